Background: an optimization exercise with open tools, aiming at small area. Do not read the settings as production practice.
RTL that was checked went through simulation tests only; none was proved equivalent to the original.
The runs stand in the order in which they began. Some may have run side by side, so a run need not build on the results above it, and the first need not be the original design.
The series may have gaps, and a smaller design here may also do less where the tests do not look.
For run 10, only the layout was checked, not whether the RTL still works.
No activity file was given, so power comes from the tool's default toggle rates.

### flow/config.mk
export PLATFORM = sky130hd
export DESIGN_NAME = lightcube8_top
export DESIGN_NICKNAME = lightcube8_top
export VERILOG_FILES = /design/flow/design.v
export SDC_FILE = /design/flow/constraint.sdc
export NUM_CORES = 4
export LEC_CHECK = 0
export CAP_MARGIN = 40
export CORE_MARGIN = 2
export CORE_UTILIZATION = 40
export SLEW_MARGIN = 40
export SYNTH_MEMORY_MAX_BITS = 8192
### flow/constraint.sdc
create_clock -name core_clock -period 10.0 [get_ports {clk}]
set_input_delay 2.0000 -clock core_clock [delete_from_list [all_inputs] [get_ports {clk}]]
set_output_delay 2.0000 -clock core_clock [all_outputs]
set_load 0.01 [all_outputs]
### flow/design.v
module lightcube8_top #(parameter FRAME_GEN_CLK_DIV = 14, parameter SCAN_CLK_DIV = 14)
(
    input wire clk,
    input wire resetn,
    input wire [15:0] switch,
    output wire [15:0] led,
    output wire [7 :0] num_csn,
    output wire [6 :0] num_a_g,
    input wire rx,
    output wire tx,
    output wire [7:0] high_csn,
    output wire [7:0] row,
    output wire [7:0] row_cs
);
    wire rst = ~resetn;
    assign led = switch;
    assign tx  = 1'b1;
    wire sel_uart   = switch[15:14] == 2'b11;
    wire sel_gen    = switch[15:14] == 2'b10;
    wire sel_static = ~switch[15];
    reg rx_delay;
    always @(posedge clk) rx_delay <= rst ? 1'b1 : rx;
    wire rx_neg_edge = ~rx & rx_delay;
    wire byte_valid;
    reg  rx_en;
    always @(posedge clk) begin
        if (rst)        rx_en <= 1'b0;
        else if (rx_en) rx_en <= ~byte_valid;
        else            rx_en <= rx_neg_edge;
    end
    localparam BAUD_DIV = 868;
    reg [9:0] bcount;
    reg       flag_start_bit;
    wire sample1 = flag_start_bit && bcount == (BAUD_DIV >> 1);
    wire sample2 = bcount == BAUD_DIV;
    always @(posedge clk) begin
        if (rx_en) begin
            if (sample1) begin
                bcount <= 0;
                flag_start_bit <= 1'b0;
            end else if (sample2) begin
                bcount <= 0;
            end else begin
                bcount <= bcount + 1'b1;
            end
        end else begin
            bcount <= 0;
            flag_start_bit <= 1'b1;
        end
    end
    wire rx_valid = sample1 | sample2;
    reg [3:0] rx_cnt;
    assign byte_valid = rx_valid && rx_cnt == 4'd9;
    always @(posedge clk)
        rx_cnt <= rst | byte_valid ? 4'd0 :
                  rx_valid         ? rx_cnt + 1'b1 : rx_cnt;
    wire flag_data = rx_cnt != 4'd0 && rx_cnt != 4'd9;
    reg pbit;
    always @(posedge clk) if (rx_valid & flag_data) pbit <= rx;
    wire       have_bit = (rx_cnt >= 4'd2) && (rx_cnt <= 4'd9);
    wire [2:0] bit_idx  = rx_cnt[2:0] - 3'd2;
    reg [5:0] byte_cnt;
    always @(posedge clk)
        byte_cnt <= rst        ? 6'd0 :
                    byte_valid ? byte_cnt + 1'b1 : byte_cnt;
    reg fv_uart;
    always @(posedge clk)
        fv_uart <= rst ? 1'b0 : ~fv_uart & byte_valid & (byte_cnt == 6'd63);
    reg [3:0] speed_cnt;
    wire speed_ctrl = speed_cnt == switch[3:0];
    always @(posedge clk)
        speed_cnt <= rst | ~sel_gen | speed_ctrl ? 4'd0 : speed_cnt + 1'b1;
    reg [FRAME_GEN_CLK_DIV-1:0] gcnt;
    always @(posedge clk)
        gcnt <= rst | ~sel_gen ? {FRAME_GEN_CLK_DIV{1'b0}} :
                speed_ctrl     ? gcnt + 1'b1 : gcnt;
    wire fv_gen = sel_gen & (gcnt == 0) & (speed_cnt == 4'd0);
    reg [5:0] grow;
    always @(posedge clk)
        if (rst)         grow <= 6'd0;
        else if (fv_gen) grow <= grow + 1'b1;
    wire take = sel_uart & fv_uart;
    reg sync;
    always @(posedge clk) sync <= take | fv_gen;
    reg [31:0] frame_cnt;
    always @(posedge clk)
        if (rst)                    frame_cnt <= 32'd0;
        else if (fv_uart | fv_gen)  frame_cnt <= frame_cnt + 1'b1;
    reg       tag_uart, tag_anim, ptr;
    reg [5:0] pat;
    always @(posedge clk) begin
        if (sel_static) begin
            tag_uart <= 1'b0;
            tag_anim <= 1'b0;
            pat      <= {2'b00, switch[3:0]};
        end else if (take) begin
            tag_uart <= 1'b1;
            tag_anim <= 1'b0;
            ptr      <= ~ptr;
        end else if (fv_gen) begin
            tag_uart <= 1'b0;
            tag_anim <= 1'b1;
            pat      <= grow;
        end
    end
    reg [SCAN_CLK_DIV-1:0] dcnt;
    always @(posedge clk) dcnt <= rst | sync ? {SCAN_CLK_DIV{1'b0}} : dcnt + 1'b1;
    wire [5:0] srow = dcnt[SCAN_CLK_DIV-1 -: 6];
    wire scan_step = ~(rst | sync) & (&dcnt[SCAN_CLK_DIV-7:0]);
    assign high_csn = ~(8'd1 << srow[5:3]);
    assign row_cs   =  (8'd1 << srow[2:0]);
    reg [5:0] phi;
    always @(posedge clk) phi <= (phi == 6'd62) ? 6'd0 : phi + 1'b1;
    wire wbank   = ~ptr;
    wire slot_in = have_bit & (phi + 6'd1 == byte_cnt);
    wire r0_in   = have_bit & (byte_cnt == 6'd0);
    wire refresh = phi == srow;
    wire load_cur = scan_step & (srow != 6'd63);
    wire [7:0] r0_0, r0_1, cur_0, cur_1;
    lc_bank bank0 (
        .clk(clk), .we(wbank == 1'b0), .slot_in(slot_in), .r0_in(r0_in),
        .bit_idx(bit_idx), .pbit(pbit), .refresh(refresh), .load_cur(load_cur),
        .r0(r0_0), .cur(cur_0)
    );
    lc_bank bank1 (
        .clk(clk), .we(wbank == 1'b1), .slot_in(slot_in), .r0_in(r0_in),
        .bit_idx(bit_idx), .pbit(pbit), .refresh(refresh), .load_cur(load_cur),
        .r0(r0_1), .cur(cur_1)
    );
    wire [7:0] uart_row = (srow == 6'd0) ? (ptr ? r0_1 : r0_0) : (ptr ? cur_1 : cur_0);
    reg [7:0] static_row;
    always @(*) begin
        static_row = 8'h00;
        case (pat[3:0])
            4'h0: static_row = 8'hff;
            4'h1, 4'h2, 4'h3, 4'h4, 4'h5, 4'h6, 4'h7, 4'h8:
                  static_row = (srow[5:3] == pat[2:0] - 3'd1) ? 8'hff : 8'h00;
            4'h9: static_row = (srow == 6'd0) ? 8'hff : 8'h00;
            4'ha: static_row = (srow == 6'd1) ? 8'hff : 8'h00;
            4'hb: static_row = (srow == 6'd2) ? 8'hff : 8'h00;
            4'hc: static_row = (srow[5:3] == 3'd0) ? 8'h01 : 8'h00;
            4'hd: static_row = (srow[5:3] == 3'd1) ? 8'h01 : 8'h00;
            4'he: static_row = (srow[5:3] == 3'd2) ? 8'h01 : 8'h00;
            4'hf: begin
                if (srow[5:3] == 3'd0 || srow[5:3] == 3'd7)
                    static_row = (srow[2:0] == 3'd0 || srow[2:0] == 3'd7) ? 8'hff : 8'h81;
                else
                    static_row = (srow[2:0] == 3'd0 || srow[2:0] == 3'd7) ? 8'h81 : 8'h00;
            end
        endcase
    end
    wire [7:0] anim_row = (srow == pat) ? 8'hff : 8'h00;
    assign row = tag_uart ? uart_row : tag_anim ? anim_row : static_row;
    reg [19:0] count;
    always @(posedge clk) count <= rst ? 20'd0 : count + 1'b1;
    reg [3:0] scan_data;
    reg [2:0] csel;
    reg       csv;
    reg [3:0] sd2;
    always @(posedge clk) begin
        if (rst) begin
            scan_data <= 4'd0;
            csv       <= 1'b0;
        end else begin
            case (count[19:17])
                3'd0: scan_data <= frame_cnt[31:28];
                3'd1: scan_data <= frame_cnt[27:24];
                3'd2: scan_data <= frame_cnt[23:20];
                3'd3: scan_data <= frame_cnt[19:16];
                3'd4: scan_data <= frame_cnt[15:12];
                3'd5: scan_data <= frame_cnt[11: 8];
                3'd6: scan_data <= frame_cnt[7 : 4];
                3'd7: scan_data <= frame_cnt[3 : 0];
            endcase
            csv <= 1'b1;
        end
        csel <= count[19:17];
        sd2  <= rst ? 4'd8 : scan_data;
    end
    assign num_csn = csv ? ~(8'h80 >> csel) : 8'hff;
    reg [6:0] seg;
    always @(*) begin
        case (sd2)
            4'd0 : seg = 7'b0000001;
            4'd1 : seg = 7'b1001111;
            4'd2 : seg = 7'b0010010;
            4'd3 : seg = 7'b0000110;
            4'd4 : seg = 7'b1001100;
            4'd5 : seg = 7'b0100100;
            4'd6 : seg = 7'b0100000;
            4'd7 : seg = 7'b0001111;
            4'd8 : seg = 7'b0000000;
            4'd9 : seg = 7'b0000100;
            4'd10: seg = 7'b0001000;
            4'd11: seg = 7'b1100000;
            4'd12: seg = 7'b0110001;
            4'd13: seg = 7'b1000010;
            4'd14: seg = 7'b0110000;
            default: seg = 7'b0111000;
        endcase
    end
    assign num_a_g = seg;
endmodule
module lc_bank (
    input  wire       clk,
    input  wire       we,         
    input  wire       slot_in,    
    input  wire       r0_in,      
    input  wire [2:0] bit_idx,
    input  wire       pbit,
    input  wire       refresh,    
    input  wire       load_cur,   
    output reg  [7:0] r0,
    output reg  [7:0] cur
);
    reg  [7:0] nxt;
    wire [7:0] head;
    wire [7:0] sel;
    genvar j;
    generate
        for (j = 0; j < 8; j = j + 1) begin : col
            reg [62:0] rg;
            assign sel[j]  = we & (bit_idx == j);
            assign head[j] = (sel[j] & slot_in) ? pbit : rg[0];
            always @(posedge clk) rg <= {head[j], rg[62:1]};
        end
    endgenerate
    always @(posedge clk) begin
        r0 <= (sel & {8{r0_in}}) & {8{pbit}} | ~(sel & {8{r0_in}}) & r0;
        if (refresh)  nxt <= head;
        if (load_cur) cur <= nxt;
    end
endmodule
### flow/run.sh
#!/bin/bash
# synth_recipe.tcl (not shown) runs the flow's synth.tcl, then flattens the netlist and writes it again
# the make line also repeats each setting of config.mk as NAME=value (left out here)
make -C /OpenROAD-flow-scripts/flow DESIGN_CONFIG=/design/flow/config.mk WORK_HOME=/design/flow/orfs CLKGATE_MAP_FILE= SYNTH_SCRIPT=/design/flow/synth_recipe.tcl finish
==> results.sh, run 1 <==
export IMPL_endpoint_kind="output pin"
export IMPL_synth_xor_area_share_pct=2.38
export IMPL_cp_top_family="compound AO/OA/AOI/OAI gates"
export IMPL_required_ns=8.00
export IMPL_area_growth_pct=17.4
export IMPL_tightest_slew_ns=0.810
export IMPL_grt_pass1_vias=14400
export IMPL_status="no timing/DRC/antenna violations"
export IMPL_power_switching_w=0.00178
export IMPL_power_density_nw_per_um2=258
export IMPL_postCtsSetupRepairBufs=0
export IMPL_drc=0
export IMPL_path_class="reg2out"
export IMPL_vias_per_cell=4.41
export IMPL_nNetsFinal=2233
export IMPL_slowest_stage="a211oi_2"
export IMPL_arrival_ns=3.32
export IMPL_relSlewSlack_pct=45.6
export IMPL_crit_buf_inv=2
export IMPL_cts_tree="built"
export IMPL_wl_per_cell_um=13.3
export IMPL_h_tree_depth=3
export IMPL_cts_root_buf="clkbuf_16"
export IMPL_setup_slack_ns=4.68
export IMPL_synthesis_area_um2=30100
export IMPL_path_clk_slew_ns=0.06
export IMPL_postCtsHoldBufs=0
export IMPL_die_area_um2=77500
export IMPL_globalRouteOverflowTotal=0
export IMPL_drt_first_pass_iters=5
export IMPL_placedCellCount=3048
export IMPL_synthMuxAreaShare_pct=1.79
export IMPL_boundaryPins=75
export IMPL_synth_compound_area_share_pct=2.94
export IMPL_p_int_w=0.00734
export IMPL_rsz0062_at_grt="no"
export IMPL_fp_dieH_um=278
export IMPL_synth_edf_count=54
export IMPL_final_common_cell="dfxtp_1"
export IMPL_start_util_pct=40.5
export IMPL_hold_violations=0
export IMPL_min_delay_start="bank1.col[7].rg[2]$_DFF_P_"
export IMPL_grt_max_degree=61
export IMPL_gp_congestion=0.780
export IMPL_cp_start_kind="flip-flop"
export IMPL_max_cap_violations=0
export IMPL_syn_nets=2137
export IMPL_antenna_found_initial=1
export IMPL_clk_latency_ns=0.66
export IMPL_synth_distinct_cells=65
export IMPL_setup_viol=0
export IMPL_fmax_mhz=188
export IMPL_synth_top_area_cell="dfxtp_1"
export IMPL_vdd_ir_drop_max_mv=0.182
export IMPL_drtIter0Drc=747
export IMPL_power_frac_seq_pct=53.0
export IMPL_critPathMaxFanout=8
export IMPL_core_region_area_um2=74400
export IMPL_synth_simple_area_share_pct=8.30
export IMPL_fin_tns_setup_ns=0
export IMPL_synth_top_family_by_area="simple AND/OR/NAND/NOR gates"
export IMPL_p_clk_share_pct=46.1
export IMPL_route_vias_total=14300
export IMPL_ys_async_sr_fraction_pct=0
export IMPL_cts_repair_resized=0
export IMPL_synth_top_area_share_pct=76.3
export IMPL_synth_area_leaders="dfxtp_1 (76%), edfxtp_1 (5.4%), nor2_1 (1.3%)"
export IMPL_seq_area_frac_synth_pct=81.7
export IMPL_fin_cells=3242
export IMPL_cp_startpoint="pat[0]$_DFFE_PP_"
export IMPL_period_share_pct=53.2
export IMPL_synth_cells=2088
export IMPL_gr_usage_all_layers_pct=11.3
export IMPL_ys_ff_latch=1202
export IMPL_placedInstanceArea_um2=31600
export IMPL_worstHoldPathType="reg2reg"
export IMPL_ys_flop_type="dfxtp_1"
export IMPL_cts_buffers_inserted=102
export IMPL_fin_util_pct=47.5
export IMPL_p_leak_nw=13.5
export IMPL_dieWidth_um=278
export IMPL_finClkSkew_ns=0.0381
export IMPL_drive_above_1_share_pct=9.94
export IMPL_drtAntennaViolNets=0
export IMPL_numPortBuffers=53
export IMPL_syn_mean_instance_area_um2=14.4
export IMPL_hpwlAfterDp_mm=24.8
export IMPL_drv_slew=0
export IMPL_p_comb_share_pct=0.9
export IMPL_p_sw_share_pct=19.5
export IMPL_wl_mm=43.2
export IMPL_cts_num_sinks=1202
export IMPL_grt_pass1_wl_mm=72.5
export IMPL_r2r_start="rx_cnt[1]$_SDFFE_PP0N_"
export IMPL_num_rows=100
export IMPL_max_stage_delay_ns=0.55
export IMPL_ys_warn_count=2
export IMPL_clock_path_buffers=3
export IMPL_timing_final_crit_period_ns=5.32
export IMPL_crit_chain="inv_1, ha_1, nor3_1, a211o_1, a31oi_1, a211oi_2, nand3_1, clkdlybuf4s50_1"
export IMPL_design_area_um2=35400
export IMPL_insertedDiodeCount=0
export IMPL_synth_fa_ha_area_share_pct=1.25
export IMPL_layout_common_cells="dfxtp_1 (1148), nor2_1 (107), clkbuf_16 (104)"
export IMPL_dp_worst_setup_slack_ns=4.67
[flip-flops by register name, summed over array words and instances, names as in the netlist, 8 cells and up, named ones only]
| signal | flops |
|---|---|
| bcount | 10 |
| bank1.nxt | 8 |
| bank1.col.rg | 504 |
| bank1.cur | 8 |
| count | 20 |
| frame_cnt | 32 |
| bank0.col.rg | 504 |
| bank0.nxt | 8 |
| bank0.cur | 8 |
| dcnt | 14 |
| gcnt | 14 |
[area by class of cell]
| type | instances | area (um2) |
|---|---|---|
| clock buffer | 137 | 2930 |
| clock inverter | 56 | 805 |
| fill | 6341 | 39100 |
| inverter | 38 | 143 |
| multi-input combinational | 776 | 5050 |
| sequential | 1202 | 24600 |
| tap | 969 | 1210 |
| timing repair buffer | 64 | 636 |
[power by group through the flow]
stage | Combinational, W | Sequential (W) | Clock (W)
floorplan | 0.0000534 | 0.00494 | 0
global placement | 0.0000799 | 0.00494 | 0
detailed placement | 0.0000843 | 0.00494 | 0
CTS | 0.0000850 | 0.00483 | 0.00431
global route | 0.0000920 | 0.00483 | 0.00451
finish | 0.0000838 | 0.00483 | 0.00420
[worst paths after layout]
path                                                   end  depth (start not counted)  slack [ns]
worst max register to register      bank1.nxt[4]$_DFFE_PN_                          7        7.27
worst min-delay path            bank1.col[7].rg[1]$_DFF_P_                          0        0.30
worst min register to register  bank1.col[7].rg[1]$_DFF_P_                          0        0.30
worst max-delay path                                row[5]                          8        4.68
[cell usage after synthesis, types with 30 or more instances]
| cell type | count |
|---|---|
| nand3_1 | 65 |
| edfxtp_1 | 54 |
| a21oi_1 | 59 |
| xor2_1 | 39 |
| xnor2_1 | 43 |
| clkbuf_1 | 41 |
| nand4_1 | 41 |
| dfxtp_1 | 1148 |
| nand2_1 | 79 |
| nor2_1 | 107 |
| ha_1 | 30 |
| inv_1 | 37 |
| nor3_1 | 38 |
[through the flow]
stage                     hold WS [ns]  total power [W]
after global placement           0.311          0.00502
after global routing             0.302          0.00943
after detailed placement         0.312          0.00503
final                            0.297          0.00911
after CTS                        0.296          0.00923
after floorplan                  0.310          0.00499
[routing by layer]
layer	GRT usage [%]	part of all wire, %	vias up
li1	-	-	7171
met1	15.1	49	6807
met2	17.4	44	221
met3	2.85	4.0	101
met4	4.67	2.7	2
met5	0	0.035	-
[logic make-up after synthesis]
group	Yosys count
AO/OA/AOI/OAI	151
multiplexers	41
XOR/XNOR	82
other	1
flip-flops	1202
AND/OR/NAND/NOR	471
adder cells (fa/ha/maj)	30
buffers and inverters	110
==> run 2, diff against run 1 <==
--- a/flow/config.mk
+++ b/flow/config.mk
@@ -10,2 +10,5 @@
 export CORE_UTILIZATION = 40
+export CTS_BUF_LIST = sky130_fd_sc_hd__clkbuf_8
+export CTS_CLUSTER_DIAMETER = 40
+export CTS_CLUSTER_SIZE = 20
 export SLEW_MARGIN = 40
==> run 2 against run 1 <==
Against the previous run: sequential cell count unchanged; largest cell class unchanged; critical path type unchanged; global-route usage shrank 0.11 points; still clean; sequential power about the same; count of clock-buffer cells in the layout decreased by 24.
==> results.sh, run 2 <==
export IMPL_status="no timing/DRC/antenna violations"
export IMPL_cts_root_buf="clkbuf_8"
export IMPL_hold_violations=0
export IMPL_fin_cells=3242
export IMPL_synth_cells=2088
export IMPL_cts_num_sinks=1202
export IMPL_whs_endpoint="bank1.col[3].rg[11]$_DFF_P_"
export IMPL_fin_tns_setup_ns=0
export IMPL_gr_usage_all_layers_pct=11.2
export IMPL_grtUsageMet2_pct=17.0
export IMPL_layout_common_cells="dfxtp_1 (1148), clkbuf_8 (113), nor2_1 (107)"
export IMPL_synth_distinct_cells=65
export IMPL_hpwlAfterDp_mm=24.8
export IMPL_drtIter0Drc=765
export IMPL_ys_async_sr_fraction_pct=0
export IMPL_postCtsHoldBufs=0
export IMPL_syn_nets=2137
export IMPL_path_clk_slew_ns=0.11
export IMPL_timing_final_crit_period_ns=5.36
export IMPL_core_region_area_um2=74400
export IMPL_cts_buffers_inserted=105
export IMPL_cts_repair_resized=0
export IMPL_yosys_top_cells_count="dfxtp_1 (1148), nor2_1 (107), nand2_1 (79)"
export IMPL_synth_top_area_share_pct=76.3
export IMPL_finClkSkew_ns=0.0431
export IMPL_p_leak_nw=12.9
export IMPL_boundaryPins=75
export IMPL_clk_latency_ns=0.72
export IMPL_r2r_start="rx_cnt[1]$_SDFFE_PP0N_"
export IMPL_yosysMostFrequentCell="dfxtp_1"
export IMPL_endpoint_kind="output pin"
export IMPL_path_class="reg2out"
export IMPL_area_growth_pct=13.2
export IMPL_nNetsFinal=2236
export IMPL_h_tree_depth=3
export IMPL_power_density_nw_per_um2=234
export IMPL_vdd_ir_drop_max_mv=0.169
export IMPL_gp_congestion=0.780
export IMPL_reg_top3="bank0.col.rg x504, bank1.col.rg x504, frame_cnt x32"
export IMPL_period_share_pct=53.6
export IMPL_fin_util_pct=45.8
export IMPL_use_met3_pct=2.93
export IMPL_arrival_ns=3.36
export IMPL_r2r_end="bank1.nxt[2]$_DFFE_PN_"
export IMPL_total_power_w=0.00799
export IMPL_final_common_cell="dfxtp_1"
export IMPL_dieWidth_um=278
export IMPL_met1_usage_pct=15.2
export IMPL_postCtsSetupRepairBufs=0
export IMPL_synthesis_area_um2=30100
export IMPL_max_stage_delay_ns=0.56
export IMPL_slowest_stage="a211oi_2"
export IMPL_cp_start_kind="flip-flop"
export IMPL_worstHoldPathType="reg2reg"
export IMPL_placedCellCount=3048
export IMPL_die_area_um2=77500
export IMPL_ys_warn_count=2
export IMPL_rsz0062_at_grt="no"
export IMPL_reg2reg_slack_ns=7.27
export IMPL_fmax_mhz=187
export IMPL_synth_area_leaders="dfxtp_1 (76%), edfxtp_1 (5.4%), nor2_1 (1.3%)"
export IMPL_grt_pass1_wl_mm=71.8
export IMPL_cts_tree="built"
export IMPL_tightest_slew_ns=0.814
export IMPL_hold_path_cell_count=0
export IMPL_start_util_pct=40.5
export IMPL_antenna_found_initial=1
export IMPL_ys_ff_latch=1202
export IMPL_numPortBuffers=53
export IMPL_globalRouteOverflowTotal=0
export IMPL_seq_area_frac_synth_pct=81.7
export IMPL_cp_top_family="compound AO/OA/AOI/OAI gates"
export IMPL_synth_top_area_cell="dfxtp_1"
export IMPL_drv_slew=0
export IMPL_clock_path_buffers=3
export IMPL_busiest_layer="met2"
export IMPL_synth_edf_count=54
export IMPL_num_rows=100
export IMPL_required_ns=8.00
export IMPL_max_cap_violations=0
export IMPL_ys_flop_type="dfxtp_1"
export IMPL_wl_mm=42.8
export IMPL_grt_max_degree=61
export IMPL_insertedDiodeCount=0
export IMPL_drtAntennaViolNets=0
export IMPL_vias_per_cell=4.43
export IMPL_crit_chain="inv_1, ha_1, nor3_1, a211o_1, a31oi_1, a211oi_2, nand3_1, clkdlybuf4s50_1"
export IMPL_hold_slack_ns=0.307
export IMPL_drc=0
export IMPL_wl_per_cell_um=13.2
export IMPL_critPathMaxFanout=8
export IMPL_rr_worst_depth=7
export IMPL_drt_first_pass_iters=5
export IMPL_drive_above_1_share_pct=10.3
export IMPL_setup_viol=0
export IMPL_fp_dieH_um=278
export IMPL_relSlewSlack_pct=45.3
export IMPL_min_delay_start="bank1.col[3].rg[12]$_DFF_P_"
export IMPL_crit_buf_inv=2
export IMPL_route_vias_total=14400
export IMPL_syn_mean_instance_area_um2=14.4
export IMPL_grt_pass1_vias=14400
-- run 2: cell counts after synthesis --
No cell type changed its count.
-- run 2: cell families (layout without fill, tap and decap cells) --
family / count (synthesis) / in the layout / synth area share [%]
buf+inv: 110 / 295 / 1.64
simple gates: 471 / 471 / 8.30
flops: 1202 / 1202 / 81.7
other cells: 1 / 1 / 0.0124
xor+xnor: 82 / 82 / 2.38
mux: 41 / 41 / 1.79
fa+ha+maj: 30 / 30 / 1.25
compound gates: 151 / 151 / 2.94
-- run 2: cell type report --
cell class / instances / area [um2]
Fill cell: 6462 / 40300
Sequential cell: 1202 / 24600
Multi-Input combinational cell: 776 / 5050
Clock buffer: 113 / 1560
Tap cell: 969 / 1210
Clock inverter: 80 / 900
Timing Repair Buffer: 64 / 636
Inverter: 38 / 143
-- run 2: how the worst max path moves through the flow --
stage	depth (start not counted)	slack (ns)	startpoint	end
final	8	4.64	pat[0]$_DFFE_PP_	row[5]
after global placement	2	4.70	switch[15]	led[15]
after floorplan	1	5.88	switch[0]	led[0]
after detailed placement	2	4.67	switch[15]	led[15]
after global routing	8	4.36	pat[0]$_DFFE_PP_	row[3]
after CTS	8	4.54	pat[0]$_DFFE_PP_	row[5]
-- run 2: stage by stage --
stage | area [um2] | setup slack (ns)
6_report | 34100 | 4.64
3_5_place_dp | 31600 | 4.67
4_1_cts | 34100 | 4.54
2_1_floorplan | 30100 | 5.88
5_1_grt | 34100 | 4.36
3_3_place_gp | 31600 | 4.70
-- run 2: per-layer routing --
layer	up-vias	wire (um)
met5	-	15
met3	107	1700
met2	233	18700
met1	6836	21200
met4	2	1200
li1	7192	-
-- run 2: power by group --
group / internal, W / switching [W]
logic: 0.0000367 / 0.0000469
clock network: 0.00136 / 0.00171
registers: 0.00482 / 0.00000921
-- run 2: worst register-to-register path, stage by stage, from the launching register on --
cell and delay (ns):
dfxtp_1 0.37, inv_1 0.11, ha_1 0.33, o21bai_1 0.12, a21oi_1 0.24, nand3_1 0.46
nor3_1 0.41, mux2_1 0.42
==> run 3, diff against run 2 <==
--- a/flow/config.mk
+++ b/flow/config.mk
@@ -9,6 +9,6 @@
 export CORE_MARGIN = 2
-export CORE_UTILIZATION = 40
+export CORE_UTILIZATION = 65
 export CTS_BUF_LIST = sky130_fd_sc_hd__clkbuf_8
-export CTS_CLUSTER_DIAMETER = 40
-export CTS_CLUSTER_SIZE = 20
+export CTS_CLUSTER_DIAMETER = 30
+export CTS_CLUSTER_SIZE = 25
 export SLEW_MARGIN = 40
==> run 3 against run 2 <==
Against the previous run: global-route usage up 8.2 points; clock skew rose by 0.017 ns; sequential cell count stayed put; total power grew 7.4%; highest routed layer is now met4; utilization up 30 points; still clean on timing, DRC and antenna; synthesized cell count is the same.
==> results.sh, run 3 <==
export IMPL_ys_ff_latch=1202
export IMPL_synth_edf_count=54
export IMPL_postCtsHoldBufs=0
export IMPL_syn_nets=2137
export IMPL_p_comb_share_pct=0.9
export IMPL_hold_path_cell_count=0
export IMPL_power_frac_seq_pct=56.3
export IMPL_yosysMostFrequentCell="dfxtp_1"
export IMPL_tightest_slew_ns=0.708
export IMPL_synth_distinct_cells=65
export IMPL_nNetsFinal=2267
export IMPL_core_region_area_um2=45600
export IMPL_globalRouteOverflowTotal=0
export IMPL_setup_viol=0
export IMPL_rr_worst_depth=7
export IMPL_grt_max_degree=55
export IMPL_fin_util_pct=75.4
export IMPL_h_tree_depth=4
export IMPL_rsz0062_at_grt="no"
export IMPL_drive_above_1_share_pct=12.3
export IMPL_die_area_um2=48100
export IMPL_fin_cells=2928
export IMPL_multiInputGateArea_um2=5060
export IMPL_placedCellCount=2677
export IMPL_ys_async_sr_fraction_pct=0
export IMPL_antenna_found_initial=1
export IMPL_p_clk_share_pct=42.7
export IMPL_final_common_cell="dfxtp_1"
export IMPL_p_leak_nw=13.3
export IMPL_critPathMaxFanout=15
export IMPL_vias_per_cell=4.96
export IMPL_status="no timing/DRC/antenna violations"
export IMPL_boundaryPins=75
export IMPL_route_vias_total=14500
export IMPL_area_growth_pct=14.1
export IMPL_gr_usage_all_layers_pct=19.3
export IMPL_finClkSkew_ns=0.0602
export IMPL_path_class="reg2out"
export IMPL_cp_start_kind="flip-flop"
export IMPL_synth_top_area_cell="dfxtp_1"
export IMPL_drt_first_pass_iters=5
export IMPL_max_cap_violations=0
export IMPL_worstHoldPathType="reg2reg"
export IMPL_seq_area_frac_synth_pct=81.7
export IMPL_fin_tns_setup_ns=0
export IMPL_clk_latency_ns=0.79
export IMPL_hold_violations=0
export IMPL_num_fill_cells=2691
export IMPL_cts_repair_resized=0
export IMPL_cts_buffers_inserted=137
export IMPL_clock_path_buffers=3
export IMPL_relSlewSlack_pct=52.3
export IMPL_numPortBuffers=53
export IMPL_yosys_top_cells_count="dfxtp_1 (1148), nor2_1 (107), nand2_1 (79)"
export IMPL_total_power_w=0.00857
export IMPL_fp_dieH_um=219
export IMPL_fmax_mhz=189
export IMPL_arrival_ns=3.30
export IMPL_seqCellArea_um2=24600
export IMPL_synthesis_area_um2=30100
export IMPL_vdd_ir_drop_max_mv=0.218
export IMPL_cts_root_buf="clkbuf_8"
export IMPL_drv_slew=0
export IMPL_layout_common_cells="dfxtp_1 (1147), clkbuf_8 (151), nor2_1 (107)"
export IMPL_cts_tree="built"
export IMPL_grt_pass1_wl_mm=72.9
export IMPL_ys_warn_count=2
export IMPL_timing_final_crit_period_ns=5.30
export IMPL_grt_pass1_vias=14500
export IMPL_power_switching_w=0.00185
export IMPL_hpwlAfterDp_mm=24.2
export IMPL_cts_num_sinks=1202
export IMPL_wl_per_cell_um=15.0
export IMPL_synth_top_area_share_pct=76.3
export IMPL_p_sw_share_pct=21.5
export IMPL_dieWidth_um=219
export IMPL_reg_top3="bank0.col.rg x504, bank1.col.rg x504, frame_cnt x32"
export IMPL_required_ns=8.00
export IMPL_synth_cells=2088
export IMPL_drtAntennaViolNets=0
export IMPL_period_share_pct=53.0
export IMPL_drc=0
export IMPL_drtIter0Drc=999
export IMPL_endpoint_kind="output pin"
export IMPL_num_rows=78
export IMPL_syn_mean_instance_area_um2=14.4
export IMPL_wl_mm=44.0
export IMPL_synth_area_leaders="dfxtp_1 (76%), edfxtp_1 (5.4%), nor2_1 (1.3%)"
export IMPL_gp_congestion=0.864
export IMPL_start_util_pct=66.1
export IMPL_power_density_nw_per_um2=249
export IMPL_path_clk_slew_ns=0.09
export IMPL_postCtsSetupRepairBufs=0
export IMPL_ys_flop_type="dfxtp_1"
export IMPL_p_int_w=0.00673
[run 3: per-stage QoR]
step | hold slack (ns) | area (um2) | setup WS, ns
after floorplan | 0.310 | 30100 | 5.88
after global placement | 0.311 | 31100 | 4.71
after detailed placement | 0.312 | 31200 | 4.70
after CTS | 0.300 | 34300 | 4.40
after global routing | 0.304 | 34400 | 4.38
final | 0.302 | 34400 | 4.70
[run 3: final timing paths]
check                           endpoint  slack, ns                         from
max                               row[0]       4.70          dcnt[11]$_SDFF_PP0_
min          bank1.col[2].rg[16]$_DFF_P_       0.30  bank1.col[2].rg[17]$_DFF_P_
max reg2reg       bank0.nxt[2]$_DFFE_PN_       7.30       rx_cnt[0]$_SDFFE_PP0N_
min reg2reg  bank1.col[2].rg[16]$_DFF_P_       0.30  bank1.col[2].rg[17]$_DFF_P_
[run 3: power groups by stage]
| stage | registers, W | clock network [W] | logic [W] |
|---|---|---|---|
| global route | 0.00483 | 0.00396 | 0.0000893 |
| finish | 0.00483 | 0.00366 | 0.0000808 |
| CTS | 0.00483 | 0.00377 | 0.0000806 |
| floorplan | 0.00494 | 0 | 0.0000534 |
| global placement | 0.00494 | 0 | 0.0000755 |
| detailed placement | 0.00494 | 0 | 0.0000804 |
[run 3: logic make-up after synthesis]
logic type	after synthesis	synth area share, %
flops	1202	81.7
simple gates	471	8.30
compound gates	151	2.94
buf+inv	110	1.64
xor+xnor	82	2.38
mux	41	1.79
fa+ha+maj	30	1.25
other cells	1	0.0124
[run 3: critical path, stage by stage, from the launching register on]
cell and delay [ns]:
dfxtp_1 0.48, nor3_1 0.51, nand2_1 0.38, mux4_2 0.39, a22oi_1 0.18, nand3_1 0.11, clkdlybuf4s50_1 0.50
[run 3: metal layers]
metal / track usage (%) / wire length [um] / share of wire, %
met1: 27.3 / 22000 / 50
met2: 27.8 / 18700 / 42
met3: 5.67 / 2260 / 5.1
met4: 8.45 / 1120 / 2.5
met5: 0 / 0 / 0
[run 3: layout make-up]
cell class	instances	share of cell area [%]
multi-input combinational	776	14.7
tap	600	2.18
clock buffer	151	6.04
timing repair buffer	63	1.87
clock inverter	97	3.20
inverter	38	0.415
sequential	1202	71.6
antenna	1	0.00728
==> run 4, diff against run 3 <==
--- a/flow/design.v
+++ b/flow/design.v
@@ -30,7 +30,6 @@
     end
-    localparam BAUD_DIV = 868;
     reg [9:0] bcount;
     reg       flag_start_bit;
-    wire sample1 = flag_start_bit && bcount == (BAUD_DIV >> 1);
-    wire sample2 = bcount == BAUD_DIV;
+    wire sample1 = flag_start_bit && bcount == 10'b0100000010;
+    wire sample2 = bcount == 10'b1011001100;
     always @(posedge clk) begin
@@ -43,3 +42,3 @@
             end else begin
-                bcount <= bcount + 1'b1;
+                bcount <= {bcount[8:0], ~(bcount[9] ^ bcount[6])};
             end
@@ -61,9 +60,9 @@
     wire [2:0] bit_idx  = rx_cnt[2:0] - 3'd2;
-    reg [5:0] byte_cnt;
-    always @(posedge clk)
-        byte_cnt <= rst        ? 6'd0 :
-                    byte_valid ? byte_cnt + 1'b1 : byte_cnt;
+    reg [5:0] bc1;
+    always @(posedge clk)
+        bc1 <= rst        ? 6'd63 :
+               byte_valid ? bc1 + 1'b1 : bc1;
     reg fv_uart;
     always @(posedge clk)
-        fv_uart <= rst ? 1'b0 : ~fv_uart & byte_valid & (byte_cnt == 6'd63);
+        fv_uart <= rst ? 1'b0 : ~fv_uart & byte_valid & (bc1 == 6'd62);
     reg [3:0] speed_cnt;
@@ -72,6 +71,7 @@
         speed_cnt <= rst | ~sel_gen | speed_ctrl ? 4'd0 : speed_cnt + 1'b1;
-    reg [FRAME_GEN_CLK_DIV-1:0] gcnt;
-    always @(posedge clk)
-        gcnt <= rst | ~sel_gen ? {FRAME_GEN_CLK_DIV{1'b0}} :
-                speed_ctrl     ? gcnt + 1'b1 : gcnt;
+    reg [13:0] gcnt;
+    wire gfb = gcnt[13] ^ gcnt[12] ^ gcnt[11] ^ gcnt[1] ^ (gcnt[12:0] == 13'd0);
+    always @(posedge clk)
+        gcnt <= rst | ~sel_gen ? 14'd0 :
+                speed_ctrl     ? {gcnt[12:0], gfb} : gcnt;
     wire fv_gen = sel_gen & (gcnt == 0) & (speed_cnt == 4'd0);
@@ -105,6 +105,12 @@
     end
-    reg [SCAN_CLK_DIV-1:0] dcnt;
-    always @(posedge clk) dcnt <= rst | sync ? {SCAN_CLK_DIV{1'b0}} : dcnt + 1'b1;
-    wire [5:0] srow = dcnt[SCAN_CLK_DIV-1 -: 6];
-    wire scan_step = ~(rst | sync) & (&dcnt[SCAN_CLK_DIV-7:0]);
+    reg [7:0] dlo;
+    reg [5:0] srow;
+    wire dz    = dlo[6:0] == 7'd0;
+    wire dlast = dlo[7] & dz;
+    wire dfb   = dlo[7] ^ dlo[5] ^ dlo[4] ^ dlo[3] ^ dz;
+    always @(posedge clk) begin
+        dlo  <= rst | sync ? 8'd0 : {dlo[6:0], dfb};
+        srow <= rst | sync ? 6'd0 : srow + dlast;
+    end
+    wire scan_step = ~(rst | sync) & dlast;
     assign high_csn = ~(8'd1 << srow[5:3]);
@@ -114,4 +120,4 @@
     wire wbank   = ~ptr;
-    wire slot_in = have_bit & (phi + 6'd1 == byte_cnt);
-    wire r0_in   = have_bit & (byte_cnt == 6'd0);
+    wire slot_in = have_bit & (phi == bc1);
+    wire r0_in   = have_bit & (bc1 == 6'd63);
     wire refresh = phi == srow;
@@ -153,4 +159,10 @@
     assign row = tag_uart ? uart_row : tag_anim ? anim_row : static_row;
-    reg [19:0] count;
-    always @(posedge clk) count <= rst ? 20'd0 : count + 1'b1;
+    reg [16:0] clo;
+    reg [2:0]  digit;
+    wire cz    = clo[15:0] == 16'd0;
+    wire cfb   = clo[16] ^ clo[13] ^ cz;
+    always @(posedge clk) begin
+        clo   <= rst ? 17'd0 : {clo[15:0], cfb};
+        digit <= rst ? 3'd0  : digit + (clo[16] & cz);
+    end
     reg [3:0] scan_data;
@@ -164,3 +176,3 @@
         end else begin
-            case (count[19:17])
+            case (digit)
                 3'd0: scan_data <= frame_cnt[31:28];
@@ -176,3 +188,3 @@
         end
-        csel <= count[19:17];
+        csel <= digit;
         sd2  <= rst ? 4'd8 : scan_data;
--- a/flow/config.mk
+++ b/flow/config.mk
@@ -9,6 +9,6 @@
 export CORE_MARGIN = 2
-export CORE_UTILIZATION = 65
+export CORE_UTILIZATION = 60
 export CTS_BUF_LIST = sky130_fd_sc_hd__clkbuf_8
-export CTS_CLUSTER_DIAMETER = 30
-export CTS_CLUSTER_SIZE = 25
+export CTS_CLUSTER_DIAMETER = 60
+export CTS_CLUSTER_SIZE = 20
 export SLEW_MARGIN = 40
==> run 4 against run 3 <==
Against the previous run: synthesized cell count down 6.8%; sequential share of layout area up 6.1 points; still clean on timing, DRC and antenna; highest routed layer is now met5; area after synthesis down 2.4%; global-route usage down 3.7 points; largest cell class unchanged.
==> results.sh, run 4 <==
export IMPL_status="no timing/DRC/antenna violations"
export IMPL_path_clk_slew_ns=0.10
export IMPL_rsz0062_at_grt="no"
export IMPL_timing_final_crit_period_ns=5.31
export IMPL_synthMuxAreaShare_pct=2.51
export IMPL_min_delay_start="bank1.col[1].rg[36]$_DFF_P_"
export IMPL_max_cap_violations=0
export IMPL_required_ns=8.00
export IMPL_synth_compound_area_share_pct=2.67
export IMPL_endpoint_kind="output pin"
export IMPL_p_sw_share_pct=19.9
export IMPL_cts_tree="built"
export IMPL_hpwlAfterDp_mm=22.6
export IMPL_yosys_top_cells_count="dfxtp_1 (1148), nor2_1 (91), nand2_1 (81)"
export IMPL_start_util_pct=60.4
export IMPL_syn_nets=1994
export IMPL_num_rows=81
export IMPL_crit_top_cell="clkdlybuf4s50_1"
export IMPL_grt_max_degree=55
export IMPL_crit_chain="clkdlybuf4s50_1, clkdlybuf4s50_1"
export IMPL_synthesis_area_um2=29400
export IMPL_vdd_ir_drop_max_mv=0.200
export IMPL_arrival_ns=3.31
export IMPL_grt_pass1_vias=12600
export IMPL_synth_fa_ha_area_share_pct=1.19
export IMPL_clk_latency_ns=0.68
export IMPL_cts_root_buf="clkbuf_8"
export IMPL_power_switching_w=0.00139
export IMPL_fin_cells=2659
export IMPL_p_clk_share_pct=29.5
export IMPL_slowest_stage="clkdlybuf4s50_1"
export IMPL_die_area_um2=50800
export IMPL_drv_slew=0
export IMPL_cp_startpoint="switch[15]"
export IMPL_h_tree_depth=3
export IMPL_critPathMaxFanout=11
export IMPL_ys_flop_type="dfxtp_1"
export IMPL_path_class="in2out"
export IMPL_core_region_area_um2=48600
export IMPL_postCtsSetupRepairBufs=0
export IMPL_cp_top_family="buffers and inverters"
export IMPL_dieWidth_um=225
export IMPL_wl_mm=37.9
export IMPL_setup_viol=0
export IMPL_synth_edf_count=54
export IMPL_placedCellCount=2566
export IMPL_synth_cells=1947
export IMPL_drive_above_1_share_pct=7.36
export IMPL_synth_top_area_share_pct=78.2
export IMPL_crit_buf_inv=2
export IMPL_gr_usage_all_layers_pct=15.6
export IMPL_p_leak_nw=12.3
export IMPL_area_growth_pct=7.72
export IMPL_ys_warn_count=2
export IMPL_fin_tns_setup_ns=0
export IMPL_cp_start_kind="input port"
export IMPL_clock_path_buffers=3
export IMPL_ys_async_sr_fraction_pct=0
export IMPL_antenna_found_initial=2
export IMPL_reg_top3="bank0.col.rg x504, bank1.col.rg x504, frame_cnt x32"
export IMPL_fp_dieH_um=225
export IMPL_synth_simple_area_share_pct=6.88
export IMPL_yosysMostFrequentCell="dfxtp_1"
export IMPL_r2r_start="rx_cnt[1]$_SDFFE_PP0N_"
export IMPL_gp_congestion=0.787
export IMPL_synth_area_leaders="dfxtp_1 (78%), edfxtp_1 (5.5%), ha_1 (1.2%)"
export IMPL_drtIter0Drc=511
export IMPL_drt_first_pass_iters=5
export IMPL_route_vias_total=12800
export IMPL_p_int_w=0.00558
export IMPL_grt_pass1_wl_mm=63.5
export IMPL_numPortBuffers=53
export IMPL_finClkSkew_ns=0.0287
export IMPL_relSlewSlack_pct=49.7
export IMPL_postCtsHoldBufs=0
export IMPL_cts_repair_resized=0
export IMPL_globalRouteOverflowTotal=0
export IMPL_synth_top_family_by_area="simple AND/OR/NAND/NOR gates"
export IMPL_vias_per_cell=4.83
export IMPL_power_density_nw_per_um2=220
export IMPL_tightest_slew_ns=0.747
export IMPL_synth_distinct_cells=65
export IMPL_layout_common_cells="dfxtp_1 (1148), nor2_1 (91), nand2_1 (81)"
export IMPL_syn_mean_instance_area_um2=15.1
export IMPL_period_share_pct=53.1
export IMPL_insertedDiodeCount=0
export IMPL_wl_per_cell_um=14.3
export IMPL_power_frac_seq_pct=69.3
export IMPL_fmax_mhz=188
export IMPL_hold_violations=0
export IMPL_cts_num_sinks=1202
export IMPL_synth_top_area_cell="dfxtp_1"
export IMPL_drc=0
export IMPL_seq_area_frac_synth_pct=83.7
export IMPL_nNetsFinal=2066
export IMPL_final_common_cell="dfxtp_1"
export IMPL_worstHoldPathType="reg2reg"
export IMPL_ys_ff_latch=1202
export IMPL_max_stage_delay_ns=0.70
export IMPL_boundaryPins=75
export IMPL_p_comb_share_pct=1.2
export IMPL_synth_xor_area_share_pct=1.61
export IMPL_cts_buffers_inserted=73
export IMPL_drtAntennaViolNets=0
[run 4: changes by cell type in the layout (fill, tap and decap cells not counted), sizes merged, moves of 11 or more]
cell	change
and2	+37
mux2i	+14
xor2	-21
nor3	-28
inv	-26
clkbuf	-78
nand3	-30
o21ai	-11
nand4	-21
a21oi	-16
nor2	-16
clkinv	-35
bufinv	-14
[run 4: worst paths after layout]
check / end / depth (start not counted) / slack [ns]
max: led[15] / 2 / 4.69
min reg2reg: bank1.col[1].rg[35]$_DFF_P_ / 0 / 0.32
max reg2reg: bank0.nxt[2]$_DFFE_PN_ / 7 / 7.40
min: bank1.col[1].rg[35]$_DFF_P_ / 0 / 0.32
[run 4: metal layers]
metal / up-vias / global-route usage (%) / part of all wire (%)
met5: - / 0 / 0.034
met3: 88 / 3.96 / 4.2
li1: 6460 / - / -
met4: 2 / 5.58 / 2.7
met1: 6101 / 22.0 / 50
met2: 192 / 23.6 / 43
[run 4: kinds of logic after synthesis]
logic type	count (synthesis)
buffers and inverters	92
adders and majority gates	28
and+or+nand+nor	385
xor gates and xnor gates	54
AOI/OAI and AO/OA	128
DFF	1202
other	1
muxes	57
[run 4: area by class of cell]
cell class              count  area (um2)
flip-flops and latches   1202       24600
multi-input cells         653        4420
repair buffers             59         579
well taps                 622         778
inverters                  30         113
clock inverters            20         180
fillers                  3608       17000
clock buffers              73        1000
[run 4: power by group through the flow]
| stage | registers [W] | clock network, W | logic (W) |
|---|---|---|---|
| 5_1_grt | 0.00483 | 0.00231 | 0.0000932 |
| 3_5_place_dp | 0.00494 | 0 | 0.0000847 |
| 6_report | 0.00483 | 0.00206 | 0.0000838 |
| 2_1_floorplan | 0.00494 | 0 | 0.0000560 |
| 3_3_place_gp | 0.00494 | 0 | 0.0000829 |
| 4_1_cts | 0.00483 | 0.00214 | 0.0000853 |
[run 4: stage by stage]
step	area (um2)	power [W]	util [%]	setup WS [ns]	hold WS, ns
after floorplan	29400	0.00499	-	5.88	0.310
after global placement	30400	0.00502	62.6	4.74	0.310
after detailed placement	30500	0.00502	62.6	4.71	0.312
after CTS	31700	0.00706	65.1	4.63	0.318
after global routing	31700	0.00723	65.1	4.46	0.321
final	31700	0.00697	65.1	4.69	0.320
==> run 5, diff against run 4 <==
==> flow/flow/run.sh (new file) <==
#!/bin/bash
# Standard layout, with clock-tree synthesis told not to add dummy loads and
# the port buffers made of the smallest buffer cell.
set -euo pipefail
export CTS_ARGS="-sink_clustering_enable -repair_clock_nets -dont_use_dummy_load -buf_list sky130_fd_sc_hd__clkbuf_8 -sink_clustering_size 20 -sink_clustering_max_diameter 60"
export BUFFER_PORTS_ARGS="-buffer_cell sky130_fd_sc_hd__buf_1"
bash standard.sh > standard_flow.log 2>&1
==> flow/standard.sh (new file) <==
#!/bin/bash
# synth_recipe.tcl (not shown) runs the flow's synth.tcl, then flattens the netlist and writes it again
# the make line also repeats each setting of config.mk as NAME=value (left out here)
make -C /OpenROAD-flow-scripts/flow DESIGN_CONFIG=/design/flow/config.mk WORK_HOME=/design/flow/orfs CLKGATE_MAP_FILE= SYNTH_SCRIPT=/design/flow/synth_recipe.tcl "${@:-finish}"
removed: flow/run.sh
==> run 5 against run 4 <==
Against the previous run: cell area is 1.6% lower; combinational power is 16% lower; register-to-register slack worse by 0.11 ns; worst hold slack worse by 0.033 ns; synthesized cell count unchanged; largest cell class unchanged; still clean; sequential cell count unchanged; sequential share of layout area up 1.3 points; via count shrank 0.25%; non-clock buffer count rose by 1.
==> results.sh, run 5 <==
export IMPL_reg_top3="bank0.col.rg x504, bank1.col.rg x504, frame_cnt x32"
export IMPL_timing_final_crit_period_ns=4.93
export IMPL_insertedDiodeCount=0
export IMPL_drtIter0Drc=553
export IMPL_synth_edf_count=54
export IMPL_r2r_start="rx_cnt[1]$_SDFFE_PP0N_"
export IMPL_cts_num_sinks=1202
export IMPL_synth_top_area_share_pct=78.2
export IMPL_drive_above_1_share_pct=6.69
export IMPL_yosys_top_cells_count="dfxtp_1 (1148), nor2_1 (91), nand2_1 (81)"
export IMPL_ys_flop_type="dfxtp_1"
export IMPL_boundaryPins=75
export IMPL_synth_simple_area_share_pct=6.88
export IMPL_route_vias_total=12800
export IMPL_required_ns=8.00
export IMPL_rsz0062_at_grt="no"
export IMPL_h_tree_depth=3
export IMPL_crit_chain="inv_1, ha_1, nor4_1, o31ai_1, o21ai_0, nand4_1, a21o_1, buf_1"
export IMPL_cts_repair_resized=0
export IMPL_area_growth_pct=6.00
export IMPL_tightest_slew_ns=0.797
export IMPL_postCtsHoldBufs=0
export IMPL_antenna_found_initial=2
export IMPL_core_region_area_um2=48600
export IMPL_seq_area_frac_synth_pct=83.7
export IMPL_drt_first_pass_iters=7
export IMPL_ys_async_sr_fraction_pct=0
export IMPL_synth_distinct_cells=65
export IMPL_numPortBuffers=53
export IMPL_fp_dieH_um=225
export IMPL_dp_worst_setup_slack_ns=5.47
export IMPL_cts_root_buf="clkbuf_8"
export IMPL_worstHoldPathType="reg2reg"
export IMPL_reg2reg_slack_ns=7.29
export IMPL_layout_common_cells="dfxtp_1 (1148), nor2_1 (91), nand2_1 (81)"
export IMPL_clk_latency_ns=0.67
export IMPL_setup_slack_ns=5.07
export IMPL_max_cap_violations=0
export IMPL_hpwlAfterDp_mm=22.6
export IMPL_synth_top_family_by_area="simple AND/OR/NAND/NOR gates"
export IMPL_synthMuxAreaShare_pct=2.51
export IMPL_path_clk_slew_ns=0.12
export IMPL_ys_ff_latch=1202
export IMPL_drv_slew=0
export IMPL_num_rows=81
export IMPL_synth_fa_ha_area_share_pct=1.19
export IMPL_path_class="reg2out"
export IMPL_nNetsFinal=2067
export IMPL_gp_congestion=0.813
export IMPL_final_common_cell="dfxtp_1"
export IMPL_slowest_stage="edfxtp_1"
export IMPL_synthesis_area_um2=29400
export IMPL_fin_tns_setup_ns=0
export IMPL_synth_xor_area_share_pct=1.61
export IMPL_hold_violations=0
export IMPL_power_density_nw_per_um2=219
export IMPL_r2r_end="bank1.nxt[2]$_DFFE_PN_"
export IMPL_gr_usage_all_layers_pct=15.6
export IMPL_synth_top_area_cell="dfxtp_1"
export IMPL_clock_path_buffers=3
export IMPL_synth_cells=1947
export IMPL_syn_nets=1994
export IMPL_die_area_um2=50800
export IMPL_grt_pass1_vias=12500
export IMPL_grt_pass1_wl_mm=63.6
export IMPL_endpoint_kind="output pin"
export IMPL_cp_startpoint="pat[0]$_DFFE_PP_"
export IMPL_vdd_ir_drop_max_mv=0.162
export IMPL_synth_area_leaders="dfxtp_1 (78%), edfxtp_1 (5.5%), ha_1 (1.2%)"
export IMPL_relSlewSlack_pct=46.4
export IMPL_wl_mm=38.1
export IMPL_globalRouteOverflowTotal=0
export IMPL_ys_warn_count=2
export IMPL_hold_slack_ns=0.288
export IMPL_setup_viol=0
export IMPL_rr_worst_depth=7
export IMPL_syn_mean_instance_area_um2=15.1
export IMPL_start_util_pct=60.4
export IMPL_max_stage_delay_ns=0.50
export IMPL_vias_per_cell=4.85
export IMPL_whs_endpoint="bank1.col[7].rg[4]$_DFF_P_"
export IMPL_hold_path_cell_count=0
export IMPL_grt_max_degree=55
export IMPL_drtAntennaViolNets=0
export IMPL_period_share_pct=49.3
export IMPL_critPathMaxFanout=6
export IMPL_p_leak_nw=12.1
export IMPL_status="no timing/DRC/antenna violations"
export IMPL_dieWidth_um=225
export IMPL_yosysMostFrequentCell="dfxtp_1"
export IMPL_fmax_mhz=203
export IMPL_min_delay_start="bank1.col[7].rg[5]$_DFF_P_"
export IMPL_drc=0
export IMPL_postCtsSetupRepairBufs=0
export IMPL_finClkSkew_ns=0.0757
export IMPL_wl_per_cell_um=14.4
export IMPL_num_fill_cells=3620
export IMPL_cts_buffers_inserted=73
export IMPL_cp_start_kind="flip-flop"
export IMPL_arrival_ns=2.93
export IMPL_cts_tree="built"
export IMPL_synth_compound_area_share_pct=2.67
run 5: cell counts after synthesis:
No cell type changed its count.
run 5: cell type report:
| type | instances | area (um2) | area share (%) |
|---|---|---|---|
| clock buffer | 73 | 1000 | 3.22 |
| inverter | 30 | 113 | 0.361 |
| multi-input combinational | 653 | 4410 | 14.1 |
| sequential | 1202 | 24600 | 78.9 |
| tap | 622 | 778 | 2.50 |
| timing repair buffer | 60 | 260 | 0.835 |
run 5: report_power, final:
part	internal, W	total [W]	switching [W]
clock	0.000662	0.00193	0.00127
sequential	0.00482	0.00483	0.00000762
combinational	0.0000263	0.0000700	0.0000437
total	0.00551	0.00683	0.00132
run 5: worst max path at each step:
stage / endpoint / slack [ns] / cells after the start
2_1_floorplan: led[0] / 5.88 / 1
3_3_place_gp: led[15] / 5.52 / 2
3_5_place_dp: led[15] / 5.47 / 2
4_1_cts: row[1] / 5.03 / 8
5_1_grt: row[1] / 4.87 / 8
6_report: row[1] / 5.07 / 8
run 5: kinds of logic (layout without fill, tap and decap cells):
family | Yosys count | in the layout
compound gates | 128 | 128
xor+xnor | 54 | 54
fa+ha+maj | 28 | 28
buf+inv | 92 | 163
flops | 1202 | 1202
mux | 57 | 57
other cells | 1 | 1
simple gates | 385 | 385
run 5: per-stage QoR:
stage	util (%)	total power, W	instances	instance area (um2)
2_1_floorplan	-	0.00499	1947	29400
3_3_place_gp	61.9	0.00501	2564	30100
3_5_place_dp	62.0	0.00501	2567	30100
4_1_cts	64.0	0.00693	2640	31100
5_1_grt	64.1	0.00710	2640	31200
6_report	64.1	0.00683	2640	31200
run 5: metal layers:
layer | wire [um] | global-route usage, %
met5 | 13 | 0
met4 | 1150 | 6.41
met3 | 1570 | 3.77
met2 | 16400 | 23.4
met1 | 19000 | 21.9
run 5: critical path, delay by kind of cell (launching register included):
family,cells,cell delay [ns]
and+or+nand+nor,2,0.63
AOI/OAI and AO/OA,3,0.62
DFF,1,0.50
adders and majority gates,1,0.26
buffers and inverters,2,0.23
==> run 6, diff against run 5 <==
--- a/flow/design.v
+++ b/flow/design.v
@@ -53,4 +53,5 @@
     always @(posedge clk)
-        rx_cnt <= rst | byte_valid ? 4'd0 :
-                  rx_valid         ? rx_cnt + 1'b1 : rx_cnt;
+        rx_cnt <= rst | byte_valid ? 4'd0 : rx_cnt_inc;
+    wire [3:0] rx_cnt_inc;
+    lc_inc #(4) rx_cnt_adder (.a(rx_cnt), .ci(rx_valid), .s(rx_cnt_inc));
     wire flag_data = rx_cnt != 4'd0 && rx_cnt != 4'd9;
@@ -62,4 +63,5 @@
     always @(posedge clk)
-        bc1 <= rst        ? 6'd63 :
-               byte_valid ? bc1 + 1'b1 : bc1;
+        bc1 <= rst ? 6'd63 : bc1_inc;
+    wire [5:0] bc1_inc;
+    lc_inc #(6) bc1_adder (.a(bc1), .ci(byte_valid), .s(bc1_inc));
     reg fv_uart;
@@ -70,3 +72,5 @@
     always @(posedge clk)
-        speed_cnt <= rst | ~sel_gen | speed_ctrl ? 4'd0 : speed_cnt + 1'b1;
+        speed_cnt <= rst | ~sel_gen | speed_ctrl ? 4'd0 : speed_inc;
+    wire [3:0] speed_inc;
+    lc_inc #(4) speed_adder (.a(speed_cnt), .ci(1'b1), .s(speed_inc));
     reg [13:0] gcnt;
@@ -79,4 +83,5 @@
     always @(posedge clk)
-        if (rst)         grow <= 6'd0;
-        else if (fv_gen) grow <= grow + 1'b1;
+        grow <= rst ? 6'd0 : grow_inc;
+    wire [5:0] grow_inc;
+    lc_inc #(6) grow_adder (.a(grow), .ci(fv_gen), .s(grow_inc));
     wire take = sel_uart & fv_uart;
@@ -84,8 +89,31 @@
     always @(posedge clk) sync <= take | fv_gen;
-    reg [31:0] frame_cnt;
-    always @(posedge clk)
-        if (rst)                    frame_cnt <= 32'd0;
-        else if (fv_uart | fv_gen)  frame_cnt <= frame_cnt + 1'b1;
-    reg       tag_uart, tag_anim, ptr;
+    reg  [31:0] frame_cnt;
+    wire [32:0] fc_c;
+    assign fc_c[0] = fv_uart | fv_gen;
+    genvar gi;
+    generate
+        for (gi = 0; gi < 32; gi = gi + 1) begin : fc_chain
+            assign fc_c[gi+1] = fc_c[gi] & frame_cnt[gi];
+        end
+    endgenerate
+    always @(posedge clk) frame_cnt <= rst ? 32'd0 : frame_cnt ^ fc_c[31:0];
+    reg       tag_uart, tag_row, ptr;
     reg [5:0] pat;
+    reg [5:0] st_pat;
+    reg       st_row;
+    always @(*) begin
+        st_row = 1'b0;
+        case (switch[3:0])
+            4'h0: st_pat = 6'b000_000;                         
+            4'h1, 4'h2, 4'h3, 4'h4, 4'h5, 4'h6, 4'h7, 4'h8:
+                  st_pat = {switch[2:0] - 3'd1, 3'b001};       
+            4'h9, 4'ha, 4'hb: begin
+                  st_pat = {4'b0000, switch[1:0] - 2'd1};      
+                  st_row = 1'b1;
+            end
+            4'hc, 4'hd, 4'he:
+                  st_pat = {1'b0, switch[1:0], 3'b010};        
+            default: st_pat = 6'b000_100;                      
+        endcase
+    end
     always @(posedge clk) begin
@@ -93,7 +121,7 @@
             tag_uart <= 1'b0;
-            tag_anim <= 1'b0;
-            pat      <= {2'b00, switch[3:0]};
+            tag_row  <= st_row;
+            pat      <= st_pat;
         end else if (take) begin
             tag_uart <= 1'b1;
-            tag_anim <= 1'b0;
+            tag_row  <= 1'b0;
             ptr      <= ~ptr;
@@ -101,3 +129,3 @@
             tag_uart <= 1'b0;
-            tag_anim <= 1'b1;
+            tag_row  <= 1'b1;
             pat      <= grow;
@@ -112,4 +140,6 @@
         dlo  <= rst | sync ? 8'd0 : {dlo[6:0], dfb};
-        srow <= rst | sync ? 6'd0 : srow + dlast;
-    end
+        srow <= rst | sync ? 6'd0 : srow_inc;
+    end
+    wire [5:0] srow_inc;
+    lc_inc #(6) srow_adder (.a(srow), .ci(dlast), .s(srow_inc));
     wire scan_step = ~(rst | sync) & dlast;
@@ -118,3 +148,5 @@
     reg [5:0] phi;
-    always @(posedge clk) phi <= (phi == 6'd62) ? 6'd0 : phi + 1'b1;
+    wire [5:0] phi_inc;
+    lc_inc #(6) phi_adder (.a(phi), .ci(1'b1), .s(phi_inc));
+    always @(posedge clk) phi <= (phi == 6'd62) ? 6'd0 : phi_inc;
     wire wbank   = ~ptr;
@@ -136,25 +168,14 @@
     wire [7:0] uart_row = (srow == 6'd0) ? (ptr ? r0_1 : r0_0) : (ptr ? cur_1 : cur_0);
-    reg [7:0] static_row;
-    always @(*) begin
-        static_row = 8'h00;
-        case (pat[3:0])
-            4'h0: static_row = 8'hff;
-            4'h1, 4'h2, 4'h3, 4'h4, 4'h5, 4'h6, 4'h7, 4'h8:
-                  static_row = (srow[5:3] == pat[2:0] - 3'd1) ? 8'hff : 8'h00;
-            4'h9: static_row = (srow == 6'd0) ? 8'hff : 8'h00;
-            4'ha: static_row = (srow == 6'd1) ? 8'hff : 8'h00;
-            4'hb: static_row = (srow == 6'd2) ? 8'hff : 8'h00;
-            4'hc: static_row = (srow[5:3] == 3'd0) ? 8'h01 : 8'h00;
-            4'hd: static_row = (srow[5:3] == 3'd1) ? 8'h01 : 8'h00;
-            4'he: static_row = (srow[5:3] == 3'd2) ? 8'h01 : 8'h00;
-            4'hf: begin
-                if (srow[5:3] == 3'd0 || srow[5:3] == 3'd7)
-                    static_row = (srow[2:0] == 3'd0 || srow[2:0] == 3'd7) ? 8'hff : 8'h81;
-                else
-                    static_row = (srow[2:0] == 3'd0 || srow[2:0] == 3'd7) ? 8'h81 : 8'h00;
-            end
-        endcase
-    end
-    wire [7:0] anim_row = (srow == pat) ? 8'hff : 8'h00;
-    assign row = tag_uart ? uart_row : tag_anim ? anim_row : static_row;
+    wire lay_eq = srow[5:3] == pat[5:3];
+    wire low_eq = srow[2:0] == pat[2:0];
+    wire l_end  = (srow[5:3] == 3'd0) | (srow[5:3] == 3'd7);
+    wire r_end  = (srow[2:0] == 3'd0) | (srow[2:0] == 3'd7);
+    wire k_all  = ~tag_row & (pat[2:0] == 3'b000);
+    wire k_lay  = ~tag_row & pat[0];
+    wire k_dot  = ~tag_row & pat[1];
+    wire k_edge = ~tag_row & pat[2];
+    wire p_mid  = (tag_row & lay_eq & low_eq) | k_all | (k_lay & lay_eq) | (k_edge & l_end & r_end);
+    wire p_hi   = p_mid | (k_edge & (l_end | r_end));
+    wire p_lo   = p_hi | (k_dot & lay_eq);
+    assign row = tag_uart ? uart_row : {p_hi, {6{p_mid}}, p_lo};
     reg [16:0] clo;
@@ -165,6 +186,7 @@
         clo   <= rst ? 17'd0 : {clo[15:0], cfb};
-        digit <= rst ? 3'd0  : digit + (clo[16] & cz);
-    end
+        digit <= rst ? 3'd0  : digit_inc;
+    end
+    wire [2:0] digit_inc;
+    lc_inc #(3) digit_adder (.a(digit), .ci(clo[16] & cz), .s(digit_inc));
     reg [3:0] scan_data;
-    reg [2:0] csel;
     reg       csv;
@@ -188,5 +210,5 @@
         end
-        csel <= digit;
         sd2  <= rst ? 4'd8 : scan_data;
     end
+    wire [2:0] csel = digit - (cz & ~clo[16]);
     assign num_csn = csv ? ~(8'h80 >> csel) : 8'hff;
@@ -245 +267,16 @@
 endmodule
+module lc_inc #(parameter W = 6) (
+    input  wire [W-1:0] a,
+    input  wire         ci,
+    output wire [W-1:0] s
+);
+    wire [W:0] c;
+    assign c[0] = ci;
+    genvar i;
+    generate
+        for (i = 0; i < W; i = i + 1) begin : chain
+            assign c[i+1] = c[i] & a[i];
+        end
+    endgenerate
+    assign s = a ^ c[W-1:0];
+endmodule
==> run 6 against run 5 <==
Against the previous run: clock power about the same; worst hold slack about the same; register-to-register slack lost 4.1 ns; non-clock buffer count is 3 lower; first-iteration DRC count fell by 2.5%; sequential share of layout area is 1.0 points higher; largest cell class unchanged.
==> results.sh, run 6 <==
export IMPL_cp_start_kind="input port"
export IMPL_clock_path_buffers=3
export IMPL_path_class="in2reg"
export IMPL_gr_usage_all_layers_pct=14.4
export IMPL_ys_flop_type="dfxtp_1"
export IMPL_r2r_end="frame_cnt[30]$_SDFF_PN0_"
export IMPL_fp_dieH_um=224
export IMPL_die_area_um2=50100
export IMPL_yosys_top_cells_count="dfxtp_1 (1142), nor2_1 (88), and2_1 (84)"
export IMPL_grt_max_degree=77
export IMPL_setup_viol=0
export IMPL_arrival_ns=8.57
export IMPL_synth_top_area_share_pct=78.9
export IMPL_cts_repair_resized=0
export IMPL_numPortBuffers=53
export IMPL_hold_path_cell_count=0
export IMPL_reg_top3="bank0.col.rg x504, bank1.col.rg x504, frame_cnt x32"
export IMPL_p_sw_share_pct=19.3
export IMPL_timing_final_crit_period_ns=8.03
export IMPL_period_share_pct=80.3
export IMPL_p_comb_share_pct=1.1
export IMPL_required_ns=10.54
export IMPL_insertedDiodeCount=0
export IMPL_boundaryPins=75
export IMPL_p_leak_nw=12.4
export IMPL_cts_num_sinks=1199
export IMPL_nNetsFinal=1994
export IMPL_gp_congestion=0.779
export IMPL_wl_per_cell_um=13.6
export IMPL_power_switching_w=0.00131
export IMPL_max_stage_delay_ns=0.26
export IMPL_p_int_w=0.00549
export IMPL_postCtsHoldBufs=0
export IMPL_grt_pass1_wl_mm=58.0
export IMPL_synth_area_leaders="dfxtp_1 (79%), edfxtp_1 (5.9%), ha_1 (3.2%)"
export IMPL_antenna_found_initial=0
export IMPL_vdd_ir_drop_max_mv=0.170
export IMPL_synth_cells=1818
export IMPL_rsz0062_at_grt="no"
export IMPL_ys_ff_latch=1199
export IMPL_wl_mm=34.2
export IMPL_critPathMaxFanout=13
export IMPL_slowest_stage="ha_1"
export IMPL_endpoint_kind="flip-flop"
export IMPL_synthesis_area_um2=29000
export IMPL_start_util_pct=60.7
export IMPL_worstHoldPathType="reg2reg"
export IMPL_drive_above_1_share_pct=6.58
export IMPL_tightest_slew_ns=0.753
export IMPL_postCtsSetupRepairBufs=0
export IMPL_relSlewSlack_pct=49.8
export IMPL_layout_common_cells="dfxtp_1 (1142), nor2_1 (88), and2_1 (84)"
export IMPL_fmax_mhz=125
export IMPL_drtAntennaViolNets=0
export IMPL_crit_top_cell="ha_1"
export IMPL_drc=0
export IMPL_fin_tns_setup_ns=0
export IMPL_hold_violations=0
export IMPL_syn_nets=1910
export IMPL_core_region_area_um2=47700
export IMPL_num_rows=80
export IMPL_ys_warn_count=2
export IMPL_path_clk_slew_ns=0.11
export IMPL_cts_tree="built"
export IMPL_final_common_cell="dfxtp_1"
export IMPL_r2r_start="gcnt[12]$_SDFFE_PP0P_"
export IMPL_yosysMostFrequentCell="dfxtp_1"
export IMPL_rr_worst_depth=37
export IMPL_min_delay_start="bank0.col[3].rg[55]$_DFF_P_"
export IMPL_max_cap_violations=0
export IMPL_grt_pass1_vias=11600
export IMPL_total_power_w=0.00680
export IMPL_fin_cells=2515
export IMPL_cts_buffers_inserted=72
export IMPL_cts_root_buf="clkbuf_8"
export IMPL_area_growth_pct=6.03
export IMPL_reg2reg_slack_ns=3.17
export IMPL_synth_edf_count=57
export IMPL_hold_slack_ns=0.287
export IMPL_dieWidth_um=224
export IMPL_ys_async_sr_fraction_pct=0
export IMPL_clk_latency_ns=0.64
export IMPL_h_tree_depth=3
export IMPL_seq_area_frac_synth_pct=84.8
export IMPL_finClkSkew_ns=0.0645
export IMPL_power_density_nw_per_um2=221
export IMPL_hpwlAfterDp_mm=19.9
export IMPL_route_vias_total=11800
export IMPL_power_frac_seq_pct=70.8
export IMPL_p_clk_share_pct=28.1
export IMPL_drt_first_pass_iters=5
export IMPL_num_fill_cells=3558
export IMPL_status="no timing/DRC/antenna violations"
export IMPL_drtIter0Drc=539
export IMPL_synth_distinct_cells=70
export IMPL_vias_per_cell=4.68
export IMPL_synth_top_area_cell="dfxtp_1"
export IMPL_whs_endpoint="bank0.col[3].rg[54]$_DFF_P_"
export IMPL_placedCellCount=2443
export IMPL_globalRouteOverflowTotal=0
export IMPL_drv_slew=0
export IMPL_syn_mean_instance_area_um2=15.9
## run 6: changes by cell type after synthesis, sizes merged, moves of 9 or more
cell    change
nand2      -40
nor4       -11
and2       +44
ha         +45
or4         -9
or3        -19
o21ai      -16
o31ai       -9
clkbuf     -18
nand3      -20
a21o       -10
xnor2      -10
nand4      -13
a21oi      -21
## run 6: kinds of logic (layout without fill, tap and decap cells)
kind of cell | count (synthesis) | after routing | synth area share, %
muxes | 45 | 45 | 2.12
AOI/OAI and AO/OA | 72 | 72 | 1.62
buffers and inverters | 73 | 155 | 1.21
adders and majority gates | 73 | 73 | 3.15
DFF | 1199 | 1199 | 84.8
and+or+nand+nor | 316 | 316 | 5.89
xor gates and xnor gates | 39 | 39 | 1.20
other | 1 | 1 | 0.0129
## run 6: through the flow
stage,utilization (%),worst slack (ns),instance area [um2]
final,64.4,1.97,30700
after floorplan,-,1.97,29000
after detailed placement,62.3,1.28,29700
after global routing,64.4,1.66,30700
after global placement,62.2,1.37,29700
after CTS,64.4,1.98,30700
## run 6: power groups by stage
stage          sequential (W)  clock [W]  combinational, W
2_1_floorplan         0.00493          0         0.0000563
3_3_place_gp          0.00493          0         0.0000738
3_5_place_dp          0.00493          0         0.0000759
4_1_cts               0.00482    0.00200         0.0000762
5_1_grt               0.00482    0.00217         0.0000830
6_report              0.00482    0.00191         0.0000747
## run 6: cell type report
cell class / instances / area (um2) / area share [%]
inverter: 26 / 97.6 / 0.318
clock buffer: 72 / 991 / 3.22
tap: 615 / 769 / 2.50
timing repair buffer: 57 / 234 / 0.761
sequential: 1199 / 24600 / 80.0
multi-input combinational: 546 / 4070 / 13.2
## run 6: routing by layer
| layer | share of wire [%] | wire [um] | GRT usage, % |
|---|---|---|---|
| met4 | 3.0 | 1030 | 5.76 |
| met3 | 4.0 | 1370 | 3.59 |
| met5 | 0 | 0 | 0 |
| met2 | 41 | 13900 | 20.6 |
| met1 | 52 | 18000 | 21.0 |
## run 6: worst max-delay path, delay by kind of cell
family                   cells  cell delay [ns]
AND/OR/NAND/NOR              5             0.68
buffers and inverters        1             0.23
adder cells (fa/ha/maj)     31             5.67
## run 6: worst max-delay path by stage
stage | from | end | slack (ns)
floorplan | switch[15] | frame_cnt[30]$_SDFF_PN0_ | 1.97
global placement | switch[15] | frame_cnt[31]$_SDFF_PN0_ | 1.37
detailed placement | switch[15] | frame_cnt[30]$_SDFF_PN0_ | 1.28
CTS | switch[15] | frame_cnt[30]$_SDFF_PN0_ | 1.98
global route | switch[15] | frame_cnt[31]$_SDFF_PN0_ | 1.66
finish | switch[15] | frame_cnt[30]$_SDFF_PN0_ | 1.97
==> run 7, diff against run 6 <==
==> flow/flow/run.sh (replaced) <==
#!/bin/bash
# Standard layout, with clock-tree synthesis told not to add dummy loads and
# the port buffers made of the smallest buffer cell.
set -euo pipefail
export CTS_ARGS="-sink_clustering_enable -repair_clock_nets -dont_use_dummy_load -buf_list sky130_fd_sc_hd__clkbuf_4 -sink_clustering_size 12 -sink_clustering_max_diameter 40"
export BUFFER_PORTS_ARGS="-buffer_cell sky130_fd_sc_hd__buf_1"
bash standard.sh > standard_flow.log 2>&1
--- a/flow/config.mk
+++ b/flow/config.mk
@@ -10,5 +10,2 @@
 export CORE_UTILIZATION = 60
-export CTS_BUF_LIST = sky130_fd_sc_hd__clkbuf_8
-export CTS_CLUSTER_DIAMETER = 60
-export CTS_CLUSTER_SIZE = 20
 export SLEW_MARGIN = 40
==> run 7 against run 6 <==
Against the previous run: worst hold slack worse by 0.020 ns; cell area about the same; sequential share of layout area about the same; non-clock buffer count stayed put; critical endpoint unchanged; highest routed layer unchanged.
==> results.sh, run 7 <==
export IMPL_status="no timing/DRC/antenna violations"
export IMPL_dp_worst_setup_slack_ns=1.28
export IMPL_p_leak_nw=12.5
export IMPL_die_area_um2=50100
export IMPL_placedCellCount=2443
export IMPL_power_switching_w=0.00134
export IMPL_yosys_top_cells_count="dfxtp_1 (1142), nor2_1 (88), and2_1 (84)"
export IMPL_grt_pass1_vias=12100
export IMPL_ys_async_sr_fraction_pct=0
export IMPL_yosysMostFrequentCell="dfxtp_1"
export IMPL_hpwlAfterDp_mm=19.9
export IMPL_boundaryPins=75
export IMPL_area_growth_pct=6.00
export IMPL_drive_above_1_share_pct=9.35
export IMPL_gp_congestion=0.779
export IMPL_final_common_cell="dfxtp_1"
export IMPL_globalRouteOverflowTotal=0
export IMPL_synth_distinct_cells=70
export IMPL_relSlewSlack_pct=50.0
export IMPL_cts_buffers_inserted=130
export IMPL_grt_max_degree=77
export IMPL_numPortBuffers=53
export IMPL_reg2reg_slack_ns=3.17
export IMPL_ys_flop_type="dfxtp_1"
export IMPL_endpoint_kind="flip-flop"
export IMPL_syn_nets=1910
export IMPL_nNetsFinal=2052
export IMPL_fin_tns_setup_ns=0
export IMPL_clock_path_buffers=3
export IMPL_synth_cells=1818
export IMPL_gr_usage_all_layers_pct=14.9
export IMPL_power_density_nw_per_um2=221
export IMPL_ys_warn_count=2
export IMPL_path_class="in2reg"
export IMPL_core_region_area_um2=47700
export IMPL_ys_ff_latch=1199
export IMPL_setup_viol=0
export IMPL_fin_cells=2575
export IMPL_cts_repair_resized=0
export IMPL_postCtsSetupRepairBufs=0
export IMPL_fmax_mhz=129
export IMPL_required_ns=10.80
export IMPL_fp_dieH_um=224
export IMPL_r2r_start="gcnt[12]$_SDFFE_PP0P_"
export IMPL_num_rows=80
export IMPL_timing_final_crit_period_ns=7.77
export IMPL_seq_area_frac_synth_pct=84.8
export IMPL_route_vias_total=12100
export IMPL_vias_per_cell=4.70
export IMPL_synth_area_leaders="dfxtp_1 (79%), edfxtp_1 (5.9%), ha_1 (3.2%)"
export IMPL_finClkSkew_ns=0.0798
export IMPL_r2r_end="frame_cnt[30]$_SDFF_PN0_"
export IMPL_max_stage_delay_ns=0.26
export IMPL_p_clk_share_pct=27.9
export IMPL_dieWidth_um=224
export IMPL_crit_top_cell="ha_1"
export IMPL_antenna_found_initial=2
export IMPL_rr_worst_depth=37
export IMPL_cts_root_buf="clkbuf_4"
export IMPL_cp_startpoint="switch[15]"
export IMPL_grt_pass1_wl_mm=59.2
export IMPL_drv_slew=0
export IMPL_power_frac_seq_pct=71.0
export IMPL_setup_slack_ns=2.23
export IMPL_drc=0
export IMPL_worstHoldPathType="reg2reg"
export IMPL_synth_top_area_share_pct=78.9
export IMPL_drtIter0Drc=539
export IMPL_endpoint="frame_cnt[30]$_SDFF_PN0_"
export IMPL_cts_num_sinks=1199
export IMPL_reg_top3="bank0.col.rg x504, bank1.col.rg x504, frame_cnt x32"
export IMPL_hold_violations=0
export IMPL_wl_per_cell_um=13.5
export IMPL_rsz0062_at_grt="no"
export IMPL_critPathMaxFanout=13
export IMPL_synth_top_area_cell="dfxtp_1"
export IMPL_start_util_pct=60.7
export IMPL_max_cap_violations=0
export IMPL_h_tree_depth=4
export IMPL_cp_start_kind="input port"
export IMPL_synthesis_area_um2=29000
export IMPL_p_int_w=0.00544
export IMPL_layout_common_cells="dfxtp_1 (1142), clkbuf_4 (130), nor2_1 (88)"
export IMPL_cts_tree="built"
export IMPL_slowest_stage="ha_1"
export IMPL_path_clk_slew_ns=0.11
export IMPL_p_comb_share_pct=1.1
export IMPL_synth_edf_count=57
export IMPL_wl_mm=34.8
export IMPL_syn_mean_instance_area_um2=15.9
export IMPL_arrival_ns=8.58
export IMPL_min_delay_start="bank0.col[3].rg[62]$_DFF_P_"
export IMPL_total_power_w=0.00679
export IMPL_postCtsHoldBufs=0
export IMPL_vdd_ir_drop_max_mv=0.155
export IMPL_tightest_slew_ns=0.750
export IMPL_drt_first_pass_iters=4
export IMPL_p_sw_share_pct=19.8
export IMPL_drtAntennaViolNets=0
export IMPL_clk_latency_ns=0.94
export IMPL_period_share_pct=77.7
-- run 7: worst min path at each step --
stage                                  endpoint  slack [ns]  cells after the start
floorplan            bank0.col[0].rg[0]$_DFF_P_        0.31                      0
global placement    bank1.col[5].rg[34]$_DFF_P_        0.31                      0
detailed placement  bank0.col[0].rg[44]$_DFF_P_        0.31                      0
CTS                 bank0.col[3].rg[61]$_DFF_P_        0.26                      0
global route        bank0.col[3].rg[61]$_DFF_P_        0.26                      0
finish              bank0.col[3].rg[61]$_DFF_P_        0.27                      0
-- run 7: logic make-up (layout without fill, tap and decap cells) --
logic type	count (synthesis)	after routing	share of synthesized area, %
XOR/XNOR	39	39	1.20
flip-flops	1199	1199	84.8
multiplexers	45	45	2.12
AND/OR/NAND/NOR	316	316	5.89
other	1	3	0.0129
buffers and inverters	73	213	1.21
adder cells (fa/ha/maj)	73	73	3.15
AO/OA/AOI/OAI	72	72	1.62
-- run 7: cell type report --
| type | instances | area (um2) |
|---|---|---|
| diodes | 2 | 5.00 |
| clock buffers | 130 | 976 |
| fillers | 3594 | 17000 |
| inverters | 26 | 97.6 |
| multi-input cells | 546 | 4070 |
| flip-flops and latches | 1199 | 24600 |
| well taps | 615 | 769 |
| repair buffers | 57 | 234 |
-- run 7: stage by stage --
stage                     hold slack (ns)  utilization (%)  area (um2)
after CTS                           0.262             64.3       30700
after detailed placement            0.312             62.3       29700
final                               0.267             64.3       30700
after floorplan                     0.310                -       29000
after global placement              0.310             62.2       29700
after global routing                0.260             64.3       30700
-- run 7: worst max-delay path, delay by kind of cell --
family        cells  cell delay [ns]
fa+ha+maj        31             5.68
simple gates      5             0.69
buf+inv           1             0.23
-- run 7: per-layer routing --
| layer | share of wire (%) | up-vias | global-route usage [%] |
|---|---|---|---|
| li1 | - | 6143 | - |
| met1 | 51 | 5650 | 20.9 |
| met2 | 41 | 208 | 20.7 |
| met3 | 5.1 | 89 | 4.98 |
| met4 | 2.9 | 0 | 7.61 |
| met5 | 0 | - | 0 |
-- run 7: power by group through the flow --
stage	Clock [W]	Sequential (W)	Combinational, W
2_1_floorplan	0	0.00493	0.0000563
3_3_place_gp	0	0.00493	0.0000738
3_5_place_dp	0	0.00493	0.0000759
4_1_cts	0.00200	0.00482	0.0000763
5_1_grt	0.00218	0.00482	0.0000831
6_report	0.00189	0.00482	0.0000748
==> run 8, diff against run 7 <==
==> flow/flow/run.sh (replaced) <==
#!/bin/bash
# Standard layout, with clock-tree synthesis told not to add dummy loads and
# the port buffers made of the smallest buffer cell.
set -euo pipefail
export CTS_ARGS="-sink_clustering_enable -repair_clock_nets -dont_use_dummy_load -buf_list sky130_fd_sc_hd__clkbuf_16 -sink_clustering_size 30 -sink_clustering_max_diameter 50"
export BUFFER_PORTS_ARGS="-buffer_cell sky130_fd_sc_hd__buf_1"
bash standard.sh > standard_flow.log 2>&1
==> run 8 against run 7 <==
Against the previous run: via count down 2.8%; sequential cell count unchanged; cell area grew 2.2%; global-route usage down 0.42 points; synthesized cell count is the same; utilization increased by 1.4 points; clock power up 32%; worst hold slack worse by 0.0019 ns; combinational power hardly changed; critical path type unchanged.
==> results.sh, run 8 <==
export IMPL_cts_num_sinks=1199
export IMPL_p_sw_share_pct=18.7
export IMPL_grt_pass1_vias=11600
export IMPL_fmax_mhz=123
export IMPL_fin_cells=2509
export IMPL_syn_mean_instance_area_um2=15.9
export IMPL_drv_slew=0
export IMPL_clock_path_buffers=3
export IMPL_cts_tree="built"
export IMPL_drt_first_pass_iters=5
export IMPL_power_switching_w=0.00138
export IMPL_power_density_nw_per_um2=236
export IMPL_wl_mm=34.5
export IMPL_route_vias_total=11700
export IMPL_boundaryPins=75
export IMPL_ys_warn_count=2
export IMPL_drtAntennaViolNets=0
export IMPL_slowest_stage="ha_1"
export IMPL_cp_start_kind="input port"
export IMPL_placedCellCount=2443
export IMPL_seq_area_frac_synth_pct=84.8
export IMPL_required_ns=10.45
export IMPL_layout_common_cells="dfxtp_1 (1142), nor2_1 (88), and2_1 (84)"
export IMPL_cts_repair_resized=0
export IMPL_postCtsHoldBufs=0
export IMPL_cts_root_buf="clkbuf_16"
export IMPL_critPathMaxFanout=13
export IMPL_p_leak_nw=12.7
export IMPL_synth_edf_count=57
export IMPL_max_cap_violations=0
export IMPL_setup_viol=0
export IMPL_fp_dieH_um=224
export IMPL_gp_congestion=0.779
export IMPL_power_frac_seq_pct=65.1
export IMPL_status="no timing/DRC/antenna violations"
export IMPL_vdd_ir_drop_max_mv=0.165
export IMPL_grt_max_degree=77
export IMPL_finClkSkew_ns=0.0738
export IMPL_wl_per_cell_um=13.7
export IMPL_yosysMostFrequentCell="dfxtp_1"
export IMPL_p_comb_share_pct=1.0
export IMPL_grt_pass1_wl_mm=58.2
export IMPL_num_rows=80
export IMPL_clk_latency_ns=0.61
export IMPL_dieWidth_um=224
export IMPL_max_stage_delay_ns=0.26
export IMPL_tightest_slew_ns=0.760
export IMPL_drive_above_1_share_pct=6.28
export IMPL_period_share_pct=81.3
export IMPL_numPortBuffers=53
export IMPL_yosys_top_cells_count="dfxtp_1 (1142), nor2_1 (88), and2_1 (84)"
export IMPL_p_clk_share_pct=33.8
export IMPL_start_util_pct=60.7
export IMPL_ys_flop_type="dfxtp_1"
export IMPL_arrival_ns=8.58
export IMPL_cts_buffers_inserted=66
export IMPL_syn_nets=1910
export IMPL_path_class="in2reg"
export IMPL_final_common_cell="dfxtp_1"
export IMPL_worstHoldPathType="reg2reg"
export IMPL_synth_top_area_share_pct=78.9
export IMPL_nNetsFinal=1988
export IMPL_gr_usage_all_layers_pct=14.5
export IMPL_synth_area_leaders="dfxtp_1 (79%), edfxtp_1 (5.9%), ha_1 (3.2%)"
export IMPL_cp_top_family="adder cells"
export IMPL_p_int_w=0.00602
export IMPL_insertedDiodeCount=0
export IMPL_relSlewSlack_pct=49.3
export IMPL_drtIter0Drc=578
export IMPL_synth_cells=1818
export IMPL_globalRouteOverflowTotal=0
export IMPL_synth_top_area_cell="dfxtp_1"
export IMPL_h_tree_depth=3
export IMPL_crit_top_cell="ha_1"
export IMPL_setup_slack_ns=1.87
export IMPL_core_region_area_um2=47700
export IMPL_antenna_found_initial=0
export IMPL_dp_worst_setup_slack_ns=1.28
export IMPL_endpoint_kind="flip-flop"
export IMPL_fin_tns_setup_ns=0
export IMPL_die_area_um2=50100
export IMPL_vias_per_cell=4.68
export IMPL_crit_buf_inv=1
export IMPL_ys_async_sr_fraction_pct=0
export IMPL_synthesis_area_um2=29000
export IMPL_area_growth_pct=8.31
export IMPL_hold_violations=0
export IMPL_drc=0
export IMPL_rsz0062_at_grt="no"
export IMPL_reg_top3="bank0.col.rg x504, bank1.col.rg x504, frame_cnt x32"
export IMPL_synth_distinct_cells=70
export IMPL_ys_ff_latch=1199
export IMPL_postCtsSetupRepairBufs=0
export IMPL_hpwlAfterDp_mm=19.9
export IMPL_timing_final_crit_period_ns=8.13
export IMPL_path_clk_slew_ns=0.10
run 8: cell counts after synthesis:
Identical to the previous run, type by type.
run 8: cells by family (layout without fill, tap and decap cells):
logic type	count (synthesis)	count (layout)	share of synthesized area (%)
AOI/OAI and AO/OA	72	72	1.62
xor gates and xnor gates	39	39	1.20
adders and majority gates	73	73	3.15
buffers and inverters	73	149	1.21
DFF	1199	1199	84.8
muxes	45	45	2.12
other	1	1	0.0129
and+or+nand+nor	316	316	5.89
run 8: routing by layer:
layer / routed length [um] / track usage [%]
met2: 14200 / 21.0
met1: 17900 / 21.1
met3: 1390 / 3.21
met4: 939 / 6.22
met5: 0 / 0
run 8: per-stage QoR:
stage          util [%]  hold WS [ns]  instance area, um2  power [W]
6_report           65.7         0.265               31400    0.00740
5_1_grt            65.7         0.274               31400    0.00767
3_5_place_dp       62.3         0.312               29700    0.00501
3_3_place_gp       62.2         0.310               29700    0.00500
2_1_floorplan         -         0.310               29000    0.00498
4_1_cts            65.7         0.269               31400    0.00750
run 8: path summary, 6_finish.rpt:
path / from / depth (start not counted) / to / slack (ns)
setup / recovery: switch[15] / 37 / frame_cnt[30]$_SDFF_PN0_ / 1.87
hold reg to reg: bank0.col[7].rg[3]$_DFF_P_ / 0 / bank0.col[7].rg[2]$_DFF_P_ / 0.27
hold / removal: bank0.col[7].rg[3]$_DFF_P_ / 0 / bank0.col[7].rg[2]$_DFF_P_ / 0.27
setup reg to reg: gcnt[12]$_SDFFE_PP0P_ / 37 / frame_cnt[30]$_SDFF_PN0_ / 3.15
run 8: area by class of cell:
type	count	area, um2
Multi-Input combinational cell	546	4070
Tap cell	615	769
Fill cell	3458	16400
Timing Repair Buffer	57	234
Clock buffer	66	1650
Inverter	26	97.6
Sequential cell	1199	24600
run 8: power by group through the flow:
stage | registers [W] | logic, W | clock network, W
after global routing | 0.00482 | 0.0000832 | 0.00277
after CTS | 0.00482 | 0.0000763 | 0.00260
after floorplan | 0.00493 | 0.0000563 | 0
after detailed placement | 0.00493 | 0.0000759 | 0
after global placement | 0.00493 | 0.0000738 | 0
final | 0.00482 | 0.0000747 | 0.00250
==> run 9, diff against run 8 <==
==> flow/flow/run.sh (replaced) <==
#!/bin/bash
# Standard layout, with clock-tree synthesis told not to add dummy loads and
# the port buffers made of the smallest buffer cell.
set -euo pipefail
export CTS_ARGS="-sink_clustering_enable -repair_clock_nets -dont_use_dummy_load -buf_list sky130_fd_sc_hd__clkbuf_8 -sink_clustering_size 22 -sink_clustering_max_diameter 45"
export BUFFER_PORTS_ARGS="-buffer_cell sky130_fd_sc_hd__buf_1"
bash standard.sh > standard_flow.log 2>&1
--- a/flow/config.mk
+++ b/flow/config.mk
@@ -9,3 +9,4 @@
 export CORE_MARGIN = 2
-export CORE_UTILIZATION = 60
+export CORE_UTILIZATION = 70
+export PLACE_DENSITY = 0.85
 export SLEW_MARGIN = 40
==> run 9 against run 8 <==
Against the previous run: utilization up 9.4 points; clock skew up 0.0092 ns; worst hold slack better by 0.0087 ns; cell area down 2.3%; first-iteration DRC count up 3.1%; sequential share of layout area up 1.8 points; fmax up 0.87%; critical endpoint unchanged.
==> results.sh, run 9 <==
export IMPL_synth_edf_count=57
export IMPL_finClkSkew_ns=0.0830
export IMPL_yosys_top_cells_count="dfxtp_1 (1142), nor2_1 (88), and2_1 (84)"
export IMPL_reg_top3="bank0.col.rg x504, bank1.col.rg x504, frame_cnt x32"
export IMPL_cts_num_sinks=1199
export IMPL_max_cap_violations=0
export IMPL_grt_pass1_vias=12500
export IMPL_timing_final_crit_period_ns=8.05
export IMPL_status="no timing/DRC/antenna violations"
export IMPL_vias_per_cell=4.91
export IMPL_relSlewSlack_pct=49.4
export IMPL_gp_congestion=0.833
export IMPL_seqCellArea_um2=24600
export IMPL_arrival_ns=8.56
export IMPL_seq_area_frac_synth_pct=84.8
export IMPL_ys_warn_count=2
export IMPL_cp_start_kind="input port"
export IMPL_postCtsHoldBufs=0
export IMPL_cts_root_buf="clkbuf_8"
export IMPL_path_clk_slew_ns=0.12
export IMPL_start_util_pct=71.0
export IMPL_postCtsSetupRepairBufs=0
export IMPL_route_vias_total=12000
export IMPL_drtAntennaViolNets=0
export IMPL_synth_area_leaders="dfxtp_1 (79%), edfxtp_1 (5.9%), ha_1 (3.2%)"
export IMPL_num_rows=74
export IMPL_crit_top_cell="ha_1"
export IMPL_hold_slack_ns=0.274
export IMPL_yosysMostFrequentCell="dfxtp_1"
export IMPL_grt_pass1_wl_mm=63.5
export IMPL_clock_path_buffers=3
export IMPL_drt_first_pass_iters=5
export IMPL_grt_max_degree=77
export IMPL_p_leak_nw=12.5
export IMPL_multiInputGateArea_um2=4070
export IMPL_slowest_stage="ha_1"
export IMPL_cts_tree="built"
export IMPL_synth_top_area_share_pct=78.9
export IMPL_endpoint_kind="flip-flop"
export IMPL_total_power_w=0.00686
export IMPL_syn_mean_instance_area_um2=15.9
export IMPL_hold_violations=0
export IMPL_vdd_ir_drop_max_mv=0.150
export IMPL_boundaryPins=75
export IMPL_p_int_w=0.00552
export IMPL_wl_mm=38.7
export IMPL_gr_usage_all_layers_pct=18.5
export IMPL_fin_tns_setup_ns=0
export IMPL_layout_common_cells="dfxtp_1 (1142), nor2_1 (88), and2_1 (84)"
export IMPL_critPathMaxFanout=13
export IMPL_rsz0062_at_grt="no"
export IMPL_worstHoldPathType="reg2reg"
export IMPL_drtIter0Drc=596
export IMPL_synthesis_area_um2=29000
export IMPL_globalRouteOverflowTotal=0
export IMPL_cts_buffers_inserted=75
export IMPL_num_fill_cells=2224
export IMPL_ys_ff_latch=1199
export IMPL_drv_slew=0
export IMPL_antenna_found_initial=0
export IMPL_h_tree_depth=3
export IMPL_die_area_um2=43000
export IMPL_dieWidth_um=207
export IMPL_wl_per_cell_um=15.9
export IMPL_hpwlAfterDp_mm=24.2
export IMPL_ys_flop_type="dfxtp_1"
export IMPL_fp_dieH_um=207
export IMPL_setup_viol=0
export IMPL_numPortBuffers=53
export IMPL_power_switching_w=0.00134
export IMPL_synth_top_area_cell="dfxtp_1"
export IMPL_p_comb_share_pct=1.1
export IMPL_area_growth_pct=5.82
export IMPL_cts_repair_resized=0
export IMPL_max_stage_delay_ns=0.26
export IMPL_power_frac_seq_pct=70.3
export IMPL_synth_distinct_cells=70
export IMPL_drc=0
export IMPL_nNetsFinal=1997
export IMPL_syn_nets=1910
export IMPL_fmax_mhz=124
export IMPL_power_density_nw_per_um2=224
export IMPL_path_class="in2reg"
export IMPL_required_ns=10.50
export IMPL_final_common_cell="dfxtp_1"
export IMPL_core_region_area_um2=40800
export IMPL_ys_async_sr_fraction_pct=0
export IMPL_insertedDiodeCount=0
export IMPL_tightest_slew_ns=0.753
export IMPL_clk_latency_ns=0.66
export IMPL_p_clk_share_pct=28.6
export IMPL_synth_cells=1818
export IMPL_period_share_pct=80.5
export IMPL_p_sw_share_pct=19.5
export IMPL_drive_above_1_share_pct=6.73
[run 9: cell counts after synthesis]
No cell type changed its count.
[run 9: final cells by class]
class | count | share of cell area [%]
flip-flops and latches | 1199 | 80.1
multi-input cells | 546 | 13.3
clock buffers | 75 | 3.37
well taps | 532 | 2.17
repair buffers | 57 | 0.763
inverters | 26 | 0.318
[run 9: power by group through the flow]
stage | Clock [W] | Combinational, W | Sequential (W)
after CTS | 0.00201 | 0.0000763 | 0.00482
after global routing | 0.00216 | 0.0000841 | 0.00482
after global placement | 0 | 0.0000718 | 0.00493
final | 0.00196 | 0.0000766 | 0.00482
after detailed placement | 0 | 0.0000758 | 0.00493
after floorplan | 0 | 0.0000563 | 0.00493
[run 9: kinds of logic (layout without fill, tap and decap cells)]
kind of cell               Yosys count  after routing  synth area share, %
other                                1              1               0.0129
AOI/OAI and AO/OA                   72             72                 1.62
muxes                               45             45                 2.12
adders and majority gates           73             73                 3.15
DFF                               1199           1199                 84.8
xor gates and xnor gates            39             39                 1.20
and+or+nand+nor                    316            316                 5.89
buffers and inverters               73            158                 1.21
[run 9: stage by stage]
stage / instance area (um2) / util [%] / std cells / setup WS (ns)
2_1_floorplan: 29000 / - / 1818 / 1.97
3_3_place_gp: 29600 / 72.5 / 2358 / 1.38
3_5_place_dp: 29600 / 72.6 / 2360 / 1.30
4_1_cts: 30700 / 75.1 / 2435 / 1.93
5_1_grt: 30700 / 75.1 / 2435 / 1.54
6_report: 30700 / 75.1 / 2435 / 1.95
[run 9: path summary, 6_finish.rpt]
kind                                                   from                           to  slack, ns  cells after the start
worst max register to register        gcnt[11]$_SDFFE_PP0P_     frame_cnt[30]$_SDFF_PN0_       3.12                     36
worst max-delay path                             switch[15]     frame_cnt[30]$_SDFF_PN0_       1.95                     37
worst min register to register  bank1.col[7].rg[30]$_DFF_P_  bank1.col[7].rg[29]$_DFF_P_       0.27                      0
worst min-delay path            bank1.col[7].rg[30]$_DFF_P_  bank1.col[7].rg[29]$_DFF_P_       0.27                      0
[run 9: worst max-delay path: cells and delay by family]
family,cells,cell delay (ns)
buffers and inverters,1,0.21
AND/OR/NAND/NOR,5,0.66
adder cells (fa/ha/maj),31,5.69
[run 9: metal layers]
metal | vias up | wire length [um] | track usage (%)
li1 | 5968 | - | -
met1 | 5623 | 17700 | 24.6
met2 | 261 | 17800 | 29.5
met3 | 99 | 1960 | 4.70
met4 | 0 | 1190 | 7.49
met5 | - | 0 | 0
==> run 10, diff against run 9 <==
--- a/flow/design.v
+++ b/flow/design.v
@@ -148,5 +148,4 @@
     reg [5:0] phi;
-    wire [5:0] phi_inc;
-    lc_inc #(6) phi_adder (.a(phi), .ci(1'b1), .s(phi_inc));
-    always @(posedge clk) phi <= (phi == 6'd62) ? 6'd0 : phi_inc;
+    wire phi_fb = ~(phi[5] ^ phi[4]) & ~(&phi[4:0]);
+    always @(posedge clk) phi <= {phi[4:0], phi_fb};
     wire wbank   = ~ptr;
==> flow/flow/run.sh (replaced) <==
#!/bin/bash
# Standard layout, with clock-tree synthesis told not to add dummy loads and
# the port buffers made of the smallest buffer cell.
set -euo pipefail
export CTS_ARGS="-sink_clustering_enable -repair_clock_nets -dont_use_dummy_load -buf_list sky130_fd_sc_hd__clkbuf_8 -sink_clustering_size 20 -sink_clustering_max_diameter 60"
export BUFFER_PORTS_ARGS="-buffer_cell sky130_fd_sc_hd__buf_1"
bash standard.sh > standard_flow.log 2>&1
--- a/flow/config.mk
+++ b/flow/config.mk
@@ -9,4 +9,6 @@
 export CORE_MARGIN = 2
-export CORE_UTILIZATION = 70
-export PLACE_DENSITY = 0.85
+export CORE_UTILIZATION = 60
+export CTS_BUF_LIST = sky130_fd_sc_hd__clkbuf_8
+export CTS_CLUSTER_DIAMETER = 60
+export CTS_CLUSTER_SIZE = 20
 export SLEW_MARGIN = 40
==> run 10 against run 9 <==
Against the previous run: clock power shrank 3%; critical path type unchanged; largest power group unchanged; die area grew 17%; area after synthesis grew 0.61%; count of clock-buffer cells in the layout shrank 3; highest routed layer unchanged; largest cell class unchanged; register-to-register slack lost 0.10 ns.
==> results.sh, run 10 <==
export IMPL_syn_nets=1919
export IMPL_yosys_top_cells_count="dfxtp_1 (1142), and2_1 (78), ha_1 (68)"
export IMPL_finClkSkew_ns=0.0843
export IMPL_postCtsHoldBufs=0
export IMPL_tightest_slew_ns=0.716
export IMPL_cts_num_sinks=1199
export IMPL_setup_viol=0
export IMPL_ys_ff_latch=1199
export IMPL_area_growth_pct=5.82
export IMPL_fp_dieH_um=224
export IMPL_layout_common_cells="dfxtp_1 (1142), and2_1 (78), clkbuf_8 (72)"
export IMPL_die_area_um2=50400
export IMPL_fin_util_pct=64.5
export IMPL_gr_usage_all_layers_pct=14.0
export IMPL_reg_top3="bank0.col.rg x504, bank1.col.rg x504, frame_cnt x32"
export IMPL_rsz0062_at_grt="no"
export IMPL_worstHoldPathType="reg2reg"
export IMPL_cts_buffers_inserted=72
export IMPL_grt_pass1_vias=11600
export IMPL_power_density_nw_per_um2=220
export IMPL_hpwlAfterDp_mm=19.5
export IMPL_max_stage_delay_ns=0.26
export IMPL_synth_distinct_cells=69
export IMPL_numPortBuffers=53
export IMPL_synth_cells=1832
export IMPL_clock_path_buffers=3
export IMPL_synth_edf_count=57
export IMPL_critPathMaxFanout=15
export IMPL_num_rows=80
export IMPL_endpoint_kind="flip-flop"
export IMPL_grt_max_degree=91
export IMPL_arrival_ns=8.78
export IMPL_p_leak_nw=12.6
export IMPL_postCtsSetupRepairBufs=0
export IMPL_fin_tns_setup_ns=0
export IMPL_ys_flop_type="dfxtp_1"
export IMPL_globalRouteOverflowTotal=0
export IMPL_num_fill_cells=3545
export IMPL_final_common_cell="dfxtp_1"
export IMPL_max_cap_violations=0
export IMPL_slowest_stage="buf_1"
export IMPL_drt_first_pass_iters=4
export IMPL_synthesis_area_um2=29200
export IMPL_wl_mm=33.5
export IMPL_design_area_um2=30900
export IMPL_seq_area_frac_synth_pct=84.3
export IMPL_h_tree_depth=3
export IMPL_period_share_pct=82.4
export IMPL_timing_final_crit_period_ns=8.24
export IMPL_grt_pass1_wl_mm=56.9
export IMPL_drtIter0Drc=479
export IMPL_nNetsFinal=1995
export IMPL_dp_worst_setup_slack_ns=1.07
export IMPL_cts_tree="built"
export IMPL_ys_warn_count=2
export IMPL_syn_mean_instance_area_um2=15.9
export IMPL_cts_repair_resized=0
export IMPL_synth_top_area_cell="dfxtp_1"
export IMPL_yosysMostFrequentCell="dfxtp_1"
export IMPL_hold_violations=0
export IMPL_path_class="in2reg"
export IMPL_boundaryPins=75
export IMPL_cts_root_buf="clkbuf_8"
export IMPL_vias_per_cell=4.69
export IMPL_drv_slew=0
export IMPL_required_ns=10.54
export IMPL_synth_area_leaders="dfxtp_1 (78%), edfxtp_1 (5.9%), ha_1 (2.9%)"
export IMPL_drive_above_1_share_pct=5.19
export IMPL_dieWidth_um=224
export IMPL_start_util_pct=60.9
export IMPL_status="no timing/DRC/antenna violations"
export IMPL_synth_top_area_share_pct=78.4
export IMPL_ys_async_sr_fraction_pct=0
export IMPL_wl_per_cell_um=13.3
export IMPL_drc=0
export IMPL_route_vias_total=11800
export IMPL_core_region_area_um2=47800
export IMPL_relSlewSlack_pct=52.3
export IMPL_cp_start_kind="input port"
export IMPL_path_clk_slew_ns=0.11
export IMPL_crit_top_cell="ha_1"
export IMPL_gp_congestion=0.814
export IMPL_antenna_found_initial=1
export IMPL_placedInstanceArea_um2=29900
export IMPL_clk_latency_ns=0.67
export IMPL_fmax_mhz=121
export IMPL_vdd_ir_drop_max_mv=0.160
export IMPL_drtAntennaViolNets=0
export IMPL_setup_slack_ns=1.76
==> run 10: cell types whose count changed in the layout (fill, tap and decap cells not counted), moves of 7 or more <==
cell,change
a21oi_1,-12
a32oi_1,+9
and3b_1,+10
inv_1,+37
mux2_1,+15
mux2_2,-8
mux2_4,-7
mux4_1,+8
mux4_2,-7
nor2_1,-38
nor4_1,+9
==> run 10: worst paths after layout <==
| kind | cells after the start | end | slack [ns] | from |
|---|---|---|---|---|
| max | 38 | frame_cnt[31]$_SDFF_PN0_ | 1.76 | switch[15] |
| min | 0 | bank0.col[7].rg[7]$_DFF_P_ | 0.25 | bank0.col[7].rg[8]$_DFF_P_ |
| max reg2reg | 38 | frame_cnt[31]$_SDFF_PN0_ | 3.02 | speed_cnt[0]$_SDFF_PP0_ |
| min reg2reg | 0 | bank0.col[7].rg[7]$_DFF_P_ | 0.25 | bank0.col[7].rg[8]$_DFF_P_ |
==> run 10: through the flow <==
step | cells | hold WS [ns] | total power, W
floorplan | 1832 | 0.310 | 0.00498
global placement | 2447 | 0.311 | 0.00500
detailed placement | 2449 | 0.312 | 0.00500
CTS | 2521 | 0.256 | 0.00689
global route | 2522 | 0.246 | 0.00707
finish | 2522 | 0.252 | 0.00680
==> run 10: worst max-delay path, delay by kind of cell <==
family | cells | cell delay (ns)
simple gates | 5 | 0.80
xor+xnor | 1 | 0.13
fa+ha+maj | 31 | 5.57
buf+inv | 1 | 0.26
==> run 10: where the power goes <==
group,internal [W],switching (W),leakage [nW]
Clock,0.000653,0.00126,0.518
Sequential,0.00481,0.00000626,9.82
Combinational,0.0000266,0.0000429,2.29
Total,0.00549,0.00131,12.6
==> run 10: cells by family after synthesis <==
logic type               synth area share, %
AND/OR/NAND/NOR                         5.73
flip-flops                              84.3
XOR/XNOR                                1.08
AO/OA/AOI/OAI                           1.87
other                                 0.0129
buffers and inverters                   1.89
multiplexers                            2.23
adder cells (fa/ha/maj)                 2.92
==> run 10: layer usage <==
layer	global-route usage, %	up-vias	part of all wire, %
met5	0	-	0
met4	5.51	0	3.1
met3	3.36	73	3.6
met2	19.1	159	39
met1	21.4	5561	54
li1	-	6033	-
==> run 10: final cells by class <==
| class | instances | area, um2 | area share [%] |
|---|---|---|---|
| antenna | 1 | 2.50 | 0.00811 |
| inverter | 64 | 240 | 0.778 |
| clock buffer | 72 | 991 | 3.21 |
| multi-input combinational | 514 | 4040 | 13.1 |
| timing repair buffer | 57 | 238 | 0.770 |
| tap | 615 | 769 | 2.49 |
| sequential | 1199 | 24600 | 79.6 |
==> run 11, diff against run 10 <==
--- a/flow/design.v
+++ b/flow/design.v
@@ -148,4 +148,5 @@
     reg [5:0] phi;
-    wire phi_fb = ~(phi[5] ^ phi[4]) & ~(&phi[4:0]);
-    always @(posedge clk) phi <= {phi[4:0], phi_fb};
+    wire [5:0] phi_inc;
+    lc_inc #(6) phi_adder (.a(phi), .ci(1'b1), .s(phi_inc));
+    always @(posedge clk) phi <= (phi == 6'd62) ? 6'd0 : phi_inc;
     wire wbank   = ~ptr;
==> flow/flow/run.sh (replaced) <==
#!/bin/bash
# Standard layout, with clock-tree synthesis told not to add dummy loads and
# the port buffers made of the smallest buffer cell.
set -euo pipefail
export CTS_ARGS="-sink_clustering_enable -repair_clock_nets -dont_use_dummy_load -buf_list sky130_fd_sc_hd__clkbuf_4 sky130_fd_sc_hd__clkbuf_8 -sink_clustering_size 16 -sink_clustering_max_diameter 50"
export BUFFER_PORTS_ARGS="-buffer_cell sky130_fd_sc_hd__buf_1"
bash standard.sh > standard_flow.log 2>&1
--- a/flow/config.mk
+++ b/flow/config.mk
@@ -10,5 +10,2 @@
 export CORE_UTILIZATION = 60
-export CTS_BUF_LIST = sky130_fd_sc_hd__clkbuf_8
-export CTS_CLUSTER_DIAMETER = 60
-export CTS_CLUSTER_SIZE = 20
 export SLEW_MARGIN = 40
==> run 11 against run 10 <==
Against the previous run: the run now fails in 4_1_cts; synthesized cell count fell by 0.76%; area after synthesis fell by 0.61%.
==> results.sh, run 11 <==
export IMPL_tool_error="[ERROR STA-0564] clock_tree_synthesis positional arguments not supported."
export IMPL_gp_congestion=0.779
export IMPL_synth_area_leaders="dfxtp_1 (79%), edfxtp_1 (5.9%), ha_1 (3.2%)"
export IMPL_hpwlAfterDp_mm=19.9
export IMPL_yosysMostFrequentCell="dfxtp_1"
export IMPL_syn_mean_instance_area_um2=15.9
export IMPL_flow_stopped_at="4_1_cts"
export IMPL_num_rows=80
export IMPL_synth_top_area_cell="dfxtp_1"
export IMPL_numPortBuffers=53
export IMPL_placedInstanceArea_um2=29700
export IMPL_yosys_top_cells_count="dfxtp_1 (1142), nor2_1 (88), and2_1 (84)"
export IMPL_dieWidth_um=224
export IMPL_ys_async_sr_fraction_pct=0
export IMPL_status="did not finish"
export IMPL_start_util_pct=60.7
export IMPL_synth_cells=1818
export IMPL_fp_dieH_um=224
export IMPL_ys_warn_count=2
export IMPL_syn_nets=1910
export IMPL_synthesis_area_um2=29000
export IMPL_seq_area_frac_synth_pct=84.8
export IMPL_ys_flop_type="dfxtp_1"
export IMPL_synth_distinct_cells=70
export IMPL_synth_top_area_share_pct=78.9
export IMPL_synth_edf_count=57
export IMPL_ys_ff_latch=1199
export IMPL_boundaryPins=75
==> run 11: cell count changes after synthesis, sizes merged, moves of 7 or more <==
cell,change
nor4,-8
a32oi,-9
a21oi,+11
nor2,+39
and3b,-11
clkbuf,-7
nand2,+7
inv,-39
==> run 11: logic make-up after synthesis <==
group / share of synthesized area (%)
flip-flops: 84.8
AND/OR/NAND/NOR: 5.89
other: 0.0129
AO/OA/AOI/OAI: 1.62
XOR/XNOR: 1.20
adder cells (fa/ha/maj): 3.15
multiplexers: 2.12
buffers and inverters: 1.21
==> run 11: worst max path at each step <==
| stage | to | slack, ns | cells past startpoint |
|---|---|---|---|
| after floorplan | frame_cnt[30]$_SDFF_PN0_ | 1.97 | 36 |
| after global placement | frame_cnt[31]$_SDFF_PN0_ | 1.37 | 38 |
| after detailed placement | frame_cnt[30]$_SDFF_PN0_ | 1.28 | 37 |
==> run 11: power by group through the flow <==
stage / Clock, W / Combinational, W / Sequential, W
detailed placement: 0 / 0.0000759 / 0.00493
global placement: 0 / 0.0000738 / 0.00493
floorplan: 0 / 0.0000563 / 0.00493
==> run 11: per-stage QoR <==
stage | worst slack, ns | hold slack [ns] | cells | utilization [%] | total power, W
2_1_floorplan | 1.97 | 0.310 | 1818 | - | 0.00498
3_5_place_dp | 1.28 | 0.312 | 2443 | 62.3 | 0.00501
3_3_place_gp | 1.37 | 0.310 | 2441 | 62.2 | 0.00500
==> run 12, diff against run 11 <==
==> flow/run.sh (new file) <==
#!/bin/bash
# synth_recipe.tcl (not shown) runs the flow's synth.tcl, then flattens the netlist and writes it again
# the make line also repeats each setting of config.mk as NAME=value (left out here)
make -C /OpenROAD-flow-scripts/flow DESIGN_CONFIG=/design/flow/config.mk WORK_HOME=/design/flow/orfs CLKGATE_MAP_FILE= SYNTH_SCRIPT=/design/flow/synth_recipe.tcl finish
--- a/flow/config.mk
+++ b/flow/config.mk
@@ -10,2 +10,5 @@
 export CORE_UTILIZATION = 60
+export CTS_BUF_LIST = sky130_fd_sc_hd__clkbuf_8
+export CTS_CLUSTER_DIAMETER = 60
+export CTS_CLUSTER_SIZE = 20
 export SLEW_MARGIN = 40
removed: flow/flow/run.sh
removed: flow/standard.sh
==> run 12 against run 11 <==
Against the previous run: area after synthesis is the same; now clean on timing, DRC and antenna; synthesized cell count is the same.
==> results.sh, run 12 <==
export IMPL_synth_area_leaders="dfxtp_1 (79%), edfxtp_1 (5.9%), ha_1 (3.2%)"
export IMPL_relSlewSlack_pct=49.8
export IMPL_wl_mm=34.4
export IMPL_postCtsHoldBufs=0
export IMPL_layout_common_cells="dfxtp_1 (1142), nor2_1 (88), and2_1 (84)"
export IMPL_drv_slew=0
export IMPL_ys_ff_latch=1199
export IMPL_yosys_top_cells_count="dfxtp_1 (1142), nor2_1 (88), and2_1 (84)"
export IMPL_syn_mean_instance_area_um2=15.9
export IMPL_cp_top_family="adder cells"
export IMPL_drive_above_1_share_pct=7.32
export IMPL_vias_per_cell=4.63
export IMPL_seq_area_frac_synth_pct=84.8
export IMPL_required_ns=10.59
export IMPL_period_share_pct=83.5
export IMPL_synth_edf_count=57
export IMPL_multiInputGateArea_um2=4070
export IMPL_hold_violations=0
export IMPL_route_vias_total=11800
export IMPL_hpwlAfterDp_mm=20.0
export IMPL_cts_repair_resized=0
export IMPL_reg_top3="bank0.col.rg x504, bank1.col.rg x504, frame_cnt x32"
export IMPL_wl_per_cell_um=13.5
export IMPL_p_leak_nw=12.7
export IMPL_dieWidth_um=224
export IMPL_num_fill_cells=3528
export IMPL_grt_pass1_wl_mm=58.6
export IMPL_yosysMostFrequentCell="dfxtp_1"
export IMPL_setup_viol=0
export IMPL_crit_buf_inv=1
export IMPL_status="no timing/DRC/antenna violations"
export IMPL_max_cap_violations=0
export IMPL_total_power_w=0.00694
export IMPL_worstHoldPathType="reg2reg"
export IMPL_grt_pass1_vias=11800
export IMPL_synth_top_area_share_pct=78.9
export IMPL_synth_top_area_cell="dfxtp_1"
export IMPL_max_stage_delay_ns=0.60
export IMPL_boundaryPins=75
export IMPL_path_clk_slew_ns=0.12
export IMPL_final_common_cell="dfxtp_1"
export IMPL_rr_worst_depth=37
export IMPL_r2r_start="speed_cnt[0]$_SDFF_PP0_"
export IMPL_tightest_slew_ns=0.753
export IMPL_nNetsFinal=1995
export IMPL_area_growth_pct=7.91
export IMPL_design_area_um2=31300
export IMPL_finClkSkew_ns=0.0228
export IMPL_numPortBuffers=53
export IMPL_insertedDiodeCount=0
export IMPL_antenna_found_initial=1
export IMPL_cts_root_buf="clkbuf_8"
export IMPL_vdd_ir_drop_max_mv=0.188
export IMPL_gp_congestion=0.766
export IMPL_core_region_area_um2=47700
export IMPL_timing_final_crit_period_ns=8.35
export IMPL_ys_async_sr_fraction_pct=0
export IMPL_gr_usage_all_layers_pct=14.5
export IMPL_ys_warn_count=2
export IMPL_cts_num_sinks=1199
export IMPL_slowest_stage="clkdlybuf4s50_1"
export IMPL_critPathMaxFanout=13
export IMPL_seqCellArea_um2=24600
export IMPL_cts_buffers_inserted=72
export IMPL_grt_max_degree=77
export IMPL_syn_nets=1910
export IMPL_clock_path_buffers=3
export IMPL_drtIter0Drc=508
export IMPL_placedInstanceArea_um2=30100
export IMPL_synth_distinct_cells=70
export IMPL_synthesis_area_um2=29000
export IMPL_ys_flop_type="dfxtp_1"
export IMPL_cp_start_kind="input port"
export IMPL_setup_slack_ns=1.65
export IMPL_reg2reg_slack_ns=3.23
export IMPL_whs_endpoint="bank1.col[2].rg[54]$_DFF_P_"
export IMPL_r2r_end="frame_cnt[30]$_SDFF_PN0_"
export IMPL_num_rows=80
export IMPL_power_density_nw_per_um2=222
export IMPL_fin_tns_setup_ns=0
export IMPL_fp_dieH_um=224
export IMPL_endpoint_kind="flip-flop"
export IMPL_dp_worst_setup_slack_ns=0.868
export IMPL_drtAntennaViolNets=0
export IMPL_h_tree_depth=3
export IMPL_postCtsSetupRepairBufs=0
export IMPL_path_class="in2reg"
export IMPL_fmax_mhz=120
export IMPL_crit_top_cell="ha_1"
export IMPL_cts_tree="built"
export IMPL_globalRouteOverflowTotal=0
export IMPL_drc=0
export IMPL_synth_cells=1818
export IMPL_hold_path_cell_count=0
export IMPL_drt_first_pass_iters=4
export IMPL_arrival_ns=8.94
export IMPL_start_util_pct=60.7
export IMPL_rsz0062_at_grt="no"
export IMPL_clk_latency_ns=0.68
export IMPL_die_area_um2=50100
export IMPL_min_delay_start="bank1.col[2].rg[55]$_DFF_P_"
[run 12: per-layer routing]
metal,share of wire (%),up-vias,global-route usage (%)
met1,53,5561,21.3
met2,40,131,20.8
met4,3.0,0,5.81
met5,0,-,0
met3,3.7,79,3.62
li1,-,5989,-
[run 12: where the power goes]
part | internal [W] | switching (W)
Combinational | 0.0000403 | 0.0000484
Sequential | 0.00481 | 0.00000567
Clock | 0.000702 | 0.00133
[run 12: worst max path at each step]
stage	from	endpoint	slack (ns)	depth (start not counted)
after global placement	switch[15]	frame_cnt[31]$_SDFF_PN0_	0.97	38
after detailed placement	switch[15]	frame_cnt[30]$_SDFF_PN0_	0.87	37
final	switch[15]	frame_cnt[30]$_SDFF_PN0_	1.65	37
after floorplan	switch[15]	frame_cnt[30]$_SDFF_PN0_	1.97	36
after global routing	switch[15]	frame_cnt[30]$_SDFF_PN0_	1.27	37
after CTS	switch[15]	frame_cnt[30]$_SDFF_PN0_	1.64	37
[run 12: cell families (layout without fill, tap and decap cells)]
group,count (synthesis),in the layout,share of synthesized area (%)
DFF,1199,1199,84.8
and+or+nand+nor,316,316,5.89
adders and majority gates,73,73,3.15
buffers and inverters,73,181,1.21
AOI/OAI and AO/OA,72,72,1.62
muxes,45,45,2.12
xor gates and xnor gates,39,39,1.20
other,1,1,0.0129
[run 12: through the flow]
step                      utilization [%]  cells  hold slack (ns)
after floorplan                         -   1818            0.310
after global placement               62.9   2440            0.310
after detailed placement             63.0   2444            0.312
after CTS                            65.5   2541            0.315
after global routing                 65.5   2541            0.321
final                                65.5   2541            0.313
[run 12: area by class of cell]
type,instances,area share (%)
flip-flops and latches,1199,78.6
clock buffers,74,3.26
inverters,26,0.312
well taps,615,2.46
clock inverters,23,0.536
repair buffers,58,1.85
multi-input cells,546,13.0

port drivers added, routing unchanged:
How much do the figures lean on ideal ports? The routed layouts below were timed once more, with nothing changed but the port constraints. Step 1 sets driving cells, clkbuf_16 on the clock port and buf_2 on the other inputs (assumed; they add their load-dependent delay and slew). Step 2 moves the port delays by t, midway between the first and last clock arrival at a register: inputs arrive t later, outputs are due t later. That takes back most of the time a late clock gives input paths. Three values: ideal, step 1, step 2; two values: the first two.
| run | shift t [ns] | slack for setup (ns) | slew at the worst register clock pin (ns) | worst slew at a driven data input, ns |
|---|---|---|---|---|
| run 1 | 0.695 | 4.678 / 4.622 / 4.650 | 0.07 / 0.07 | 0.09 |
| run 2 | 0.750 | 4.640 / 4.589 / 4.658 | 0.11 / 0.11 | 0.09 |
| run 3 | 0.820 | 4.701 / 4.648 / 4.675 | 0.12 / 0.12 | 0.06 |
| run 4 | 0.718 | 4.690 / 4.659 / 4.659 | 0.12 / 0.12 | 0.12 |
| run 5 | 0.684 | 5.070 / 5.016 / 5.456 | 0.12 / 0.12 | 0.12 |
| run 6 | 0.671 | 1.973 / 2.005 / 1.333 | 0.11 / 0.11 | 0.06 |
| run 7 | 0.940 | 2.225 / 2.256 / 1.316 | 0.11 / 0.11 | 0.06 |
| run 8 | 0.626 | 1.875 / 1.911 / 1.285 | 0.10 / 0.10 | 0.06 |
| run 9 | 0.666 | 1.945 / 1.977 / 1.311 | 0.12 / 0.12 | 0.06 |
| run 10 | 0.678 | 1.761 / 1.788 / 1.110 | 0.11 / 0.11 | 0.07 |
| run 12 | 0.719 | 1.648 / 1.675 / 0.956 | 0.12 / 0.12 | 0.06 |
After both steps setup and hold are still met in every run listed. For run 7, which loses most, drivers alone change the setup slack by +0.031 ns; drivers and shift together by -0.909 ns.
